Background: an optimization exercise with open tools, aiming at small area, a short achievable clock period and few clock cycles per item. Do not read the settings as production practice. The RTL was checked by simulation tests, not by an equivalence proof against the original design. Runs are listed by start time; runs that overlapped did not see each other's results, and the first one shown may already differ from the original design. Not every run is shown, and edits may drop behaviour that the tests do not exercise. No activity file was given, so power comes from the tool's default toggle rates.

==> design/flow/config.mk <==
export PLATFORM = sky130hd
export DESIGN_NAME = bloom_filter_optimized
export DESIGN_NICKNAME = bloom_filter_optimized
export VERILOG_FILES = /design/flow/design.v
export SDC_FILE = /design/flow/constraint.sdc
export NUM_CORES = 4
export LEC_CHECK = 0
export CAP_MARGIN = 20
export CORE_MARGIN = 2
export CORE_UTILIZATION = 40
export PLACE_DENSITY = 0.6
export SLEW_MARGIN = 20
==> design/flow/constraint.sdc <==
create_clock -name core_clock -period 14.0 [get_ports {clk}]
set_input_delay 2.8000 -clock core_clock [delete_from_list [all_inputs] [get_ports {clk}]]
set_output_delay 2.8000 -clock core_clock [all_outputs]
set_load 0.01 [all_outputs]
==> design/flow/design.v <==
module bloom_bram #(
  parameter BIT_ARRAY_SIZE = 1024,
  parameter ADDR_WIDTH     = $clog2(BIT_ARRAY_SIZE)
)(
  input  logic                     clk,
  input  logic                     rst_n,
  input  logic                     we,
  input  logic [ADDR_WIDTH-1:0]    addr0,
  input  logic [ADDR_WIDTH-1:0]    addr1,
  output logic                     dout0,
  output logic                     dout1
);
  localparam ROW_BITS = ADDR_WIDTH / 2;
  localparam COL_BITS = ADDR_WIDTH - ROW_BITS;
  localparam ROWS     = 1 << ROW_BITS;
  localparam COLS     = 1 << COL_BITS;
  logic [BIT_ARRAY_SIZE-1:0] mem;
  logic [ROWS-1:0] row0, row1;
  logic [COLS-1:0] col0, col1;
  assign row0 = we ? {{(ROWS-1){1'b0}}, 1'b1} << addr0[ADDR_WIDTH-1:COL_BITS] : '0;
  assign row1 = we ? {{(ROWS-1){1'b0}}, 1'b1} << addr1[ADDR_WIDTH-1:COL_BITS] : '0;
  assign col0 = {{(COLS-1){1'b0}}, 1'b1} << addr0[COL_BITS-1:0];
  assign col1 = {{(COLS-1){1'b0}}, 1'b1} << addr1[COL_BITS-1:0];
  logic [BIT_ARRAY_SIZE-1:0] set;
  for (genvar i = 0; i < BIT_ARRAY_SIZE; i++) begin : g_set
    assign set[i] = (row0[i / COLS] & col0[i % COLS]) | (row1[i / COLS] & col1[i % COLS]);
  end
  always_ff @(posedge clk) begin
    if (!rst_n)
      mem <= '0;
    else
      mem <= mem | set;
  end
  assign dout0 = mem[addr0];
  assign dout1 = mem[addr1];
endmodule
module bloom_filter_optimized #(
  parameter BIT_ARRAY_SIZE = 1024,
  parameter HASH_WIDTH     = $clog2(BIT_ARRAY_SIZE)
)(
  input  logic                clk,
  input  logic                rst_n,        
  input  logic                enable,       
  input  logic [31:0]         src_ip,       
  input  logic [31:0]         dest_ip,      
  input  logic [15:0]         tag,          
  output logic                safe,         
  output logic                output_valid, 
  output logic [63:0]         header,       
  output logic [15:0]         out_tag,      
  output logic                busy          
);
  assign busy = 1'b0;
  function automatic [31:0] jround (input logic [31:0] h, input logic [7:0] b);
    logic [31:0] x;
    begin
      x = h + (h << 10) + {14'd0, b, 2'd0, b};
      jround = x ^ (x >> 6);
    end
  endfunction
  function automatic [HASH_WIDTH-1:0] jfinal (input logic [31:0] f);
    logic [20:0] g;
    begin
      g = f[20:0] + {f[17:0], 3'd0};
      jfinal = g[9:0] ^ g[20:11];
    end
  endfunction
  logic        v1, v2, v3, v4, v5;
  logic [79:0] d1, d2, d3, d4, d5;        
  logic [31:0] s2, t2, s3, t3, s4, t4;    
  logic [HASH_WIDTH-1:0] hs5, hd5;
  logic [BIT_ARRAY_SIZE-1:0] bits_q;
  logic rd_s, rd_d;
  always_ff @(posedge clk) begin
    d1 <= {src_ip, dest_ip, tag};
    d2 <= d1;
    d3 <= d2;
    d4 <= d3;
    d5 <= d4;
    s2 <= jround(jround(32'd0, d1[55:48]), d1[63:56]);
    t2 <= jround(jround(32'd0, d1[23:16]), d1[31:24]);
    s3 <= jround(s2, d2[71:64]);
    t3 <= jround(t2, d2[39:32]);
    s4 <= jround(s3, d3[79:72]);
    t4 <= jround(t3, d3[47:40]);
    hs5 <= jfinal(s4);
    hd5 <= jfinal(t4);
    header  <= d5[79:16];
    out_tag <= d5[15:0];
    safe    <= rd_s & rd_d;
  end
  always_ff @(posedge clk) begin
    if (!rst_n) begin
      v1 <= 1'b0;
      v2 <= 1'b0;
      v3 <= 1'b0;
      v4 <= 1'b0;
      v5 <= 1'b0;
      output_valid <= 1'b0;
    end else begin
      v1 <= enable;
      v2 <= v1;
      v3 <= v2;
      v4 <= v3;
      v5 <= v4;
      output_valid <= v5;
    end
  end
  bloom_bram #(
    .BIT_ARRAY_SIZE(BIT_ARRAY_SIZE),
    .ADDR_WIDTH(HASH_WIDTH)
  ) u_bram (
    .clk(clk),
    .rst_n(rst_n),
    .we(v5),
    .addr0(hs5),
    .addr1(hd5),
    .dout0(rd_s),
    .dout1(rd_d)
  );
endmodule
==> design/flow/run.sh <==
#!/bin/bash
# synth_recipe.tcl (not shown) runs the flow's synth.tcl, then flattens the netlist and writes it again
# the make line also repeats each setting of config.mk as NAME=value (left out here)
make -C /OpenROAD-flow-scripts/flow DESIGN_CONFIG=/design/flow/config.mk WORK_HOME=/design/flow/orfs CLKGATE_MAP_FILE= SYNTH_SCRIPT=/design/flow/synth_recipe.tcl finish
==> results of run 1 <==
==> layout by cell type, fill, tap and decap left out, types with 52 or more instances in the layout <==
cell	n
dfxtp_1	1677
buf_4	52
ha_1	286
nand2_4	60
o21a_1	1035
xor2_1	151
mux4_2	624
o22ai_1	1031
a21oi_1	118
o21ai_0	52
nor2_1	111
xnor2_1	200
nand2_1	120
clkbuf_16	182
a21o_1	66
clkdlybuf4s50_1	163
==> metrics by stage <==
| step | setup slack, ns | std cells | utilization | hold slack [ns] |
|---|---|---|---|---|
| 2_1_floorplan | 10.03 | 6836 | - | 0.3096 |
| 3_5_place_dp | 8.256 | 8998 | 0.4187 | 0.3121 |
| 3_3_place_gp | 8.272 | 8997 | 0.4186 | 0.3096 |
| 6_report | 8.506 | 9339 | 0.4515 | 0.3062 |
| 5_1_grt | 8.131 | 9335 | 0.4514 | 0.3169 |
| 4_1_cts | 8.383 | 9331 | 0.4503 | 0.3083 |
==> per-layer routing <==
layer  up-vias  GRT usage  wire (um)
met5         -  0.0009768         94
met4        12     0.1766      20970
met3      1162    0.08641      34750
met2      4079     0.4071     121700
met1     30320     0.3442     104600
li1      25760          -          -
==> cells by family after synthesis <==
kind of cell	count (synthesis)
flops	1685
other cells	1
buf+inv	740
compound gates	2485
mux	669
xor+xnor	354
simple gates	572
fa+ha+maj	330
==> path summary, 6_finish.rpt <==
| path | start | endpoint | cells past startpoint |
|---|---|---|---|
| worst min-delay path | d5[60] | header[44] | 0 |
| worst max register to register | hd5[0] | safe | 9 |
| worst min register to register | d5[60] | header[44] | 0 |
| worst max-delay path | hd5[0] | safe | 9 |
==> state kept, by name, indices dropped and copies added, names as in the netlist, 10 cells and up <==
| register | flops |
|---|---|
| d3 | 80 |
| d1 | 80 |
| u_bram.mem | 1024 |
| hd5 | 10 |
| t3 | 27 |
| d5 | 80 |
| t4 | 21 |
| out_tag | 16 |
| s2 | 29 |
| header | 64 |
| d2 | 80 |
| hs5 | 10 |
| s3 | 27 |
| t2 | 29 |
| s4 | 21 |
| d4 | 80 |
==> layout make-up <==
cell class | count | area, um2 | area share
antenna | 5 | 12.51 | 0.0001420
multi-input combinational | 4411 | 42440 | 0.4815
clock inverter | 71 | 849.6 | 0.009640
inverter | 53 | 203.9 | 0.002314
clock buffer | 262 | 5325 | 0.06043
timing repair buffer | 228 | 2257 | 0.02561
tap | 2624 | 3283 | 0.03725
sequential | 1685 | 33760 | 0.3831
==> worst max-delay path, delay by kind of cell, from the launching register on <==
family                 cells  cell delay, ns
buffers and inverters      3            2.38
muxes                      3            1.46
DFF                        1            0.75
AOI/OAI and AO/OA          3            0.66
==> report_power, final <==
| part | total (uW) | switching [uW] | internal (uW) |
|---|---|---|---|
| Sequential | 5790 | 518 | 5270 |
| Combinational | 8710 | 5270 | 3440 |
| Clock | 4930 | 2070 | 2860 |
==> flow_summary.yaml, run 1 <==
logic_synthesis:
  syn_inst: 6836
  synthMuxAreaShare: 0.1847
  ys_seq_area_frac: 0.4291
  ys_async_sr_fraction: 0
  synthTopCellsByArea: "dfxtp_1, mux4_2, o21a_1"
  yosys.cell_count.top_type: "dfxtp_1"
  synth_fp_nets: 7249
  ys_ff_latch: 1685
  synth_top_area_share: 0.4291
  synth_xor_area_frac: 0.03998
  syn_area_per_cell_um2: 11.50
  synth.distinct_cells: 80
  synth-edff-count: 0
  synth_compound_area_frac: 0.2163
  post_synth_instance_area_um2: 78620
  synth_top_area_cell: "dfxtp_1"
  synth_simple_gate_area_frac: 0.03376
  yosys_warnings: 2
  synthAdderAreaFrac: 0.05672
  synth_top_family_by_area: "compound AO/OA/AOI/OAI gates"
  synthFlopType: "dfxtp_1"
  netlist_top_cells_count: "dfxtp_1, o21a_1, o22ai_1, mux4_2, clkbuf_1"
routing:
  drtPass1Iterations: 9
  vias_per_cell: 6.568
  first_iter_violations: 8886
  drt-total-wl_mm: 282.1
  drc: 0
  drtAntennaViolNets: 0
  routedWlPerCell_um: 30.20
  num_vias: 61330
sta:
  rsz0062_at_grt: "false"
  worst_pin_slew_ns: 1.190
  finalClockSkew_ns: 0.02646
  fin_setup_tns_ns: 0
  finalCritPeriodShare: 0.3924
  layout_min_cycle_time_ns: 5.494
  final-max-slew-violation-count: 0
  setup_violations: 0
  hold_viol: 0
  max_slew_margin: 0.2035
  fmax_mhz: 182.0
critical_path:
  arrival_ns: 6.22
  path_common_cell: "buf_4"
  rrSetupSlack_ns: 8.51
  crit_slowest_cell: "buf_4"
  end_kind: "register"
  worst_path_largest_cell_delay_ns: 0.89
  crit_chain: "buf_4 > buf_4 > buf_4 > mux4_2 > mux4_2 > mux2i_1 > o22ai_1 > o41ai_2 > a32oi_1"
  path_class: "register to register"
  path_max_fanout: 46
  start_kind: "register"
  cp.required_ns: 14.72
floorplan:
  pin_count: 166
  rows: 162
  dieHeight_um: 447.3
  dieWidth_um: 447.3
  core_um2: 195200
  start_util: 0.4028
  dieArea_um2: 200100
clock_tree:
  cts_hold_buf: 0
  insertion_delay_ns: 0.85
  tritoncts: "yes"
  clockBufferDepth: 3
  clockRootBuffer: "clkbuf_16"
  cts_buffers: 181
  cts.clk_slew.worst_paths_ns: 0.07
  post_cts_resize_count: 0
  clock_sinks: 1685
  htree_levels: 4
  post_cts.repair.setup_buffers: 0
pwr:
  power_uw: 19430
  p_per_area_nw_per_um2: 220.5
  cellLeakagePower_uw: 0.03180
  peakVddDrop_mv: 0.1666
job:
  maxCapViolCount: 0
grt:
  grt_usage: 0.2743
  antenna_found_initial: 8
  grt_max_degree: 220
  grt_overflow: 0
  grt_pass1_vias: 59730
  grt_pass1_wl_mm: 405.1
cells_and_area:
  layout.nets: 6973
  design_area_um2: 88130
  synthToLayoutAreaGrowth_pct: 12.10
  fillCellCount: 17840
  drive_gt1_frac: 0.1715
placed_design:
  dpl.hpwl_mm: 151.1
  gp_congestion: 0.9286
  dpl_cell_area_um2: 81730
  io_buffers: 164
outcome:
  status: "complete, no violations"
min_path:
  hp-class: "register to register"
Testbench counts, summed over its fixed seeds: cycles 12,048, items 12,000.
==> inputs of run 2 (changes only) <==
--- a/design/flow/design.v
+++ b/design/flow/design.v
@@ -3,7 +3,7 @@
   parameter ADDR_WIDTH     = $clog2(BIT_ARRAY_SIZE)
 )(
   input  logic                     clk,
-  input  logic                     rst_n,
+  input  logic                     clr,
   input  logic                     we,
   input  logic [ADDR_WIDTH-1:0]    addr0,
   input  logic [ADDR_WIDTH-1:0]    addr1,
@@ -26,13 +26,22 @@
     assign set[i] = (row0[i / COLS] & col0[i % COLS]) | (row1[i / COLS] & col1[i % COLS]);
   end
   always_ff @(posedge clk) begin
-    if (!rst_n)
+    if (clr)
       mem <= '0;
     else
       mem <= mem | set;
   end
-  assign dout0 = mem[addr0];
-  assign dout1 = mem[addr1];
+  logic [COLS-1:0] hit0, hit1;
+  for (genvar c = 0; c < COLS; c++) begin : g_rd
+    logic [ROWS-1:0] colbits;
+    for (genvar r = 0; r < ROWS; r++) begin : g_r
+      assign colbits[r] = mem[r * COLS + c];
+    end
+    assign hit0[c] = col0[c] & |(row0 & colbits);
+    assign hit1[c] = col1[c] & |(row1 & colbits);
+  end
+  assign dout0 = |hit0;
+  assign dout1 = |hit1;
 endmodule
 module bloom_filter_optimized #(
   parameter BIT_ARRAY_SIZE = 1024,
@@ -69,7 +78,7 @@
   logic [79:0] d1, d2, d3, d4, d5;        
   logic [31:0] s2, t2, s3, t3, s4, t4;    
   logic [HASH_WIDTH-1:0] hs5, hd5;
-  logic [BIT_ARRAY_SIZE-1:0] bits_q;
+  logic clr;
   logic rd_s, rd_d;
   always_ff @(posedge clk) begin
     d1 <= {src_ip, dest_ip, tag};
@@ -89,6 +98,8 @@
     out_tag <= d5[15:0];
     safe    <= rd_s & rd_d;
   end
+  always_ff @(posedge clk)
+    clr <= !rst_n;
   always_ff @(posedge clk) begin
     if (!rst_n) begin
       v1 <= 1'b0;
@@ -111,7 +122,7 @@
     .ADDR_WIDTH(HASH_WIDTH)
   ) u_bram (
     .clk(clk),
-    .rst_n(rst_n),
+    .clr(clr),
     .we(v5),
     .addr0(hs5),
     .addr1(hd5),
==> design/flow/flow/run.sh (new file) <==
#!/bin/bash
# Standard ORFS layout (standard.sh), with the timing repair steps
# aiming for more setup slack than the design's clock period needs, and a
# clock tree without dummy loads.  Each tool's output goes to its own log.
set -euo pipefail
bash standard.sh \
  SETUP_SLACK_MARGIN=9.6 \
  "CTS_ARGS=-sink_clustering_enable -repair_clock_nets -dont_use_dummy_load" \
  finish > standard_flow.log 2>&1
==> design/flow/standard.sh (new file) <==
#!/bin/bash
# synth_recipe.tcl (not shown) runs the flow's synth.tcl, then flattens the netlist and writes it again
# the make line also repeats each setting of config.mk as NAME=value (left out here)
make -C /OpenROAD-flow-scripts/flow DESIGN_CONFIG=/design/flow/config.mk WORK_HOME=/design/flow/orfs CLKGATE_MAP_FILE= SYNTH_SCRIPT=/design/flow/synth_recipe.tcl "${@:-finish}"
--- a/design/flow/config.mk
+++ b/design/flow/config.mk
@@ -7,6 +7,6 @@
 export LEC_CHECK = 0
 export CAP_MARGIN = 20
 export CORE_MARGIN = 2
-export CORE_UTILIZATION = 40
-export PLACE_DENSITY = 0.6
+export CORE_UTILIZATION = 50
+export PLACE_DENSITY = 0.65
 export SLEW_MARGIN = 20
removed: design/flow/run.sh
==> run 2 against run 1 <==
Net effect: still clean on timing, DRC and antenna; final cell count is 2.0% lower; routed wire length is 2.0% lower; combinational power is 27% lower; highest routed layer unchanged; register-to-register slack better by 1.0 ns.
==> flow_summary.yaml, run 2 <==
floorplan:
  dieWidth_um: 386.3
  rows: 140
  dieHeight_um: 386.3
  core_um2: 145400
  pin_count: 166
  dieArea_um2: 149200
  start_util: 0.5026
logic_synthesis:
  yosys.cell_count.top_type: "dfxtp_1"
  syn_area_per_cell_um2: 9.750
  synth.distinct_cells: 80
  ys_async_sr_fraction: 0
  netlist_top_cells_count: "dfxtp_1, a221oi_1, nor2_1, a22oi_1, clkbuf_1"
  ys_ff_latch: 1686
  yosys_warnings: 2
  synth_top_area_cell: "dfxtp_1"
  syn_inst: 7495
  synth_fp_nets: 7908
  synthFlopType: "dfxtp_1"
  synth-edff-count: 0
  ys_seq_area_frac: 0.4619
  post_synth_instance_area_um2: 73080
  synthTopCellsByArea: "dfxtp_1, a221oi_1, a22oi_1"
  synth_top_area_share: 0.4619
placed_design:
  gp_congestion: 0.9748
  io_buffers: 164
  dpl.hpwl_mm: 161.5
pwr:
  cell_internal_pwr_uw: 10140
  swShare: 0.3610
  seqPwrFrac: 0.353
  p_per_area_nw_per_um2: 197.8
  cellLeakagePower_uw: 0.02943
  p_sw_uw: 5728
  p_comb_frac: 0.398
  clockPowerShare: 0.249
  peakVddDrop_mv: 0.1656
sta:
  fin_setup_tns_ns: 0
  max_slew_margin: 0.1260
  layout_min_cycle_time_ns: 4.450
  final-max-slew-violation-count: 0
  finalCritPeriodShare: 0.3179
  setup_violations: 0
  rsz0062_at_grt: "true"
  finalClockSkew_ns: 0.07029
  hold_viol: 0
  worst_pin_slew_ns: 1.299
  fmax_mhz: 224.7
cells_and_area:
  layout_commonest_cell: "dfxtp_1"
  layout.nets: 7651
  drive_gt1_frac: 0.07546
  layout_common_cells: "dfxtp_1, a221oi_1, nor2_1, a22oi_1, ha_1"
  fillCellCount: 12900
  synthToLayoutAreaGrowth_pct: 9.745
  largest_reg_flops: 1024
  utilization: 0.5516
  largest-register: "u_bram.mem"
  multi_input_area_um2: 36520
  ff_latch_area_um2: 33770
clock_tree:
  tritoncts: "yes"
  cts_buffers: 174
  htree_levels: 4
  insertion_delay_ns: 0.83
  clockRootBuffer: "clkbuf_16"
  clock_sinks: 1686
  cts.clk_slew.worst_paths_ns: 0.06
  clockBufferDepth: 3
grt:
  grt_usage: 0.3557
  grt_pass1_vias: 62690
  grt_overflow: 0
  antenna_found_initial: 7
  grt_pass1_wl_mm: 404.2
  grt_max_degree: 219
job:
  maxCapViolCount: 0
routing:
  routedWlPerCell_um: 30.20
  drtAntennaViolNets: 0
  num_vias: 67160
  drtPass1Iterations: 8
  first_iter_violations: 12290
  vias_per_cell: 7.337
  drt-total-wl_mm: 276.4
  drc: 0
critical_path:
  end_kind: "register"
  arrival_ns: 5.20
  path_class: "register to register"
  start_kind: "register"
  path_max_fanout: 36
  cp.required_ns: 14.75
outcome:
  status: "complete, no violations"
min_path:
  hp-class: "register to register"
-- run 2: changes by cell type after synthesis, sizes merged, moves of 28 or more --
cell,delta
nand2,-143
and2,+36
and3,+35
a22oi,+708
o22ai,-1028
mux4,-624
nand3,+28
a221oi,+1170
o21a,-1025
nor2,+1057
nand4,+178
a22o,+144
buf,+67
-- run 2: path summary, 6_finish.rpt --
kind                            depth (start not counted)     end  slack (ns)    from
worst max-delay path                                   10    safe        9.55      v5
worst min-delay path                                    0  d3[40]        0.30  d2[40]
worst min register to register                          0  d3[40]        0.30  d2[40]
worst max register to register                         10    safe        9.55      v5
-- run 2: timing repair --
| item | in CTS | in global routing |
|---|---|---|
| pin swaps | 0 | 3 |
| endpoints found under the setup margin | 92 | 12 |
| hold buffers | 0 | 0 |
| gates resized for setup | 87 | 17 |
| buffers inserted | 0 | 5 |
| cloned | 0 | 0 |
-- run 2: metrics by stage --
stage          hold slack (ns)  setup slack [ns]  area, um2  std cells  power (uW)
2_1_floorplan           0.3096             9.733      73080       7495       10420
3_3_place_gp            0.3095             9.327      75780       8973       11850
3_5_place_dp            0.3121             9.345      75780       8973       11960
4_1_cts                 0.3100             9.522      80050       9147       15880
5_1_grt                 0.3161             9.593      80200       9153       16760
6_report                0.2999             9.550      80200       9154       15870
-- run 2: final cells by class --
| cell class | count | area share |
|---|---|---|
| Tap cell | 1917 | 0.02991 |
| Inverter | 43 | 0.002013 |
| Antenna cell | 1 | 0.00003120 |
| Multi-Input combinational cell | 4985 | 0.4554 |
| Clock buffer | 174 | 0.05429 |
| Timing Repair Buffer | 348 | 0.03735 |
| Sequential cell | 1686 | 0.4211 |
-- run 2: cell families after synthesis --
logic type / Yosys count / share of synthesized area
AO/OA/AOI/OAI: 2449 / 0.2715
XOR/XNOR: 352 / 0.04390
adder cells (fa/ha/maj): 330 / 0.06102
buffers and inverters: 824 / 0.04494
flip-flops: 1686 / 0.4619
multiplexers: 13 / 0.001901
other: 1 / 0.00005131
AND/OR/NAND/NOR: 1840 / 0.1148
-- run 2: metal layers --
metal  share of wire  wire [um]  global-route usage  vias up
met5         0.00021         58                   0        -
li1                -          -                   -    28230
met4           0.072      19920              0.2096       10
met2            0.42     116300              0.5285     5415
met1            0.37     102800              0.4600    32130
met3            0.14      37360             0.09973     1382
-- run 2: critical path, stage by stage (launching register included) --
cell,delay [ns]
dfxtp_1,0.70
nor4bb_1,0.75
and2_4,0.81
buf_4,0.66
a22oi_1,0.20
nand4_1,0.16
o31a_1,0.47
a2111oi_0,0.18
buf_4,0.20
nand4_1,0.09
o22a_1,0.15
-- run 2: power by group through the flow --
stage                     clock network [uW]  logic [uW]  registers [uW]
final                                   3940        6320            5600
after global routing                    4170        6960            5630
after CTS                               3990        6290            5600
after detailed placement                   0        6260            5700
after global placement                     0        6160            5700
after floorplan                            0        4890            5540
Testbench counts for the RTL of run 2, summed over its fixed seeds: cycles 12,048, items 12,000.
==> inputs of run 3 (changes only) <==
==> design/flow/design.v (replaced) <==
module bloom_bram #(
  parameter BIT_ARRAY_SIZE = 1024,
  parameter ADDR_WIDTH     = $clog2(BIT_ARRAY_SIZE)
)(
  input  logic                     clk,
  input  logic                     clr,
  input  logic                     we,
  input  logic [7:0]               row0_hi,
  input  logic [3:0]               row0_lo,
  input  logic [4:0]               col0,
  input  logic [7:0]               row1_hi,
  input  logic [3:0]               row1_lo,
  input  logic [4:0]               col1,
  output logic                     dout0,
  output logic                     dout1
);
  localparam ROWS = 32;
  localparam COLS = 32;
  logic [BIT_ARRAY_SIZE-1:0] mem;
  logic [ROWS-1:0] row0, row1;
  logic [COLS-1:0] colw0, colw1;
  for (genvar r = 0; r < ROWS; r++) begin : g_row
    assign row0[r] = row0_hi[r / 4] & row0_lo[r % 4];
    assign row1[r] = row1_hi[r / 4] & row1_lo[r % 4];
  end
  assign colw0 = we ? {{(COLS-1){1'b0}}, 1'b1} << col0 : '0;
  assign colw1 = we ? {{(COLS-1){1'b0}}, 1'b1} << col1 : '0;
  logic [BIT_ARRAY_SIZE-1:0] set;
  for (genvar i = 0; i < BIT_ARRAY_SIZE; i++) begin : g_set
    assign set[i] = (row0[i / COLS] & colw0[i % COLS]) | (row1[i / COLS] & colw1[i % COLS]);
  end
  always_ff @(posedge clk) begin
    if (clr)
      mem <= '0;
    else
      mem <= mem | set;
  end
  logic [COLS-1:0] hit0, hit1;
  for (genvar c = 0; c < COLS; c++) begin : g_rd
    logic [ROWS-1:0] colbits;
    for (genvar r = 0; r < ROWS; r++) begin : g_r
      assign colbits[r] = mem[r * COLS + c];
    end
    assign hit0[c] = colw0[c] & |(row0 & colbits);
    assign hit1[c] = colw1[c] & |(row1 & colbits);
  end
  assign dout0 = |hit0;
  assign dout1 = |hit1;
endmodule
module bloom_filter_optimized #(
  parameter BIT_ARRAY_SIZE = 1024,
  parameter HASH_WIDTH     = $clog2(BIT_ARRAY_SIZE)
)(
  input  logic                clk,
  input  logic                rst_n,        
  input  logic                enable,       
  input  logic [31:0]         src_ip,       
  input  logic [31:0]         dest_ip,      
  input  logic [15:0]         tag,          
  output logic                safe,         
  output logic                output_valid, 
  output logic [63:0]         header,       
  output logic [15:0]         out_tag,      
  output logic                busy          
);
  assign busy = 1'b0;
  function automatic [31:0] jsum (input logic [31:0] h, input logic [7:0] b);
    jsum = h + (h << 10) + {14'd0, b, 2'd0, b};
  endfunction
  function automatic [31:0] jmix (input logic [31:0] x);
    jmix = x ^ (x >> 6);
  endfunction
  function automatic [HASH_WIDTH-1:0] jfinal (input logic [31:0] f);
    logic [20:0] g;
    begin
      g = f[20:0] + {f[17:0], 3'd0};
      jfinal = g[9:0] ^ g[20:11];
    end
  endfunction
  logic        v1, v2, v3, v4, v5;
  logic [79:0] d1, d2, d3, d4, d5;        
  logic [31:0] s2, t2, s3, t3, s4, t4;    
  logic [HASH_WIDTH-1:0] hs, hd;
  logic [7:0] rs_hi5, rd_hi5;
  logic [3:0] rs_lo5, rd_lo5;
  logic [4:0] cs5, cd5;
  logic rd_s, rd_d;
  assign hs = jfinal(jmix(s4));
  assign hd = jfinal(jmix(t4));
  always_ff @(posedge clk) begin
    d1 <= {src_ip, dest_ip, tag};
    d2 <= d1;
    d3 <= d2;
    d4 <= d3;
    d5 <= d4;
    s2 <= jsum(jmix({14'd0, d1[55:48], 2'd0, d1[55:48]}), d1[63:56]);
    t2 <= jsum(jmix({14'd0, d1[23:16], 2'd0, d1[23:16]}), d1[31:24]);
    s3 <= jsum(jmix(s2), d2[71:64]);
    t3 <= jsum(jmix(t2), d2[39:32]);
    s4 <= jsum(jmix(s3), d3[79:72]);
    t4 <= jsum(jmix(t3), d3[47:40]);
    rs_hi5 <= 8'd1 << hs[9:7];
    rs_lo5 <= 4'd1 << hs[6:5];
    cs5    <= hs[4:0];
    rd_hi5 <= 8'd1 << hd[9:7];
    rd_lo5 <= 4'd1 << hd[6:5];
    cd5    <= hd[4:0];
    header  <= d5[79:16];
    out_tag <= d5[15:0];
    safe    <= rd_s & rd_d;
  end
  logic clr;
  always_ff @(posedge clk)
    clr <= !rst_n;
  always_ff @(posedge clk) begin
    if (!rst_n) begin
      v1 <= 1'b0;
      v2 <= 1'b0;
      v3 <= 1'b0;
      v4 <= 1'b0;
      v5 <= 1'b0;
      output_valid <= 1'b0;
    end else begin
      v1 <= enable;
      v2 <= v1;
      v3 <= v2;
      v4 <= v3;
      v5 <= v4;
      output_valid <= v5;
    end
  end
  bloom_bram #(
    .BIT_ARRAY_SIZE(BIT_ARRAY_SIZE),
    .ADDR_WIDTH(HASH_WIDTH)
  ) u_bram (
    .clk(clk),
    .clr(clr),
    .we(v5),
    .row0_hi(rs_hi5),
    .row0_lo(rs_lo5),
    .col0(cs5),
    .row1_hi(rd_hi5),
    .row1_lo(rd_lo5),
    .col1(cd5),
    .dout0(rd_s),
    .dout1(rd_d)
  );
endmodule
==> design/flow/flow/run.sh (replaced) <==
#!/bin/bash
# Standard ORFS layout (standard.sh), with the timing repair steps
# aiming for more setup slack than the design's clock period needs, plain
# buffers on the ports and a clock tree without dummy loads.  The flow's
# output goes to its own log.
set -euo pipefail
bash standard.sh \
  SETUP_SLACK_MARGIN=10.0 \
  "BUFFER_PORTS_ARGS=-buffer_cell sky130_fd_sc_hd__buf_1" \
  "CTS_ARGS=-sink_clustering_enable -repair_clock_nets -dont_use_dummy_load" \
  finish > standard_flow.log 2>&1
==> run 3 against run 2 <==
Net effect: still clean on timing, DRC and antenna; fmax up 0.80%; total power up 27%; die area up 3.5%; sequential share of layout area down 0.27 points; setup slack better by 0.035 ns; combinational power up about 60%; clock power up 4%; clock skew down 0.0063 ns; utilization about the same; cell area up 3.2%; hold slack worse by 0.023 ns; critical path depth unchanged; highest routed layer unchanged.
==> flow_summary.yaml, run 3 <==
cells_and_area:
  largest-register: "u_bram.mem"
  layout_common_cells: "dfxtp_1, nor2_1, a221oi_1, a22oi_1, a22o_1"
  layout_commonest_cell: "dfxtp_1"
  synthToLayoutAreaGrowth_pct: 9.389
  layout.nets: 8073
  drive_gt1_frac: 0.09441
  layout.cells.non_filler: 9683
  largest_reg_flops: 1024
clock_tree:
  clock_sinks: 1722
  insertion_delay_ns: 0.84
  clockBufferDepth: 3
  htree_levels: 4
  cts_buffers: 180
  clockRootBuffer: "clkbuf_16"
  cts.clk_slew.worst_paths_ns: 0.06
  tritoncts: "yes"
sta:
  finalCritPeriodShare: 0.3154
  finalClockSkew_ns: 0.06403
  rsz0062_at_grt: "true"
  fmax_mhz: 226.5
  fin_setup_tns_ns: 0
  hold_viol: 0
  final-max-slew-violation-count: 0
  worst_pin_slew_ns: 1.258
  holdWs_ns: 0.2773
  max_slew_margin: 0.1523
  setup_violations: 0
  layout_min_cycle_time_ns: 4.415
logic_synthesis:
  post_synth_instance_area_um2: 75670
  synth_top_area_cell: "dfxtp_1"
  ys_ff_latch: 1722
  ys_async_sr_fraction: 0
  synthTopCellsByArea: "dfxtp_1, a221oi_1, nor2_1"
  yosys_warnings: 2
  yosys.cell_count.top_type: "dfxtp_1"
  syn_inst: 7952
  synth.distinct_cells: 79
  synth_top_area_share: 0.4556
  syn_area_per_cell_um2: 9.515
  synth_fp_nets: 8365
  synthFlopType: "dfxtp_1"
  netlist_top_cells_count: "dfxtp_1, nor2_1, a221oi_1, clkbuf_1, a22oi_1"
  ys_seq_area_frac: 0.4556
  synth-edff-count: 0
min_path:
  hp-class: "register to register"
pwr:
  cellLeakagePower_uw: 0.03085
  p_per_area_nw_per_um2: 242.5
  cell_internal_pwr_uw: 11330
  p_sw_uw: 8744
  peakVddDrop_mv: 0.3230
  power_uw: 20080
  swShare: 0.4356
  seqPwrFrac: 0.296
  clockPowerShare: 0.204
  p_comb_frac: 0.501
outcome:
  status: "complete, no violations"
placed_design:
  gp_congestion: 1.017
  dpl.hpwl_mm: 192.4
  io_buffers: 164
  dp_cells: 9492
grt:
  grt_max_degree: 217
  grt_usage: 0.4097
  grt_overflow: 0
  grt_pass1_wl_mm: 468.8
  grt_pass1_vias: 68230
  antenna_found_initial: 13
critical_path:
  path_class: "register to register"
  arrival_ns: 5.08
  end_kind: "register"
  cp.required_ns: 14.66
  path_max_fanout: 40
  start_kind: "register"
routing:
  drt-total-wl_mm: 329.1
  first_iter_violations: 15120
  drc: 0
  drtAntennaViolNets: 0
  num_vias: 73290
  drtPass1Iterations: 13
  routedWlPerCell_um: 33.99
  vias_per_cell: 7.569
floorplan:
  rows: 142
  pin_count: 166
  dieWidth_um: 393.0
  start_util: 0.5040
  dieArea_um2: 154500
  dieHeight_um: 393.0
  core_um2: 150100
job:
  maxCapViolCount: 0
run 3: changes by cell type after synthesis, sizes merged, moves of 61 or more:
cell,delta
a22oi,-316
a221oi,-61
inv,+132
buf,-109
o21ai,+92
clkbuf,+170
nand4,-115
a222oi,+161
a21oi,+70
a22o,+186
run 3: per-layer routing:
layer  vias up  part of all wire  GRT usage
met3      2092              0.16     0.1701
li1      29660                 -          -
met4        17             0.091     0.2847
met2      6756              0.40     0.5754
met5         -           0.00060  0.0003190
met1     34760              0.35     0.5056
run 3: worst paths after layout:
path,to,cells past startpoint,slack [ns],startpoint
worst max register to register,safe,10,9.58,rs_lo5[1]
worst min register to register,out_tag[0],0,0.28,d5[0]
worst min-delay path,out_tag[0],0,0.28,d5[0]
worst max-delay path,safe,10,9.58,rs_lo5[1]
run 3: what timing repair did:
action,4_1_cts,5_1_grt
gates cloned,0,1
hold buffers,0,0
pin swaps,0,4
hold endpoints to repair,0,0
buffers inserted,0,1
setup endpoints to repair,88,265
gates resized for setup,164,65
run 3: cells by family (layout without fill, tap and decap cells):
family / after synthesis / after routing / synth area share
multiplexers: 8 / 8 / 0.001157
AND/OR/NAND/NOR: 1839 / 1840 / 0.1054
XOR/XNOR: 357 / 357 / 0.04132
other: 1 / 10 / 0.00004956
adder cells (fa/ha/maj): 330 / 330 / 0.05893
buffers and inverters: 1020 / 725 / 0.05163
AO/OA/AOI/OAI: 2675 / 2675 / 0.2859
flip-flops: 1722 / 1722 / 0.4556
run 3: through the flow:
| step | area [um2] | worst slack [ns] | util |
|---|---|---|---|
| after global routing | 82750 | 9.779 | 0.5512 |
| after detailed placement | 77530 | 8.954 | 0.5164 |
| after global placement | 77530 | 9.132 | 0.5164 |
| after floorplan | 75670 | 10.57 | - |
| final | 82770 | 9.585 | 0.5513 |
| after CTS | 82450 | 9.874 | 0.5492 |
run 3: final cells by class:
class | instances | area [um2]
Antenna cell | 9 | 22.52
Clock buffer | 180 | 4504
Fill cell | 13390 | 67360
Inverter | 178 | 668.1
Multi-Input combinational cell | 5211 | 37790
Sequential cell | 1722 | 34630
Tap cell | 2016 | 2522
Timing Repair Buffer | 367 | 2629
run 3: power by group through the flow:
stage | Sequential, uW | Clock [uW] | Combinational, uW
3_5_place_dp | 6000 | 0 | 9630
5_1_grt | 5940 | 4300 | 10800
4_1_cts | 5900 | 4110 | 9700
3_3_place_gp | 5990 | 0 | 9530
6_report | 5940 | 4090 | 10100
2_1_floorplan | 5710 | 0 | 7050
run 3: critical path: stages, from the launching register on:
cell      delay (ns)
dfxtp_4         0.47
buf_4           0.40
and2_4          0.39
buf_4           0.40
a22o_1          0.34
a211oi_1        0.31
nand4_1         0.21
o41ai_4         0.62
nand4_1         0.40
nor4_4          0.48
a22oi_1         0.16
Testbench counts for the RTL of run 3, summed over its fixed seeds: cycles 12,048, items 12,000.
==> inputs of run 4 (changes only) <==
--- a/design/flow/design.v
+++ b/design/flow/design.v
@@ -4,12 +4,9 @@
 )(
   input  logic                     clk,
   input  logic                     clr,
-  input  logic                     we,
-  input  logic [7:0]               row0_hi,
-  input  logic [3:0]               row0_lo,
+  input  logic [31:0]              row0,
   input  logic [4:0]               col0,
-  input  logic [7:0]               row1_hi,
-  input  logic [3:0]               row1_lo,
+  input  logic [31:0]              row1,
   input  logic [4:0]               col1,
   output logic                     dout0,
   output logic                     dout1
@@ -17,17 +14,12 @@
   localparam ROWS = 32;
   localparam COLS = 32;
   logic [BIT_ARRAY_SIZE-1:0] mem;
-  logic [ROWS-1:0] row0, row1;
-  logic [COLS-1:0] colw0, colw1;
-  for (genvar r = 0; r < ROWS; r++) begin : g_row
-    assign row0[r] = row0_hi[r / 4] & row0_lo[r % 4];
-    assign row1[r] = row1_hi[r / 4] & row1_lo[r % 4];
-  end
-  assign colw0 = we ? {{(COLS-1){1'b0}}, 1'b1} << col0 : '0;
-  assign colw1 = we ? {{(COLS-1){1'b0}}, 1'b1} << col1 : '0;
+  logic [COLS-1:0] col0d, col1d;
+  assign col0d = {{(COLS-1){1'b0}}, 1'b1} << col0;
+  assign col1d = {{(COLS-1){1'b0}}, 1'b1} << col1;
   logic [BIT_ARRAY_SIZE-1:0] set;
   for (genvar i = 0; i < BIT_ARRAY_SIZE; i++) begin : g_set
-    assign set[i] = (row0[i / COLS] & colw0[i % COLS]) | (row1[i / COLS] & colw1[i % COLS]);
+    assign set[i] = (row0[i / COLS] & col0d[i % COLS]) | (row1[i / COLS] & col1d[i % COLS]);
   end
   always_ff @(posedge clk) begin
     if (clr)
@@ -41,8 +33,8 @@
     for (genvar r = 0; r < ROWS; r++) begin : g_r
       assign colbits[r] = mem[r * COLS + c];
     end
-    assign hit0[c] = colw0[c] & |(row0 & colbits);
-    assign hit1[c] = colw1[c] & |(row1 & colbits);
+    assign hit0[c] = col0d[c] & |(row0 & colbits);
+    assign hit1[c] = col1d[c] & |(row1 & colbits);
   end
   assign dout0 = |hit0;
   assign dout1 = |hit1;
@@ -81,9 +73,8 @@
   logic [79:0] d1, d2, d3, d4, d5;        
   logic [31:0] s2, t2, s3, t3, s4, t4;    
   logic [HASH_WIDTH-1:0] hs, hd;
-  logic [7:0] rs_hi5, rd_hi5;
-  logic [3:0] rs_lo5, rd_lo5;
-  logic [4:0] cs5, cd5;
+  logic [31:0] rs5, rd5;
+  logic [4:0]  cs5, cd5;
   logic rd_s, rd_d;
   assign hs = jfinal(jmix(s4));
   assign hd = jfinal(jmix(t4));
@@ -99,12 +90,10 @@
     t3 <= jsum(jmix(t2), d2[39:32]);
     s4 <= jsum(jmix(s3), d3[79:72]);
     t4 <= jsum(jmix(t3), d3[47:40]);
-    rs_hi5 <= 8'd1 << hs[9:7];
-    rs_lo5 <= 4'd1 << hs[6:5];
-    cs5    <= hs[4:0];
-    rd_hi5 <= 8'd1 << hd[9:7];
-    rd_lo5 <= 4'd1 << hd[6:5];
-    cd5    <= hd[4:0];
+    rs5 <= v4 ? 32'd1 << hs[9:5] : 32'd0;
+    cs5 <= hs[4:0];
+    rd5 <= v4 ? 32'd1 << hd[9:5] : 32'd0;
+    cd5 <= hd[4:0];
     header  <= d5[79:16];
     out_tag <= d5[15:0];
     safe    <= rd_s & rd_d;
@@ -135,12 +124,9 @@
   ) u_bram (
     .clk(clk),
     .clr(clr),
-    .we(v5),
-    .row0_hi(rs_hi5),
-    .row0_lo(rs_lo5),
+    .row0(rs5),
     .col0(cs5),
-    .row1_hi(rd_hi5),
-    .row1_lo(rd_lo5),
+    .row1(rd5),
     .col1(cd5),
     .dout0(rd_s),
     .dout1(rd_d)
==> design/flow/flow/run.sh (replaced) <==
#!/bin/bash
# Standard ORFS layout (standard.sh), with the timing repair steps
# aiming for more setup slack than the design's clock period needs, plain
# buffers on the ports and a clock tree without dummy loads and with larger
# sink clusters.  The flow's output goes to its own log.
set -euo pipefail
bash standard.sh \
  SETUP_SLACK_MARGIN=10.1 \
  "BUFFER_PORTS_ARGS=-buffer_cell sky130_fd_sc_hd__buf_1" \
  "CTS_ARGS=-sink_clustering_enable -repair_clock_nets -dont_use_dummy_load -sink_clustering_size 28 -sink_clustering_max_diameter 60" \
  finish > standard_flow.log 2>&1
--- a/design/flow/config.mk
+++ b/design/flow/config.mk
@@ -7,6 +7,6 @@
 export LEC_CHECK = 0
 export CAP_MARGIN = 20
 export CORE_MARGIN = 2
-export CORE_UTILIZATION = 50
-export PLACE_DENSITY = 0.65
+export CORE_UTILIZATION = 45
+export PLACE_DENSITY = 0.6
 export SLEW_MARGIN = 20
==> run 4 against run 3 <==
Net effect: still clean; register-to-register slack improved by 0.62 ns; cell area decreased by 2.1%; setup slack improved by 0.29 ns; largest power group unchanged.
==> flow_summary.yaml, run 4 <==
critical_path:
  path_class: "register to primary output"
  end_kind: "primary output"
  worst-path-buf-inv: 1
  path_delay_family: "flip-flops"
  r2r_start: "rs5[27]"
  path_max_fanout: 1
  cp.required_ns: 11.20
  arrival_ns: 1.33
  startpoint: "safe"
  crit_slowest_cell: "dfxtp_4"
  worst_path_largest_cell_delay_ns: 0.40
  crit_chain: "buf_6"
  start_kind: "register"
sta:
  finalCritPeriodShare: 0.2948
  rsz0062_at_grt: "true"
  fmax_mhz: 242.3
  hold_viol: 0
  worst_pin_slew_ns: 1.294
  fin_setup_tns_ns: 0
  finalClockSkew_ns: 0.06522
  fin_ws_ns: 9.873
  max_slew_margin: 0.1296
  layout_min_cycle_time_ns: 4.127
  setup_violations: 0
  final-max-slew-violation-count: 0
cells_and_area:
  largest-register: "u_bram.mem"
  layout_common_cells: "dfxtp_1, a221oi_1, nor2_1, a22oi_1, ha_1"
  drive_gt1_frac: 0.09333
  synthToLayoutAreaGrowth_pct: 8.951
  layout_commonest_cell: "dfxtp_1"
  fillCellCount: 15270
  largest_reg_flops: 1024
  utilization: 0.4926
  design_area_um2: 80990
  layout.nets: 7729
pwr:
  cellLeakagePower_uw: 0.02980
  p_per_area_nw_per_um2: 240.7
  peakVddDrop_mv: 0.4475
floorplan:
  start_util: 0.4521
  core_um2: 164400
  dieHeight_um: 410.4
  rows: 149
  dieWidth_um: 410.4
  dieArea_um2: 168500
  pin_count: 166
logic_synthesis:
  synth_top_area_cell: "dfxtp_1"
  synth.distinct_cells: 82
  synth_fp_nets: 8009
  synthTopCellsByArea: "dfxtp_1, a221oi_1, nor2_1"
  post_synth_instance_area_um2: 74340
  ys_async_sr_fraction: 0
  syn_area_per_cell_um2: 9.781
  ys_ff_latch: 1762
  ys_seq_area_frac: 0.4745
  synth-edff-count: 0
  synthFlopType: "dfxtp_1"
  syn_inst: 7600
  yosys_warnings: 2
  netlist_top_cells_count: "dfxtp_1, a221oi_1, nor2_1, clkbuf_1, a22oi_1"
  synth_top_area_share: 0.4745
  yosys.cell_count.top_type: "dfxtp_1"
min_path:
  hp-class: "register to register"
  worstHoldStart: "d3[58]"
routing:
  num_vias: 66910
  drt-total-wl_mm: 282.3
  drc: 0
  drtPass1Iterations: 14
  routedWlPerCell_um: 29.69
  drtAntennaViolNets: 0
  vias_per_cell: 7.037
  first_iter_violations: 11170
clock_tree:
  clockBufferDepth: 3
  cts.clk_slew.worst_paths_ns: 0.10
  cts_buffers: 141
  insertion_delay_ns: 0.83
  clockRootBuffer: "clkbuf_16"
  htree_levels: 4
  clock_sinks: 1762
  tritoncts: "yes"
grt:
  grt_pass1_vias: 62740
  antenna_found_initial: 3
  grt_max_degree: 218
  grt_usage: 0.3200
  grt_overflow: 0
  grt_pass1_wl_mm: 411.4
placed_design:
  post-place-ws_ns: 9.817
  dpl.hpwl_mm: 167.4
  gp_congestion: 0.9476
  dpl_cell_area_um2: 76750
  io_buffers: 164
outcome:
  status: "complete, no violations"
job:
  maxCapViolCount: 0
## run 4: layout make-up
class	count	area, um2	area share
Antenna cell	2	5.005	0.00006179
Clock buffer	141	3528	0.04356
Inverter	138	518.0	0.006396
Multi-Input combinational cell	4915	35960	0.4440
Sequential cell	1762	35590	0.4395
Tap cell	2189	2739	0.03382
Timing Repair Buffer	362	2644	0.03264
## run 4: metrics by stage
step                      power [uW]  instances  hold slack [ns]
after floorplan                13460       7600           0.3096
after global placement         15660       9363           0.3095
after detailed placement       15850       9364           0.3121
after CTS                      19380       9506           0.2553
after global routing           20780       9507           0.2454
final                          19500       9509           0.2558
## run 4: worst paths after layout
path	depth (start not counted)	endpoint	slack [ns]
setup reg to reg	9	safe	10.20
setup / recovery	1	safe	9.87
hold reg to reg	0	d4[58]	0.26
hold / removal	0	d4[58]	0.26
## run 4: power by group
part           total [uW]  switching, uW  internal [uW]  leakage, uW
sequential           5950            455           5490       0.0145
clock                3530           1760           1770      0.00174
combinational       10000           6300           3720       0.0136
total               19500           8510          11000       0.0298
## run 4: logic make-up (layout without fill, tap and decap cells)
logic type | after synthesis | count (layout) | synth area share
flip-flops | 1762 | 1762 | 0.4745
AND/OR/NAND/NOR | 1738 | 1738 | 0.1030
multiplexers | 7 | 7 | 0.001043
adder cells (fa/ha/maj) | 330 | 330 | 0.05988
other | 1 | 3 | 0.00005044
AO/OA/AOI/OAI | 2479 | 2479 | 0.2718
XOR/XNOR | 360 | 360 | 0.04272
buffers and inverters | 923 | 641 | 0.04699
## run 4: layer usage
metal	wire length, um	track usage	vias to the layer above
li1	-	-	28450
met1	106900	0.4133	32440
met2	120500	0.4817	4897
met3	35640	0.07981	1119
met4	19240	0.1914	4
met5	33	0	-
## run 4: what timing repair did
item	4_1_cts	5_1_grt
setup buffers	1	1
pin swaps	1	4
gates cloned	0	0
gates resized for setup	152	78
hold buffers	0	0
setup endpoints to repair	175	347
Testbench counts for the RTL of run 4, summed over its fixed seeds: cycles 12,048, items 12,000.
==> inputs of run 5 (changes only) <==
--- a/design/flow/flow/run.sh
+++ b/design/flow/flow/run.sh
@@ -7,5 +7,5 @@
 bash standard.sh \
   SETUP_SLACK_MARGIN=10.1 \
   "BUFFER_PORTS_ARGS=-buffer_cell sky130_fd_sc_hd__buf_1" \
-  "CTS_ARGS=-sink_clustering_enable -repair_clock_nets -dont_use_dummy_load -sink_clustering_size 28 -sink_clustering_max_diameter 60" \
+  "CTS_ARGS=-sink_clustering_enable -repair_clock_nets -dont_use_dummy_load -sink_clustering_size 35 -sink_clustering_max_diameter 70" \
   finish > standard_flow.log 2>&1
==> run 5 against run 4 <==
Net effect: synthesized cell count is the same; routed wire length decreased by 0.21%; critical path depth unchanged; cell area is 0.60% lower; combinational power about the same; via count is 0.26% lower; hold slack better by 0.021 ns; clock-buffer cell count decreased by 21; flip-flop and latch count did not move; fmax is 0.59% higher; sequential share of layout area is 0.27 points higher; clock skew is 0.021 ns higher; largest power group unchanged.
==> flow_summary.yaml, run 5 <==
outcome:
  status: "complete, no violations"
sta:
  setup_violations: 0
  fmax_mhz: 243.8
  worst_pin_slew_ns: 1.257
  rsz0062_at_grt: "true"
  finalCritPeriodShare: 0.2930
  layout_min_cycle_time_ns: 4.103
  fin_ws_ns: 9.897
  final-max-slew-violation-count: 0
  max_slew_margin: 0.1547
  fin_setup_tns_ns: 0
  finalClockSkew_ns: 0.08664
  hold_viol: 0
logic_synthesis:
  synth_fp_nets: 8009
  netlist_top_cells_count: "dfxtp_1, a221oi_1, nor2_1, clkbuf_1, a22oi_1"
  synthFlopType: "dfxtp_1"
  synthTopCellsByArea: "dfxtp_1, a221oi_1, nor2_1"
  syn_inst: 7600
  ys_seq_area_frac: 0.4745
  syn_area_per_cell_um2: 9.781
  yosys.cell_count.top_type: "dfxtp_1"
  post_synth_instance_area_um2: 74340
  yosys_warnings: 2
  synth.distinct_cells: 82
  synth_top_area_cell: "dfxtp_1"
  ys_async_sr_fraction: 0
  synth-edff-count: 0
  synth_top_area_share: 0.4745
  ys_ff_latch: 1762
clock_tree:
  insertion_delay_ns: 0.79
  cts_buffers: 120
  clockBufferDepth: 3
  htree_levels: 3
  cts.clk_slew.worst_paths_ns: 0.11
  clockRootBuffer: "clkbuf_16"
  tritoncts: "yes"
  clock_sinks: 1762
routing:
  met1Wirelength_mm: 107.5
  met2RoutedLength_mm: 120.2
  first_iter_violations: 10740
  routedWlPerCell_um: 29.67
  drtPass1Iterations: 8
  top_layer_used: "met5"
  drtAntennaViolNets: 0
  num_vias: 66740
  drt-total-wl_mm: 281.7
  vias_per_cell: 7.029
  drc: 0
  met3_length_mm: 35.14
job:
  maxCapViolCount: 0
pwr:
  cellLeakagePower_uw: 0.02955
  power_uw: 19190
  p_per_area_nw_per_um2: 238.4
  peakVddDrop_mv: 0.4437
cells_and_area:
  drive_gt1_frac: 0.09126
  fillCellCount: 15310
  ff_latch_area_um2: 35600
  layout_common_cells: "dfxtp_1, a221oi_1, nor2_1, a22oi_1, ha_1"
  largest_reg_flops: 1024
  layout.nets: 7709
  layout_commonest_cell: "dfxtp_1"
  layout.cells.non_filler: 9494
  largest-register: "u_bram.mem"
  utilization: 0.4896
  multi_input_area_um2: 35980
  synthToLayoutAreaGrowth_pct: 8.299
critical_path:
  worst-path-buf-inv: 1
  crit_chain: "buf_6"
  worst_path_largest_cell_delay_ns: 0.40
  start_kind: "register"
  crit_slowest_cell: "dfxtp_4"
  path_class: "register to primary output"
  end_kind: "primary output"
  path_max_fanout: 1
  arrival_ns: 1.30
  cp.required_ns: 11.20
  path_delay_family: "flip-flops"
floorplan:
  dieHeight_um: 410.4
  core_um2: 164400
  dieArea_um2: 168500
  start_util: 0.4521
  dieWidth_um: 410.4
  pin_count: 166
  rows: 149
placed_design:
  dpl.hpwl_mm: 167.4
  dp_cells: 9364
  io_buffers: 164
  post-place-ws_ns: 9.817
  gp_congestion: 0.9476
grt:
  grt_overflow: 0
  grt_pass1_vias: 62560
  antenna_found_initial: 4
  grt_pass1_wl_mm: 411.1
  grt_usage: 0.3189
  grt_max_degree: 218
min_path:
  hp-class: "register to register"
run 5: cell count changes in the layout (fill, tap and decap cells not counted), sizes merged:
cell / previous run / this run
buf: 362 / 363
clkbuf: 141 / 120
diode: 2 / 7
run 5: layout make-up:
cell class / count / share of cell area
Multi-Input combinational cell: 4915 / 0.4470
Sequential cell: 1762 / 0.4421
Clock buffer: 120 / 0.03730
Tap cell: 2189 / 0.03402
Timing Repair Buffer: 363 / 0.03293
Inverter: 138 / 0.006434
Antenna cell: 7 / 0.0002176
run 5: worst paths after layout:
check / from / to / slack (ns) / depth (start not counted)
worst min-delay path: d4[62] / d5[62] / 0.28 / 0
worst max register to register: rs5[27] / safe / 10.17 / 9
worst min register to register: d4[62] / d5[62] / 0.28 / 0
worst max-delay path: safe / safe / 9.90 / 1
run 5: cells by family (layout without fill, tap and decap cells):
group | Yosys count | count (layout) | synth area share
compound gates | 2479 | 2479 | 0.2718
xor+xnor | 360 | 360 | 0.04272
fa+ha+maj | 330 | 330 | 0.05988
buf+inv | 923 | 621 | 0.04699
flops | 1762 | 1762 | 0.4745
mux | 7 | 7 | 0.001043
other cells | 1 | 8 | 0.00005044
simple gates | 1738 | 1738 | 0.1030
run 5: timing repair:
| item | 4_1_cts | 5_1_grt |
|---|---|---|
| hold buffers | 0 | 0 |
| buffers inserted | 2 | 1 |
| pin swaps | 1 | 4 |
| gates resized for setup | 152 | 82 |
| setup endpoints to repair | 192 | 371 |
run 5: power by group:
part | switching (uW) | internal [uW]
sequential | 456 | 5490
clock | 1710 | 1500
combinational | 6290 | 3750
total | 8450 | 10700
run 5: stage by stage:
step,hold slack [ns],instance area (um2)
floorplan,0.3096,74340
global placement,0.3095,76700
detailed placement,0.3121,76750
CTS,0.2755,80130
global route,0.2751,80490
finish,0.2763,80510
run 5: layer usage:
| metal | vias to the layer above | track usage |
|---|---|---|
| met5 | - | 0 |
| met2 | 4787 | 0.4819 |
| met1 | 32420 | 0.4144 |
| met4 | 2 | 0.1848 |
| li1 | 28430 | - |
| met3 | 1099 | 0.07667 |
==> inputs of run 6 (changes only) <==
--- a/design/flow/flow/run.sh
+++ b/design/flow/flow/run.sh
@@ -7,5 +7,5 @@
 bash standard.sh \
   SETUP_SLACK_MARGIN=10.1 \
   "BUFFER_PORTS_ARGS=-buffer_cell sky130_fd_sc_hd__buf_1" \
-  "CTS_ARGS=-sink_clustering_enable -repair_clock_nets -dont_use_dummy_load -sink_clustering_size 35 -sink_clustering_max_diameter 70" \
+  "CTS_ARGS=-sink_clustering_enable -repair_clock_nets -dont_use_dummy_load -sink_clustering_size 28 -sink_clustering_max_diameter 60" \
   finish > standard_flow.log 2>&1
--- a/design/flow/config.mk
+++ b/design/flow/config.mk
@@ -7,6 +7,6 @@
 export LEC_CHECK = 0
 export CAP_MARGIN = 20
 export CORE_MARGIN = 2
-export CORE_UTILIZATION = 45
-export PLACE_DENSITY = 0.6
+export CORE_UTILIZATION = 50
+export PLACE_DENSITY = 0.65
 export SLEW_MARGIN = 20
==> run 6 against run 5 <==
Net effect: highest routed layer unchanged; utilization rose by 5.6 points; clock-buffer cell count increased by 19; via count hardly changed; total power rose by 1.0%; synthesized cell count did not move; critical path depth unchanged; sequential power is 0.7% higher; setup slack better by 0.037 ns; global-route usage up 2.7 points; largest cell class unchanged; final cell count is 2.6% lower; cell area about the same.
==> flow_summary.yaml, run 6 <==
floorplan:
  core_um2: 147700
  rows: 141
  start_util: 0.5034
  pin_count: 166
  dieHeight_um: 389.6
  dieWidth_um: 389.6
  dieArea_um2: 151800
grt:
  antenna_found_initial: 2
  grt_max_degree: 241
  grt_pass1_wl_mm: 402.3
  grt_overflow: 0
  grt_usage: 0.3458
  grt_pass1_vias: 62380
routing:
  drt-total-wl_mm: 274.2
  vias_per_cell: 7.221
  first_iter_violations: 11310
  drtPass1Iterations: 9
  routedWlPerCell_um: 29.66
  drc: 0
  num_vias: 66750
  drtAntennaViolNets: 0
critical_path:
  worst-path-buf-inv: 1
  worst_path_largest_cell_delay_ns: 0.37
  path_delay_family: "flip-flops"
  cp.required_ns: 11.20
  end_kind: "primary output"
  path_class: "register to primary output"
  reg2reg_depth: 8
  worst-path-stages: 1
  start_kind: "register"
  crit_slowest_cell: "dfxtp_2"
  path_max_fanout: 1
  crit_chain: "buf_6"
  arrival_ns: 1.27
cells_and_area:
  layout_commonest_cell: "dfxtp_1"
  layout_common_cells: "dfxtp_1, a221oi_1, nor2_1, a22oi_1, ha_1"
  largest_reg_flops: 1024
  utilization: 0.5452
  layout.nets: 7724
  design_area_um2: 80500
  largest-register: "u_bram.mem"
  synthToLayoutAreaGrowth_pct: 8.293
  fillCellCount: 13100
  drive_gt1_frac: 0.09216
placed_design:
  io_buffers: 164
  dpl_cell_area_um2: 76320
  dpl.hpwl_mm: 164.9
  gp_congestion: 0.9941
logic_synthesis:
  netlist_top_cells_count: "dfxtp_1, a221oi_1, nor2_1, clkbuf_1, a22oi_1"
  syn_inst: 7600
  ys_async_sr_fraction: 0
  synthTopCellsByArea: "dfxtp_1, a221oi_1, nor2_1"
  synth.distinct_cells: 82
  synth_top_area_cell: "dfxtp_1"
  yosys_warnings: 2
  ys_ff_latch: 1762
  yosys.cell_count.top_type: "dfxtp_1"
  synth_fp_nets: 8009
  synth-edff-count: 0
  post_synth_instance_area_um2: 74340
  synthFlopType: "dfxtp_1"
  ys_seq_area_frac: 0.4745
  syn_area_per_cell_um2: 9.781
  synth_top_area_share: 0.4745
sta:
  fmax_mhz: 246.0
  setup_violations: 0
  final-max-slew-violation-count: 0
  layout_min_cycle_time_ns: 4.065
  worst_pin_slew_ns: 1.278
  rsz0062_at_grt: "true"
  finalCritPeriodShare: 0.2904
  max_slew_margin: 0.1482
  fin_setup_tns_ns: 0
  finalClockSkew_ns: 0.05960
  hold_viol: 0
  holdWs_ns: 0.2775
outcome:
  status: "complete, no violations"
clock_tree:
  clockBufferDepth: 3
  cts_buffers: 139
  tritoncts: "yes"
  cts.clk_slew.worst_paths_ns: 0.09
  htree_levels: 4
  insertion_delay_ns: 0.79
  clockRootBuffer: "clkbuf_16"
  clock_sinks: 1762
pwr:
  p_per_area_nw_per_um2: 240.8
  cellLeakagePower_uw: 0.02977
  peakVddDrop_mv: 0.7114
min_path:
  hp-class: "register to register"
  hold_depth: 0
job:
  maxCapViolCount: 0
[run 6: power by group]
group | switching (uW) | leakage [uW] | internal, uW | total [uW]
sequential | 493 | 0.0145 | 5490 | 5990
combinational | 6170 | 0.0136 | 3750 | 9930
clock | 1720 | 0.00171 | 1750 | 3470
[run 6: kinds of logic after synthesis]
kind of cell,after synthesis,share of synthesized area
compound gates,2479,0.2718
xor+xnor,360,0.04272
fa+ha+maj,330,0.05988
buf+inv,923,0.04699
flops,1762,0.4745
mux,7,0.001043
other cells,1,0.00005044
simple gates,1738,0.1030
[run 6: worst paths after layout]
check	start	end	slack, ns
worst max-delay path	safe	safe	9.93
worst max register to register	rd5[10]	safe	10.19
worst min register to register	d3[56]	d4[56]	0.28
worst min-delay path	d3[56]	d4[56]	0.28
[run 6: layout make-up]
class,instances,area [um2],area share
multi-input cells,4915,35930,0.4464
flip-flops and latches,1762,35590,0.4421
clock buffers,139,3478,0.04321
repair buffers,359,2566,0.03188
well taps,1930,2415,0.03000
inverters,138,518.0,0.006434
diodes,1,2.502,0.00003108
[run 6: per-layer routing]
layer,track usage,up-vias,share of wire
met2,0.5207,5084,0.43
li1,-,28440,-
met5,0,-,0.000040
met4,0.1995,2,0.070
met1,0.4485,32050,0.37
met3,0.08933,1179,0.13
[run 6: through the flow]
step,power (uW),setup slack [ns],cells
after floorplan,13460,10.45,7600
after global placement,15490,9.877,9102
after detailed placement,15650,9.976,9102
after CTS,19130,9.897,9241
after global routing,20640,9.871,9243
final,19380,9.935,9244
[run 6: timing repair]
item,4_1_cts,5_1_grt
setup endpoints to repair,91,376
hold buffers,0,0
pin swaps,0,5
setup buffers,0,2
resized for setup,142,83
==> inputs of run 7 (changes only) <==
--- a/design/flow/flow/run.sh
+++ b/design/flow/flow/run.sh
@@ -7,5 +7,5 @@
 bash standard.sh \
   SETUP_SLACK_MARGIN=10.1 \
   "BUFFER_PORTS_ARGS=-buffer_cell sky130_fd_sc_hd__buf_1" \
-  "CTS_ARGS=-sink_clustering_enable -repair_clock_nets -dont_use_dummy_load -sink_clustering_size 28 -sink_clustering_max_diameter 60" \
+  "CTS_ARGS=-sink_clustering_enable -repair_clock_nets -dont_use_dummy_load -sink_clustering_size 35 -sink_clustering_max_diameter 70" \
   finish > standard_flow.log 2>&1
==> run 7 against run 6 <==
Net effect: still clean; global-route usage is 0.14 points lower; routed wire length hardly changed; clock-buffer cell count is 25 lower; total power is 2.0% lower; via count is 0.41% lower; utilization is 0.43 points lower; clock skew is 0.022 ns higher; setup slack better by 0.019 ns; synthesized cell count stayed put; critical path depth stayed put; critical endpoint is now header[37]; highest routed layer unchanged.
==> flow_summary.yaml, run 7 <==
outcome:
  status: "complete, no violations"
cells_and_area:
  n_antenna_cell: 0
  layout.cells.non_filler: 9218
  fillCellCount: 13160
  design_area_um2: 79870
  largest-register: "u_bram.mem"
  layout_common_cells: "dfxtp_1, a221oi_1, nor2_1, a22oi_1, ha_1"
  layout.nets: 7699
  layout_commonest_cell: "dfxtp_1"
  drive_gt1_frac: 0.08905
  largest_reg_flops: 1024
  synthToLayoutAreaGrowth_pct: 7.434
routing:
  drt-total-wl_mm: 274.1
  drtAntennaViolNets: 0
  drc: 0
  num_vias: 66480
  routedWlPerCell_um: 29.74
  first_iter_violations: 11500
  drtPass1Iterations: 12
  vias_per_cell: 7.212
clock_tree:
  cts.clk_slew.worst_paths_ns: 0.12
  htree_levels: 3
  clockRootBuffer: "clkbuf_16"
  clockBufferDepth: 3
  clock_sinks: 1762
  cts_buffers: 114
  tritoncts: "yes"
  insertion_delay_ns: 0.76
grt:
  antenna_found_initial: 1
  grt_max_degree: 241
  grt_overflow: 0
  grt_pass1_vias: 62030
  grt_usage: 0.3444
  grt_pass1_wl_mm: 401.2
sta:
  final-max-slew-violation-count: 0
  fin_ws_ns: 9.953
  max_slew_margin: 0.2240
  fmax_mhz: 247.1
  finalCritPeriodShare: 0.2890
  fin_setup_tns_ns: 0
  finalClockSkew_ns: 0.08115
  setup_violations: 0
  worst_pin_slew_ns: 1.154
  layout_min_cycle_time_ns: 4.047
  rsz0062_at_grt: "true"
  hold_viol: 0
min_path:
  hold_depth: 0
  hp-class: "register to register"
  min_to: "d2[32]"
  worstHoldStart: "d1[32]"
job:
  maxCapViolCount: 0
logic_synthesis:
  yosys_warnings: 2
  post_synth_instance_area_um2: 74340
  synthFlopType: "dfxtp_1"
  syn_inst: 7600
  netlist_top_cells_count: "dfxtp_1, a221oi_1, nor2_1, clkbuf_1, a22oi_1"
  synth_top_area_cell: "dfxtp_1"
  synth_top_area_share: 0.4745
  synth-edff-count: 0
  synth_fp_nets: 8009
  ys_async_sr_fraction: 0
  synthTopCellsByArea: "dfxtp_1, a221oi_1, nor2_1"
  yosys.cell_count.top_type: "dfxtp_1"
  synth.distinct_cells: 82
  syn_area_per_cell_um2: 9.781
  ys_seq_area_frac: 0.4745
  ys_ff_latch: 1762
floorplan:
  dieWidth_um: 389.6
  dieArea_um2: 151800
  pin_count: 166
  core_um2: 147700
  start_util: 0.5034
  dieHeight_um: 389.6
  rows: 141
critical_path:
  worst-path-buf-inv: 1
  path_delay_family: "flip-flops"
  arrival_ns: 1.25
  start_kind: "register"
  end_kind: "primary output"
  worst_path_largest_cell_delay_ns: 0.37
  crit_slowest_cell: "dfxtp_2"
  rrSetupSlack_ns: 10.20
  path_max_fanout: 1
  r2r_start: "rd5[10]"
  path_class: "register to primary output"
  crit_chain: "buf_6"
  r2r-end: "safe"
  cp.required_ns: 11.20
  worst-path-stages: 1
  reg2reg_depth: 8
placed_design:
  dp_cells: 9102
  dpl_cell_area_um2: 76320
  gp_congestion: 0.9941
  io_buffers: 164
  post-place-ws_ns: 9.976
  dpl.hpwl_mm: 164.9
pwr:
  cellLeakagePower_uw: 0.02946
  power_uw: 19000
  peakVddDrop_mv: 0.5781
  p_per_area_nw_per_um2: 237.9
[run 7: changes by cell type in the layout (fill, tap and decap cells not counted)]
cell       change
nand2_1        +1
a21oi_2        +1
diode_2        -1
xor2_2         +1
clkbuf_16     -25
xor2_4         -1
nand2_2        -1
a21oi_1        -1
[run 7: how the worst max path moves through the flow]
stage | to | from | slack, ns
2_1_floorplan | s2[26] | d1[54] | 10.45
3_3_place_gp | s2[26] | d1[54] | 9.88
3_5_place_dp | s2[26] | d1[54] | 9.98
4_1_cts | header[37] | header[37] | 9.91
5_1_grt | header[37] | header[37] | 9.88
6_report | header[37] | header[37] | 9.95
[run 7: cell families (layout without fill, tap and decap cells)]
kind of cell,Yosys count,in the layout,synth area share
AOI/OAI and AO/OA,2479,2479,0.2718
DFF,1762,1762,0.4745
and+or+nand+nor,1738,1738,0.1030
buffers and inverters,923,611,0.04699
xor gates and xnor gates,360,360,0.04272
adders and majority gates,330,330,0.05988
muxes,7,7,0.001043
other,1,1,0.00005044
[run 7: final cells by class]
class                      instances  area [um2]  area share
multi-input combinational       4915       35920      0.4498
clock buffer                     114        2853     0.03572
inverter                         138       518.0    0.006486
tap                             1930        2415     0.03024
sequential                      1762       35590      0.4456
timing repair buffer             359        2566     0.03213
[run 7: worst register-to-register path: stages (launching register included)]
cell and delay, ns:
dfxtp_4 0.58, buf_4 0.46, a22o_1 0.32, a221oi_1 0.25, nand4_1 0.16, o31ai_1 0.75, nand4_1 0.48, nor4_1 0.50
a22oi_1 0.13
[run 7: metrics by stage]
stage	hold WS [ns]	utilization
after global placement	0.3096	0.5168
after floorplan	0.3096	-
after global routing	0.2393	0.5409
after detailed placement	0.3121	0.5168
final	0.2442	0.5409
after CTS	0.2437	0.5384
[run 7: power breakdown]
part | internal, uW | switching, uW | total (uW) | leakage (uW)
combinational | 3750 | 6170 | 9920 | 0.0136
sequential | 5490 | 493 | 5980 | 0.0145
clock | 1430 | 1670 | 3090 | 0.00140
total | 10700 | 8330 | 19000 | 0.0295
[run 7: what timing repair did]
item / CTS / global route
gates resized for setup: 144 / 80
buffers inserted: 0 / 2
setup endpoints to repair: 90 / 374
hold buffers: 0 / 0
pin swaps: 0 / 4
endpoints found under the hold margin: 0 / 0
[run 7: layer usage]
layer | track usage | vias up | part of all wire
met3 | 0.08691 | 1137 | 0.13
met2 | 0.5182 | 5048 | 0.43
met4 | 0.1982 | 2 | 0.071
met1 | 0.4484 | 31920 | 0.37
met5 | 0 | - | 0.000040
li1 | - | 28370 | -
==> inputs of run 8 (changes only) <==
--- a/design/flow/config.mk
+++ b/design/flow/config.mk
@@ -7,6 +7,6 @@
 export LEC_CHECK = 0
 export CAP_MARGIN = 20
 export CORE_MARGIN = 2
-export CORE_UTILIZATION = 50
-export PLACE_DENSITY = 0.65
+export CORE_UTILIZATION = 55
+export PLACE_DENSITY = 0.7
 export SLEW_MARGIN = 20
==> run 8 against run 7 <==
Net effect: critical path depth unchanged; routed wire length fell by 2.5%; critical endpoint is now safe; cell area fell by 0.38%; highest routed layer unchanged; still clean; fmax down 0.33%; hold slack gained 0.0028 ns; sequential power about the same.
==> flow_summary.yaml, run 8 <==
outcome:
  status: "complete, no violations"
logic_synthesis:
  syn_inst: 7600
  ys_ff_latch: 1762
  ys_seq_area_frac: 0.4745
  yosys.cell_count.top_type: "dfxtp_1"
  synthMuxAreaShare: 0.001044
  synth_compound_area_frac: 0.2718
  synth_simple_gate_area_frac: 0.1030
  synth_fp_nets: 8009
  synthTopCellsByArea: "dfxtp_1, a221oi_1, nor2_1"
  synth-edff-count: 0
  yosys_warnings: 2
  synth_top_area_cell: "dfxtp_1"
  synth_xor_area_frac: 0.04272
  netlist_top_cells_count: "dfxtp_1, a221oi_1, nor2_1, clkbuf_1, a22oi_1"
  synth_top_family_by_area: "compound AO/OA/AOI/OAI gates"
  syn_area_per_cell_um2: 9.781
  ys_async_sr_fraction: 0
  synthFlopType: "dfxtp_1"
  synthAdderAreaFrac: 0.05988
  post_synth_instance_area_um2: 74340
  synth.distinct_cells: 82
  synth_top_area_share: 0.4745
clock_tree:
  insertion_delay_ns: 0.81
  htree_levels: 3
  cts_hold_buf: 0
  clock_sinks: 1762
  cts_buffers: 111
  clockRootBuffer: "clkbuf_16"
  tritoncts: "yes"
  clockBufferDepth: 3
  cts.clk_slew.worst_paths_ns: 0.11
cells_and_area:
  layout_commonest_cell: "dfxtp_1"
  largest-register: "u_bram.mem"
  utilization: 0.5947
  design_area_um2: 79560
  layout.nets: 7700
  synthToLayoutAreaGrowth_pct: 7.025
  drive_gt1_frac: 0.08849
  largest_reg_flops: 1024
  ff_latch_area_um2: 35590
  fillCellCount: 11480
  layout_common_cells: "dfxtp_1, a221oi_1, nor2_1, a22oi_1, ha_1"
  multi_input_area_um2: 35900
sta:
  fin_setup_tns_ns: 0
  holdWs_ns: 0.2470
  finalClockSkew_ns: 0.07939
  rsz0062_at_grt: "true"
  setup_violations: 0
  finalCritPeriodShare: 0.2900
  layout_min_cycle_time_ns: 4.060
  hold_viol: 0
  max_slew_margin: 0.1706
  final-max-slew-violation-count: 0
  worst_pin_slew_ns: 1.233
  fmax_mhz: 246.3
floorplan:
  rows: 134
  dieWidth_um: 371.6
  dieHeight_um: 371.6
  dieArea_um2: 138100
  pin_count: 166
  core_um2: 133800
  start_util: 0.5556
routing:
  drtAntennaViolNets: 0
  routedWlPerCell_um: 29.49
  drc: 0
  drtPass1Iterations: 9
  num_vias: 66860
  vias_per_cell: 7.381
  drt-total-wl_mm: 267.1
  first_iter_violations: 12800
critical_path:
  cp.required_ns: 11.20
  path_max_fanout: 1
  rrSetupSlack_ns: 10.22
  r2r_start: "rd5[7]"
  worst-path-buf-inv: 1
  r2r-end: "safe"
  start_kind: "register"
  crit_chain: "buf_6"
  arrival_ns: 1.26
  end_kind: "primary output"
  crit_slowest_cell: "dfxtp_4"
  reg2reg_depth: 9
  path_delay_family: "flip-flops"
  path_class: "register to primary output"
  worst_path_largest_cell_delay_ns: 0.37
grt:
  grt_max_degree: 242
  grt_pass1_wl_mm: 392.7
  grt_overflow: 0
  grt_usage: 0.3700
  grt_pass1_vias: 61930
  antenna_found_initial: 6
min_path:
  hp-class: "register to register"
  worstHoldStart: "d1[32]"
  min_to: "d2[32]"
  hold_depth: 0
pwr:
  peakVddDrop_mv: 0.4602
  p_per_area_nw_per_um2: 238.0
  cellLeakagePower_uw: 0.02944
placed_design:
  gp_congestion: 1.006
  io_buffers: 164
  dpl_cell_area_um2: 76100
  dpl.hpwl_mm: 161.4
job:
  maxCapViolCount: 0
run 8: changes by cell type in the layout (fill, tap and decap cells not counted), moves of 2 or more:
cell,delta
buf_4,+7
o21ai_2,+2
clkbuf_16,-3
o31ai_1,+2
buf_12,-2
xor2_1,+2
dfxtp_2,-2
o21ai_1,-2
o31ai_2,-2
xor2_2,-3
run 8: where the power goes:
part           total, uW  internal, uW  leakage [uW]  switching [uW]
Sequential          5960          5490        0.0145             471
Clock               3040          1390       0.00137            1650
Combinational       9930          3740        0.0136            6200
Total              18900         10600        0.0294            8320
run 8: per-stage QoR:
stage | total power, uW | instances | setup slack, ns
floorplan | 13460 | 7600 | 10.45
global placement | 15480 | 8944 | 9.750
detailed placement | 15670 | 8944 | 9.901
CTS | 18690 | 9055 | 9.927
global route | 20140 | 9058 | 9.919
finish | 18940 | 9058 | 9.940
run 8: metal layers:
metal  GRT usage  vias to the layer above  routed length, um
li1            -                    28380                  -
met1      0.4781                    32030              97570
met2      0.5479                     5184             112300
met3      0.1008                     1255              36870
met4      0.2294                       10              20350
met5           0                        -                 57
run 8: worst max-delay path by stage:
stage / start / endpoint / slack [ns] / cells after the start
5_1_grt: safe / safe / 9.92 / 1
2_1_floorplan: d1[54] / s2[26] / 10.45 / 16
4_1_cts: safe / safe / 9.93 / 1
3_3_place_gp: d1[54] / s2[26] / 9.75 / 15
6_report: safe / safe / 9.94 / 1
3_5_place_dp: d1[54] / s2[26] / 9.90 / 15
run 8: cell type report:
| type | count | area share |
|---|---|---|
| Tap cell | 1768 | 0.02780 |
| Multi-Input combinational cell | 4915 | 0.4512 |
| Antenna cell | 1 | 0.00003145 |
| Inverter | 138 | 0.006511 |
| Timing Repair Buffer | 363 | 0.03214 |
| Clock buffer | 111 | 0.03491 |
| Sequential cell | 1762 | 0.4473 |
run 8: cell families (layout without fill, tap and decap cells):
family	Yosys count	after routing
AOI/OAI and AO/OA	2479	2479
DFF	1762	1762
and+or+nand+nor	1738	1738
buffers and inverters	923	612
xor gates and xnor gates	360	360
adders and majority gates	330	330
muxes	7	7
other	1	2
run 8: what timing repair did:
action / CTS / global route
gates resized for setup: 157 / 64
setup buffers: 0 / 2
endpoints found under the setup margin: 89 / 200
gates cloned: 0 / 0
pin swaps: 0 / 5
run 8: worst reg2reg max path, stage by stage (launching register included):
cell,delay [ns]
dfxtp_4,0.45
buf_4,0.36
buf_4,0.38
a22o_1,0.27
a221oi_1,0.26
nand4_1,0.14
o31ai_1,0.92
nand4_1,0.36
nor4_1,0.39
a22oi_1,0.11
==> inputs of run 9 (changes only) <==
==> design/flow/config.mk (replaced) <==
export PLATFORM = sky130hd
export DESIGN_NAME = bloom_filter_optimized
export DESIGN_NICKNAME = bloom_filter_optimized
export VERILOG_FILES = /design/flow/design.v
export SDC_FILE = /design/flow/constraint.sdc
export NUM_CORES = 4
export LEC_CHECK = 0
export CAP_MARGIN = 10
export CORE_MARGIN = 2
export CORE_UTILIZATION = 50
export PLACE_DENSITY = 0.65
export SLEW_MARGIN = 10
==> run 9 against run 8 <==
Net effect: still clean on timing, DRC and antenna; clock-buffer cell count up 1; largest cell class unchanged; global-route usage down 2.7 points; sequential share of layout area down 0.14 points; clock skew up 0.0073 ns.
==> flow_summary.yaml, run 9 <==
sta:
  fin_setup_tns_ns: 0
  fmax_mhz: 247.3
  setup_violations: 0
  max_slew_margin: 0.05301
  layout_min_cycle_time_ns: 4.043
  rsz0062_at_grt: "true"
  finalClockSkew_ns: 0.08665
  finalCritPeriodShare: 0.2888
  final-max-slew-violation-count: 0
  worst_pin_slew_ns: 1.408
  hold_viol: 0
min_path:
  hp-class: "register to register"
  min_to: "d2[32]"
  hold_depth: 0
  worstHoldStart: "d1[32]"
critical_path:
  reg2reg_depth: 9
  r2r_start: "rs5[5]"
  start_kind: "register"
  crit_chain: "buf_6"
  rrSetupSlack_ns: 10.22
  r2r-end: "safe"
  worst_path_largest_cell_delay_ns: 0.37
  end_kind: "primary output"
  worst-path-buf-inv: 1
  crit_slowest_cell: "dfxtp_2"
  path_delay_family: "flip-flops"
  cp.required_ns: 11.20
  arrival_ns: 1.24
  path_max_fanout: 1
  path_class: "register to primary output"
logic_synthesis:
  synth.distinct_cells: 82
  synth-edff-count: 0
  yosys.cell_count.top_type: "dfxtp_1"
  syn_area_per_cell_um2: 9.781
  synth_fp_nets: 8009
  synthFlopType: "dfxtp_1"
  syn_inst: 7600
  yosys_warnings: 2
  ys_seq_area_frac: 0.4745
  netlist_top_cells_count: "dfxtp_1, a221oi_1, nor2_1, clkbuf_1, a22oi_1"
  post_synth_instance_area_um2: 74340
  synth_top_area_cell: "dfxtp_1"
  synth_top_area_share: 0.4745
  synthTopCellsByArea: "dfxtp_1, a221oi_1, nor2_1"
  ys_ff_latch: 1762
  ys_async_sr_fraction: 0
grt:
  grt_pass1_vias: 61970
  grt_pass1_wl_mm: 400.3
  antenna_found_initial: 2
  grt_usage: 0.3433
  grt_max_degree: 241
  grt_overflow: 0
cells_and_area:
  layout_commonest_cell: "dfxtp_1"
  layout.nets: 7697
  synthToLayoutAreaGrowth_pct: 7.348
  drive_gt1_frac: 0.08811
  largest-register: "u_bram.mem"
  largest_reg_flops: 1024
  design_area_um2: 79800
  layout_common_cells: "dfxtp_1, a221oi_1, nor2_1, a22oi_1, ha_1"
placed_design:
  dpl_cell_area_um2: 76310
  gp_congestion: 0.9941
  dpl.hpwl_mm: 164.9
  io_buffers: 164
clock_tree:
  htree_levels: 3
  cts_buffers: 112
  clockRootBuffer: "clkbuf_16"
  insertion_delay_ns: 0.76
  cts.clk_slew.worst_paths_ns: 0.12
  cts_hold_buf: 0
  clock_sinks: 1762
  clockBufferDepth: 3
  tritoncts: "yes"
floorplan:
  dieHeight_um: 389.6
  start_util: 0.5034
  dieArea_um2: 151800
  pin_count: 166
  rows: 141
  core_um2: 147700
  dieWidth_um: 389.6
routing:
  vias_per_cell: 7.200
  drtPass1Iterations: 7
  met3_length_mm: 35.66
  num_vias: 66370
  met1Wirelength_mm: 101.7
  drc: 0
  met2RoutedLength_mm: 116.2
  top_layer_used: "met4"
  first_iter_violations: 11690
  drt-total-wl_mm: 273.3
  routedWlPerCell_um: 29.65
  drtAntennaViolNets: 0
pwr:
  peakVddDrop_mv: 0.5330
  p_per_area_nw_per_um2: 237.4
  cellLeakagePower_uw: 0.02944
job:
  maxCapViolCount: 0
outcome:
  status: "complete, no violations"
run 9: where the power goes:
part	switching [uW]	internal, uW	total, uW
logic	6160	3740	9900
clock network	1660	1410	3060
registers	490	5490	5980
total	8300	10600	18900
run 9: final cells by class:
type	instances	area [um2]
Antenna cell	1	2.502
Clock buffer	112	2803
Fill cell	13090	67860
Inverter	138	518.0
Multi-Input combinational cell	4915	35930
Sequential cell	1762	35580
Tap cell	1930	2415
Timing Repair Buffer	359	2554
run 9: timing repair:
action | CTS | global route
setup buffers | 0 | 2
resized for setup | 138 | 82
endpoints found under the setup margin | 94 | 402
pin swaps | 0 | 4
run 9: metrics by stage:
step / total power, uW / util / std cells / setup slack (ns) / hold slack [ns]
global placement: 15490 / 0.5168 / 9102 / 9.877 / 0.3096
CTS: 18720 / 0.5379 / 9214 / 9.917 / 0.2436
global route: 20180 / 0.5404 / 9216 / 9.908 / 0.2376
finish: 18940 / 0.5404 / 9217 / 9.957 / 0.2443
floorplan: 13460 / - / 7600 / 10.45 / 0.3096
detailed placement: 15660 / 0.5168 / 9102 / 9.951 / 0.3121
run 9: cell families after synthesis:
group / Yosys count / synth area share
xor gates and xnor gates: 360 / 0.04272
and+or+nand+nor: 1738 / 0.1030
buffers and inverters: 923 / 0.04699
AOI/OAI and AO/OA: 2479 / 0.2718
muxes: 7 / 0.001043
other: 1 / 0.00005044
adders and majority gates: 330 / 0.05988
DFF: 1762 / 0.4745
run 9: how the worst max path moves through the flow:
| stage | slack, ns | start | cells after the start | to |
|---|---|---|---|---|
| final | 9.96 | header[37] | 1 | header[37] |
| after global routing | 9.91 | header[37] | 1 | header[37] |
| after CTS | 9.92 | header[37] | 1 | header[37] |
| after detailed placement | 9.95 | d1[54] | 15 | s2[26] |
| after global placement | 9.88 | d1[54] | 15 | s2[26] |
| after floorplan | 10.45 | d1[54] | 16 | s2[26] |
run 9: layer usage:
metal / global-route usage / vias up
met5: 0 / -
met4: 0.2047 / 0
met3: 0.08708 / 1147
met2: 0.5129 / 5044
met1: 0.4470 / 31780
li1: - / 28390
==> inputs of run 10 (changes only) <==
--- a/design/flow/config.mk
+++ b/design/flow/config.mk
@@ -5,8 +5,8 @@
 export SDC_FILE = /design/flow/constraint.sdc
 export NUM_CORES = 4
 export LEC_CHECK = 0
-export CAP_MARGIN = 10
+export CAP_MARGIN = 20
 export CORE_MARGIN = 2
 export CORE_UTILIZATION = 50
-export PLACE_DENSITY = 0.65
-export SLEW_MARGIN = 10
+export PLACE_DENSITY = 0.72
+export SLEW_MARGIN = 20
==> run 10 against run 9 <==
Net effect: fmax fell by 1.1%; largest power group unchanged; routed wire length down 0.75%; clock power is 2% lower; critical path type unchanged.
==> flow_summary.yaml, run 10 <==
outcome:
  status: "complete, no violations"
cells_and_area:
  layout.cells.non_filler: 9211
  design_area_um2: 79750
  largest-register: "u_bram.mem"
  largest_reg_flops: 1024
  fillCellCount: 13020
  ff_latch_area_um2: 35600
  layout_common_cells: "dfxtp_1, a221oi_1, nor2_1, a22oi_1, ha_1"
  multi_input_area_um2: 35900
  layout.nets: 7688
  synthToLayoutAreaGrowth_pct: 7.279
  layout_commonest_cell: "dfxtp_1"
  drive_gt1_frac: 0.08822
clock_tree:
  clockBufferDepth: 3
  cts_buffers: 108
  tritoncts: "yes"
  clockRootBuffer: "clkbuf_16"
  cts_hold_buf: 0
  cts.clk_slew.worst_paths_ns: 0.12
  htree_levels: 3
  post_cts.repair.setup_buffers: 0
  insertion_delay_ns: 0.81
  clock_sinks: 1762
routing:
  top_layer_used: "met5"
  vias_per_cell: 7.364
  met3_length_mm: 39.80
  drc: 0
  drtAntennaViolNets: 0
  num_vias: 67830
  met1Wirelength_mm: 95.45
  drt-total-wl_mm: 271.2
  met2RoutedLength_mm: 113.2
  routedWlPerCell_um: 29.44
  drtPass1Iterations: 11
  first_iter_violations: 13070
floorplan:
  pin_count: 166
  rows: 141
  start_util: 0.5034
  dieWidth_um: 389.6
  dieHeight_um: 389.6
  core_um2: 147700
  dieArea_um2: 151800
grt:
  grt_overflow: 0
  grt_max_degree: 241
  grt_pass1_wl_mm: 399.3
  grt_pass1_vias: 64010
  antenna_found_initial: 4
  grt_usage: 0.3399
critical_path:
  arrival_ns: 1.29
  path_class: "register to primary output"
  worst-path-buf-inv: 1
  path_max_fanout: 1
  r2r_start: "d1[49]"
  end_kind: "primary output"
  crit_chain: "buf_6"
  start_kind: "register"
  startpoint: "header[6]"
  crit_slowest_cell: "dfxtp_2"
  path_delay_family: "flip-flops"
  cp.required_ns: 11.20
  worst_path_largest_cell_delay_ns: 0.39
  rrSetupSlack_ns: 10.18
logic_synthesis:
  ys_async_sr_fraction: 0
  ys_seq_area_frac: 0.4745
  synth_top_area_share: 0.4745
  synth_fp_nets: 8009
  synth_top_area_cell: "dfxtp_1"
  syn_area_per_cell_um2: 9.781
  post_synth_instance_area_um2: 74340
  yosys_warnings: 2
  synthTopCellsByArea: "dfxtp_1, a221oi_1, nor2_1"
  synth.distinct_cells: 82
  syn_inst: 7600
  netlist_top_cells_count: "dfxtp_1, a221oi_1, nor2_1, clkbuf_1, a22oi_1"
  ys_ff_latch: 1762
  synthFlopType: "dfxtp_1"
  synth-edff-count: 0
  yosys.cell_count.top_type: "dfxtp_1"
pwr:
  p_per_area_nw_per_um2: 237.4
  cellLeakagePower_uw: 0.02939
  peakVddDrop_mv: 0.5445
placed_design:
  dp_cells: 9098
  dpl.hpwl_mm: 161.0
  io_buffers: 164
  dpl_cell_area_um2: 76300
  gp_congestion: 1.004
sta:
  fmax_mhz: 244.7
  hold_viol: 0
  finalCritPeriodShare: 0.2919
  fin_setup_tns_ns: 0
  holdWs_ns: 0.2826
  layout_min_cycle_time_ns: 4.087
  finalClockSkew_ns: 0.1242
  max_slew_margin: 0.04654
  final-max-slew-violation-count: 0
  setup_violations: 0
  worst_pin_slew_ns: 1.430
  rsz0062_at_grt: "true"
min_path:
  worstHoldStart: "d3[34]"
  hp-class: "register to register"
job:
  maxCapViolCount: 0
==> run 10: cell types whose count changed in the layout (fill, tap and decap cells not counted), moves of 2 or more <==
cell / before / now
buf_4: 188 / 182
clkbuf_16: 112 / 108
o21ai_0: 66 / 68
buf_2: 35 / 24
xor2_2: 11 / 9
diode_2: 1 / 4
dfxtp_1: 1644 / 1631
xor2_1: 174 / 176
o21ai_1: 3 / 1
dfxtp_2: 53 / 66
buf_12: 4 / 6
buf_6: 49 / 59
==> run 10: worst paths after layout <==
| path | to | cells after the start |
|---|---|---|
| worst max-delay path | header[6] | 1 |
| worst min-delay path | d4[34] | 0 |
| worst max register to register | s2[26] | 15 |
| worst min register to register | d4[34] | 0 |
==> run 10: what timing repair did <==
item                       in CTS  in global routing
pin swaps                       0                  2
resized for setup             154                 77
setup endpoints to repair      87                135
==> run 10: report_power, final <==
group	total, uW	internal, uW	leakage (uW)	switching (uW)
clock	3010	1360	0.00133	1650
sequential	5980	5490	0.0145	487
combinational	9950	3710	0.0136	6240
==> run 10: logic make-up (layout without fill, tap and decap cells) <==
| kind of cell | Yosys count | in the layout | synth area share |
|---|---|---|---|
| adder cells (fa/ha/maj) | 330 | 330 | 0.05988 |
| other | 1 | 5 | 0.00005044 |
| buffers and inverters | 923 | 600 | 0.04699 |
| XOR/XNOR | 360 | 360 | 0.04272 |
| AO/OA/AOI/OAI | 2479 | 2479 | 0.2718 |
| flip-flops | 1762 | 1762 | 0.4745 |
| multiplexers | 7 | 7 | 0.001043 |
| AND/OR/NAND/NOR | 1738 | 1738 | 0.1030 |
==> run 10: per-layer routing <==
metal	global-route usage	up-vias
met5	0.002552	-
li1	-	28410
met3	0.1069	1485
met4	0.2342	6
met2	0.5050	5689
met1	0.4194	32240
==> run 10: worst reg2reg max path, cell delays in order (launching register included) <==
cell,delay [ns]
dfxtp_1,0.47
xor2_2,0.18
ha_1,0.22
ha_1,0.28
ha_1,0.17
inv_1,0.07
fa_1,0.45
nor2b_1,0.11
o21ai_0,0.10
a21boi_0,0.38
o21bai_1,0.21
a21oi_2,0.24
o41ai_2,0.13
o21ai_2,0.28
nand4_1,0.20
xnor2_1,0.19
==> run 10: area by class of cell <==
cell class	instances	share of cell area
repair buffers	354	0.03268
flip-flops and latches	1762	0.4464
diodes	4	0.0001255
multi-input cells	4915	0.4501
inverters	138	0.006495
well taps	1930	0.03028
clock buffers	108	0.03389
==> run 10: stage by stage <==
step	setup WS, ns	total power (uW)	util
after floorplan	10.45	13460	-
after global placement	9.779	15430	0.5167
after detailed placement	9.729	15690	0.5167
after CTS	9.874	18680	0.5375
after global routing	9.891	20080	0.5400
final	9.913	18930	0.5401

-- port drivers added, routing unchanged --
The results above use ideal ports. As a check the final layouts listed here were re-extracted and re-timed, cells and wires unchanged. Step 1 sets driving cells, clkbuf_16 on the clock port and buf_2 on the other inputs (assumed; they add their load-dependent delay and slew). Step 2 times the ports against the registers' clock, not the clock port: input delays grow and output delays shrink by t, the midpoint of the rising clock arrivals with the driver on. Slacks: ideal / step 1 / step 2; pairs: ideal / step 1.
run | t, ns | slack for setup (ns) | hold WS [ns] | latest minus earliest clock arrival (ns) | pins driven straight from the clock port
run 1 | 0.917 | 8.506 / 8.506 / 8.078 | 0.306 / 0.306 / 0.306 | 0.033 / 0.033 | 1
run 2 | 0.881 | 9.550 / 9.550 / 9.550 | 0.300 / 0.300 / 0.300 | 0.077 / 0.077 | 1
run 3 | 0.894 | 9.585 / 9.585 / 9.585 | 0.277 / 0.277 / 0.277 | 0.068 / 0.068 | 1
run 4 | 0.869 | 9.873 / 9.793 / 10.203 | 0.256 / 0.256 / 0.256 | 0.090 / 0.090 | 1
run 5 | 0.844 | 9.897 / 9.812 / 10.169 | 0.276 / 0.276 / 0.276 | 0.110 / 0.110 | 1
run 6 | 0.843 | 9.935 / 9.856 / 10.195 | 0.277 / 0.277 / 0.277 | 0.065 / 0.065 | 1
run 7 | 0.815 | 9.953 / 9.874 / 10.202 | 0.244 / 0.244 / 0.244 | 0.120 / 0.121 | 1
run 8 | 0.820 | 9.940 / 9.865 / 10.219 | 0.247 / 0.247 / 0.247 | 0.124 / 0.124 | 1
run 9 | 0.817 | 9.957 / 9.880 / 10.216 | 0.244 / 0.244 / 0.244 | 0.128 / 0.128 | 1
run 10 | 0.823 | 9.913 / 9.834 / 10.176 | 0.283 / 0.283 / 0.283 | 0.125 / 0.124 | 1
After both steps every run listed still meets setup and hold. For run 1, which loses most, drivers alone change the setup slack by 0.000 ns; drivers and shift together by -0.428 ns.
